Context: an optimization exercise on an open-source flow, tuned for small area. The choices shown serve that exercise and are no tape-out recipe. Only simulation tests tie the RTL to the original design; equivalence was not proved. Runs are listed by start time; runs that overlapped did not see each other's results, and the first one shown may already differ from the original design. Some runs may be left out. An edit can pass the tests and still lose a function that they never use. No activity file was given, so power comes from the tool's default toggle rates.

==> design/flow/design.v <==
`timescale 1ns / 1ps
module dallanmaOngorucu(
input rst_g,
input clk_g,
input [31:0] i_buyruk_adresi,
input [31:0] i_buyruk,
input is_jr,
input is_branch,
input is_jalr,
input is_j,
input is_jal,
input is_comp,
output [31:0] o_atlanan_adres,
output o_buyruk_ongoru,
input guncelle_gecerli_g,
input [31:0] i_eski_buyruk,
input [31:0] i_eski_buyruk_adresi,
input i_buyruk_atladi,
input [31:0] i_atlanan_adres,
input i_ongoru_yanlis
    );
    reg [31:0] r_atlanan_adres;
    reg        r_buyruk_ongoru;
    assign o_atlanan_adres = r_atlanan_adres;
    assign o_buyruk_ongoru = r_buyruk_ongoru;
    reg [31:0] btb_t [0:31];    
    reg [1:0]  btb_c [0:31];    
    reg [7:0] bht;
    reg [2:0] bht_pointer;
    wire [4:0] r_idx = ((is_branch && guncelle_gecerli_g) ? {bht[4:1], i_buyruk_atladi} : bht[4:0])
                       ^ i_buyruk_adresi[6:2];
    wire [31:0] rd_t   = btb_t[r_idx];
    wire        rd_p   = btb_c[r_idx][1];
    wire upd_br  = (i_eski_buyruk[6:0] == 7'b1100011) && guncelle_gecerli_g;
    wire upd_j   = ((i_eski_buyruk[6:0] == 7'b1100111) || (is_comp && (i_eski_buyruk[15:12] == 4'b1001)))
                   && i_ongoru_yanlis;
    wire upd_c   = upd_br && i_ongoru_yanlis;
    wire [7:0] bht_sh = is_branch ? {bht[6:0], rd_p} : bht;
    wire [15:0] bht_ext = {8'd0, bht};
    wire [4:1] bht_rwd = {bht_ext[bht_pointer+4], bht_ext[bht_pointer+3], bht_ext[bht_pointer+2], bht_ext[bht_pointer+1]};
    wire [7:0] bht_next = upd_c ? {bht_sh[7:5], bht_rwd, i_buyruk_atladi} : bht_sh;
    wire [15:0] bht_next_ext = {8'd0, bht_next};
    wire [4:0] w_idx = {i_eski_buyruk_adresi[4], bht_next_ext[bht_pointer +: 4] ^ i_eski_buyruk_adresi[3:0]};
    wire [2:0] bht_pointer_next = upd_br ? ((bht_pointer != 3'd0) ? (is_branch ? bht_pointer : bht_pointer - 3'd1) : 3'd0)
                                         : (is_branch ? bht_pointer + 3'd1 : bht_pointer);
    wire [1:0] old_c = btb_c[w_idx];
    wire [1:0] new_c = i_buyruk_atladi ? ((old_c == 2'b11) ? 2'b11 : old_c + 2'b01)
                                       : ((old_c == 2'b00) ? 2'b00 : old_c - 2'b01);
    wire [31:0] w_t  = rst_g ? 32'd0 : (i_ongoru_yanlis ? i_atlanan_adres : i_eski_buyruk_adresi);
    wire [1:0]  w_c  = rst_g ? 2'b11 : new_c;
    wire        we_t = upd_br | upd_j;
    integer k;
    always @(posedge clk_g) begin
        for (k = 0; k < 32; k = k + 1) begin
            if (rst_g || (we_t && w_idx == k))
                btb_t[k] <= w_t;
            if (rst_g || (upd_c && w_idx == k))
                btb_c[k] <= w_c;
        end
    end
    wire [31:0] imm_jal = {{13{i_buyruk[31]}}, i_buyruk[19:12], i_buyruk[20], i_buyruk[30:21]};
    wire [31:0] imm_j   = {1'b0, {21{i_buyruk[11]}}, i_buyruk[4], i_buyruk[9:8], i_buyruk[10], i_buyruk[6], i_buyruk[7], i_buyruk[3:1], i_buyruk[5]};
    wire [31:0] jsum    = i_buyruk_adresi + (is_j ? imm_j : imm_jal);
    always @(posedge clk_g) begin
        if (rst_g) begin
            bht <= 8'd0;
            bht_pointer <= 3'd0;
            r_atlanan_adres <= 32'd0;
            r_buyruk_ongoru <= 1'b0;
        end else begin
            bht <= bht_next;
            bht_pointer <= bht_pointer_next;
            if (is_branch)
                r_buyruk_ongoru <= rd_p;
            if (is_j || is_jal)
                r_atlanan_adres <= jsum;
            else if (is_branch || is_jr || is_jalr)
                r_atlanan_adres <= rd_t;
        end
    end
endmodule
==> design/flow/run.sh <==
#!/bin/bash
# synth_recipe.tcl (not shown) runs the flow's synth.tcl, then flattens the netlist and writes it again
# the make line also repeats each setting of config.mk as NAME=value (left out here)
make -C /OpenROAD-flow-scripts/flow DESIGN_CONFIG=/design/flow/config.mk WORK_HOME=/design/flow/orfs CLKGATE_MAP_FILE= SYNTH_SCRIPT=/design/flow/synth_recipe.tcl finish
==> design/flow/config.mk <==
export PLATFORM = sky130hd
export DESIGN_NAME = dallanmaOngorucu
export DESIGN_NICKNAME = dallanmaOngorucu
export VERILOG_FILES = /design/flow/design.v
export SDC_FILE = /design/flow/constraint.sdc
export NUM_CORES = 4
export LEC_CHECK = 0
export CAP_MARGIN = 20
export CORE_MARGIN = 2
export CORE_UTILIZATION = 40
export SLEW_MARGIN = 20
==> design/flow/constraint.sdc <==
create_clock -name core_clock -period 10.0 [get_ports {clk_g}]
set_input_delay 2.0000 -clock core_clock [delete_from_list [all_inputs] [get_ports {clk_g}]]
set_output_delay 2.0000 -clock core_clock [all_outputs]
set_load 0.01 [all_outputs]
==> impl_metrics.toml, run 1 <==
[routing]
drt_first_iter_violations = 4870
vias = 29700
drtAntennaViolNets = 0
drt_first_pass_iters = 8
avgViaCountPerCell = 6.44
routedWlPerCell_um = 34.1
detail_route.wirelength_um = 158000
drc_errors = 0

[die]
dieArea_sq_um = 115000
die_w_um = 339
die_y_um = 339
start_util_pct = 40.2
core_sq_um = 112000
fp-row-count = 123
ios = 204

[setup_path]
path_cells = "clkdlybuf4s50_1, nand2_1, mux2i_4, xnor2_2, nand3_1, o22ai_1, nor2_1, nand3_2, nand4b_1, and3_1, nor2_1, a41o_2, buf_4"
crit_path_top_delay_cell = "clkdlybuf4s50_1"
required_ns = 10.39
path_buf_inv = 2
crit_top_cell = "nor2_1"
crit_type = "in -> reg"
startpoint_type = "input port"
slowest_delay_ns = 1.03
cp_max_fo = 23
cp_data_arrival_time_ns = 8.12
crit_path_end_kind = "register"
critical_path.top_delay_family = "simple AND/OR/NAND/NOR gates"

[logic_synthesis]
yosys_warnings = 3
synthCells = 2801
ys_seq_area_share_pct = 74.5
syn_avg_cell_area_sq_um = 16.1
ys_async_sr_fraction_pct = 0
yosysTopAreaCellShare_pct = 72.6
synth-seq-cells = 1132
synthFlopType = "edfxtp_1"
synth_area_leaders = "edfxtp_1 73%, a221oi_1 3.1%, a22o_1 3.1%, a22oi_1 2.9%, dfxtp_1 2.0%"
synth_area_leader_cell = "edfxtp_1"
synth_cell_types = 81
syn_area_sq_um = 45000
synth_edf_count = 1088

[worst_hold_path]
hold_class = "reg -> reg"

[placed_design]
io_buffers = 181
gp_congestion = 0.912
placed_cells = 4408
dp_hpwl_um = 85200
placed_area_sq_um = 49200

[timing]
tightestPinTransition_ns = 1.26
finalSetupViolCount = 0
max-slew-margin-rel_pct = 15.5
fin_skew_ns = 0.0686
slew_viol_final = 0
max_freq_mhz = 129
finalCritPeriodShare_pct = 77.3
tns_ns = 0
fin_crit_ns = 7.73
rsz0062_at_grt = "false"
hold_viol_final = 0

[clocking]
post_cts_buffers = 0
post_cts_resized = 0
root_buffer = "clkbuf_16"
numCtsBuffers = 111
clk_pin_slew_ns = 0.06
cts_sinks = 1132
postCtsHoldBufs = 0
clk_latency_ns = 0.72
clockBufferDepth = 3
cts_max_level = 3
tritoncts = "built"

[global_route]
grt_remaining_overflow = 0
grt_pass1_vias = 28500
grt_util_all_layers_pct = 26.7
grt_start_max_net_pins = 104
grt_pass1_wl_um = 219000
antenna_found_initial = 6

[finish]
nets = 3232
area_delta_synth_final_pct = 17.4
fin_cells = 4618
fillers = 9624
drive_above_1_share_pct = 12.5
fin_area_sq_um = 52800

[status]
status = "no timing/DRC/antenna violations"

[power]
p_per_area_nw_per_um2 = 211
ir_worst_vdd_uv = 170
p_leak_uw = 0.0180

[flow_run]
maxCapViolations = 0
[per-layer routing]
metal,vias to the layer above,GRT usage (%),share of wire (%)
met5,-,0,0.018
met4,4,7.77,3.2
li1,12100,-,-
met1,15100,36.9,38
met2,2185,42.3,46
met3,328,6.17,13
[layout by cell type, fill, tap and decap left out, types with 21 or more instances in the layout]
cell                n
nor3_1             23
clkinv_2           21
clkinv_1           28
clkbuf_16         112
dfxtp_1            44
a221oi_1          159
o32ai_1            24
clkbuf_1           26
a211oi_1           50
a22oi_1           175
buf_4              88
nor2_1             99
nor2_4             35
clkdlybuf4s50_1   179
ha_1               35
o21ai_0            40
edfxtp_1         1088
a21o_1             45
nand4_1            77
a22o_1            157
inv_1              29
mux2i_1            62
nand3_1            46
xor2_1             22
nand2_1            71
a21oi_1            90
[path summary, 6_finish.rpt]
| path | startpoint | endpoint | slack [ns] | cells after the start |
|---|---|---|---|---|
| worst max-delay path | is_branch | btb_t[18][8] | 2.27 | 13 |
| worst min-delay path | r_buyruk_ongoru | r_buyruk_ongoru | 0.52 | 2 |
| worst max register to register | bht_pointer[0] | btb_t[23][20] | 3.77 | 9 |
| worst min register to register | r_buyruk_ongoru | r_buyruk_ongoru | 0.52 | 2 |
[flip-flops by register name, summed over array words and instances, names as in the netlist]
name	count
bht	8
bht_pointer	3
btb_c	64
btb_t	1024
r_atlanan_adres	32
r_buyruk_ongoru	1
[final cells by class]
type / instances / area [sq um] / share of cell area [%]
clock inverters: 67 / 574 / 1.09
clock buffers: 138 / 2900 / 5.49
flip-flops and latches: 1132 / 33600 / 63.5
multi-input cells: 1472 / 11200 / 21.2
inverters: 31 / 116 / 0.220
repair buffers: 277 / 2620 / 4.95
diodes: 1 / 2.50 / 0.00474
well taps: 1500 / 1880 / 3.55
[logic make-up (layout without fill, tap and decap cells)]
kind of cell    after synthesis  count (layout)  synth area share, %
mux                          86              86                 2.13
buf+inv                     197             513                 1.74
compound gates              868             868                 14.9
other cells                   0               1                    0
flops                      1132            1132                 74.5
simple gates                443             443                 4.85
xor+xnor                     39              39                0.826
fa+ha+maj                    36              36                 1.02
[worst min-delay path: cells and delay by family, from the launching register on]
kind	cells	cell delay, ns
DFF	1	0.34
AOI/OAI and AO/OA	1	0.07
and+or+nand+nor	1	0.07
[synthesized netlist by cell type (all sizes together) (18+ instances only)]
cell type,n
nand2,71
clkbuf,129
a211oi,50
nand3,47
o32ai,29
and3,18
a22oi,175
nand4,77
ha,35
inv,30
dfxtp,44
nor3,30
xor2,23
mux2,18
a21oi,91
a21o,72
edfxtp,1088
buf,37
o21ai,41
mux2i,64
nor2,147
a221oi,160
a22o,157
[power breakdown]
group / internal, uW / switching, uW / leakage [uW]
clock: 2200 / 1830 / 0.00168
sequential: 5700 / 147 / 0.0110
combinational: 402 / 892 / 0.00533
[per-stage QoR]
stage | util (%) | setup WS [ns] | total power, uW | hold WS, ns
6_report | 47.2 | 2.27 | 11200 | 0.521
5_1_grt | 47.2 | 2.13 | 11500 | 0.546
4_1_cts | 47.1 | 2.41 | 11100 | 0.516
3_5_place_dp | 44.0 | 1.70 | 7200 | 0.501
3_3_place_gp | 43.9 | 1.83 | 7160 | 0.493
2_1_floorplan | - | 3.82 | 6530 | 0.524
==> inputs of run 2 (changes only) <==
--- a/design/flow/design.v
+++ b/design/flow/design.v
@@ -1,4 +1,29 @@
 `timescale 1ns / 1ps
+module ongoru_oku #(parameter W = 33, parameter N = 32) (
+    input  [N*W-1:0] d,
+    input  [N-1:0]   sel,
+    output reg [W-1:0] q
+);
+    integer k;
+    always @* begin
+        q = {W{1'b0}};
+        for (k = 0; k < N; k = k + 1)
+            q = q | ({W{sel[k]}} & d[k*W +: W]);
+    end
+endmodule
+module ongoru_yaz #(parameter W = 32, parameter N = 32) (
+    input  [N*W-1:0] q,
+    input  [W-1:0]   wd,
+    input  [N-1:0]   en,
+    input  [N-1:0]   hold,
+    output reg [N*W-1:0] d
+);
+    integer k;
+    always @* begin
+        for (k = 0; k < N; k = k + 1)
+            d[k*W +: W] = ({W{en[k]}} & wd) | ({W{hold[k]}} & q[k*W +: W]);
+    end
+endmodule
 module dallanmaOngorucu(
 input rst_g,
 input clk_g,
@@ -23,14 +48,22 @@
     reg        r_buyruk_ongoru;
     assign o_atlanan_adres = r_atlanan_adres;
     assign o_buyruk_ongoru = r_buyruk_ongoru;
-    reg [31:0] btb_t [0:31];    
-    reg [1:0]  btb_c [0:31];    
+    reg [1023:0] btb_t;
+    reg [63:0]   btb_c;
     reg [7:0] bht;
     reg [2:0] bht_pointer;
     wire [4:0] r_idx = ((is_branch && guncelle_gecerli_g) ? {bht[4:1], i_buyruk_atladi} : bht[4:0])
                        ^ i_buyruk_adresi[6:2];
-    wire [31:0] rd_t   = btb_t[r_idx];
-    wire        rd_p   = btb_c[r_idx][1];
+    wire [31:0] r_sel = 32'd1 << r_idx;
+    wire [32*33-1:0] rd_words;
+    genvar g;
+    generate for (g = 0; g < 32; g = g + 1) begin : rw
+        assign rd_words[g*33 +: 33] = {btb_c[g*2+1], btb_t[g*32 +: 32]};
+    end endgenerate
+    wire [32:0] rd;
+    ongoru_oku #(.W(33), .N(32)) u_oku (.d(rd_words), .sel(r_sel), .q(rd));
+    wire [31:0] rd_t = rd[31:0];
+    wire        rd_p = rd[32];
     wire upd_br  = (i_eski_buyruk[6:0] == 7'b1100011) && guncelle_gecerli_g;
     wire upd_j   = ((i_eski_buyruk[6:0] == 7'b1100111) || (is_comp && (i_eski_buyruk[15:12] == 4'b1001)))
                    && i_ongoru_yanlis;
@@ -41,22 +74,24 @@
     wire [7:0] bht_next = upd_c ? {bht_sh[7:5], bht_rwd, i_buyruk_atladi} : bht_sh;
     wire [15:0] bht_next_ext = {8'd0, bht_next};
     wire [4:0] w_idx = {i_eski_buyruk_adresi[4], bht_next_ext[bht_pointer +: 4] ^ i_eski_buyruk_adresi[3:0]};
+    wire [31:0] w_sel = 32'd1 << w_idx;
     wire [2:0] bht_pointer_next = upd_br ? ((bht_pointer != 3'd0) ? (is_branch ? bht_pointer : bht_pointer - 3'd1) : 3'd0)
                                          : (is_branch ? bht_pointer + 3'd1 : bht_pointer);
-    wire [1:0] old_c = btb_c[w_idx];
+    wire [1:0] old_c;
+    ongoru_oku #(.W(2), .N(32)) u_oku_c (.d(btb_c), .sel(w_sel), .q(old_c));
     wire [1:0] new_c = i_buyruk_atladi ? ((old_c == 2'b11) ? 2'b11 : old_c + 2'b01)
                                        : ((old_c == 2'b00) ? 2'b00 : old_c - 2'b01);
     wire [31:0] w_t  = rst_g ? 32'd0 : (i_ongoru_yanlis ? i_atlanan_adres : i_eski_buyruk_adresi);
     wire [1:0]  w_c  = rst_g ? 2'b11 : new_c;
-    wire        we_t = upd_br | upd_j;
-    integer k;
+    wire [31:0] en_t = {32{rst_g}} | ({32{upd_br | upd_j}} & w_sel);
+    wire [31:0] en_c = {32{rst_g}} | ({32{upd_c}} & w_sel);
+    wire [1023:0] btb_t_d;
+    wire [63:0]   btb_c_d;
+    ongoru_yaz #(.W(32), .N(32)) u_yaz_t (.q(btb_t), .wd(w_t), .en(en_t), .hold(~en_t), .d(btb_t_d));
+    ongoru_yaz #(.W(2),  .N(32)) u_yaz_c (.q(btb_c), .wd(w_c), .en(en_c), .hold(~en_c), .d(btb_c_d));
     always @(posedge clk_g) begin
-        for (k = 0; k < 32; k = k + 1) begin
-            if (rst_g || (we_t && w_idx == k))
-                btb_t[k] <= w_t;
-            if (rst_g || (upd_c && w_idx == k))
-                btb_c[k] <= w_c;
-        end
+        btb_t <= btb_t_d;
+        btb_c <= btb_c_d;
     end
     wire [31:0] imm_jal = {{13{i_buyruk[31]}}, i_buyruk[19:12], i_buyruk[20], i_buyruk[30:21]};
     wire [31:0] imm_j   = {1'b0, {21{i_buyruk[11]}}, i_buyruk[4], i_buyruk[9:8], i_buyruk[10], i_buyruk[6], i_buyruk[7], i_buyruk[3:1], i_buyruk[5]};
==> design/flow/flow/run.sh (new file) <==
#!/bin/bash
# Own layout flow: the standard synthesis unchanged, then the standard
# ORFS steps with a few extra settings:
#  - remove the buffers abc inserted (repair_design re-buffers what needs it)
#  - port buffers use the smallest buffer cell
#  - CTS with clkbuf_8 leaf clusters of at most 16 sinks and no dummy loads
#  - downsize gates off the critical paths after global routing
set -euo pipefail
bash standard.sh synth > log_synth.txt 2>&1
bash standard.sh \
  REMOVE_ABC_BUFFERS=1 \
  RECOVER_POWER=100 \
  "BUFFER_PORTS_ARGS=-buffer_cell sky130_fd_sc_hd__buf_1" \
  "CTS_ARGS=-sink_clustering_enable -repair_clock_nets -dont_use_dummy_load -buf_list {sky130_fd_sc_hd__clkbuf_8} -sink_clustering_size 16 -sink_clustering_max_diameter 60" \
  finish > log_finish.txt 2>&1
==> design/flow/standard.sh (new file) <==
#!/bin/bash
# synth_recipe.tcl (not shown) runs the flow's synth.tcl, then flattens the netlist and writes it again
# the make line also repeats each setting of config.mk as NAME=value (left out here)
make -C /OpenROAD-flow-scripts/flow DESIGN_CONFIG=/design/flow/config.mk WORK_HOME=/design/flow/orfs CLKGATE_MAP_FILE= SYNTH_SCRIPT=/design/flow/synth_recipe.tcl "${@:-finish}"
--- a/design/flow/config.mk
+++ b/design/flow/config.mk
@@ -7,5 +7,6 @@
 export LEC_CHECK = 0
 export CAP_MARGIN = 20
 export CORE_MARGIN = 2
-export CORE_UTILIZATION = 40
+export CORE_UTILIZATION = 60
 export SLEW_MARGIN = 20
+export SYNTH_HIERARCHICAL = 1
removed: design/flow/run.sh
==> impl_metrics.toml, run 2 <==
[setup_path]
slowest_delay_ns = 1.56
crit_path_end_kind = "register"
crit_type = "in -> reg"
cp_data_arrival_time_ns = 9.88
path_cells = "buf_1, nand2_1, mux2i_1, xor2_1, nand2_1, nor2_4, buf_4, a22oi_1, nand4_1, or4_1, mux2i_1, o21ai_0, o22ai_1, o31ai_1, xor2_1, nor3_1, clkbuf_1, a21o_1, clkbuf_1, a22o_1"
crit_path_top_delay_cell = "clkbuf_1"
critical_path.top_delay_family = "buffers and inverters"
cp_max_fo = 33
reg2reg_from = "bht[0]"
critPathLaunch = "guncelle_gecerli_g"
path_buf_inv = 4
startpoint_type = "input port"
required_ns = 10.69

[finish]
regMostFlops = "btb_t"
fillers = 6359
nets = 4375
fin_cells = 5210
mostFrequentLayoutCell = "dfxtp_1"
drive_above_1_share_pct = 8.57
area_delta_synth_final_pct = 1.56
layout_common_cells = "1,132 x dfxtp_1, 1,085 x a22o_1, 560 x a22oi_1"
largest_register_ff_count = 1024
reg_top3 = "btb_t (1024), btb_c (64), r_atlanan_adres (32)"

[global_route]
grt_util_all_layers_pct = 39.1
grt_pass1_wl_um = 244000
grt_remaining_overflow = 0
antenna_found_initial = 9
grt_pass1_vias = 38500
grt_start_max_net_pins = 80

[timing]
fin_crit_ns = 9.19
slew_viol_final = 943
tightestPinTransition_ns = 3.58
tns_ns = 0
max-slew-margin-rel_pct = -138
hold_viol_final = 0
max_freq_mhz = 109
finalCritPeriodShare_pct = 91.9
fin_skew_ns = 0.0836
rsz0062_at_grt = "false"
finalSetupViolCount = 0

[logic_synthesis]
ys_seq_area_share_pct = 48.0
synth.area.mux_share_pct = 2.04
synth_top_family_by_area = "compound AO/OA/AOI/OAI gates"
ys_async_sr_fraction_pct = 0
synth_edf_count = 0
synth_compound_area_share_pct = 33.6
synth_area_leaders = "dfxtp_1 48%, a22o_1 20%, a22oi_1 8.9%, buf_6 6.2%, nand4_1 2.0%"
synth_xor_area_share_pct = 0.650
synth_fa_ha_area_share_pct = 0.992
synth_cell_types = 73
synth_most_common_cell = "dfxtp_1"
yosysTopAreaCellShare_pct = 48.0
synth_commonest_cells = "1,132 x dfxtp_1, 1,085 x a22o_1, 560 x a22oi_1, 258 x buf_6, 148 x nand4_1"
synth_area_leader_cell = "dfxtp_1"
yosys_warnings = 11
synthCells = 4280
syn_avg_cell_area_sq_um = 11.0
syn_area_sq_um = 47200
synth-simple-area-share_pct = 5.70
synth-seq-cells = 1132
synthFlopType = "dfxtp_1"

[placed_design]
placed_cells = 5115
io_buffers = 181
gp_congestion = 0.911
dp_hpwl_um = 98900

[routing]
detail_route.wirelength_um = 165000
avgViaCountPerCell = 7.55
drc_errors = 0
vias = 39300
drt_first_pass_iters = 6
drt_first_iter_violations = 4720
routedWlPerCell_um = 31.7
drtAntennaViolNets = 0

[die]
fp-row-count = 102
dieArea_sq_um = 80900
start_util_pct = 60.8
core_sq_um = 77600
ios = 204
die_y_um = 284
die_w_um = 284

[clocking]
tritoncts = "built"
clockBufferDepth = 3
cts_max_level = 3
post_cts_resized = 0
root_buffer = "clkbuf_8"
post_cts_buffers = 0
cts_sinks = 1132
clk_latency_ns = 0.76
clk_pin_slew_ns = 0.09
numCtsBuffers = 89
postCtsHoldBufs = 0

[power]
p_per_area_nw_per_um2 = 192
p_leak_uw = 0.0186
ir_worst_vdd_uv = 127

[flow_run]
maxCapViolations = 29

[worst_hold_path]
hold_start = "btb_c[40]"
hold_class = "reg -> reg"

[status]
status = "failed layout checks"
violations = "capacitance limit, slew limit"
## run 2: cell types whose count changed after synthesis, sizes merged, moves of 33 or more
cell / delta
a221oi: -159
a22o: +931
a22oi: +387
a31o: +33
buf: +381
dfxtp: +1088
edfxtp: -1088
nand3: -35
nand4: +71
or4: +36
## run 2: per-layer routing
metal	up-vias	share of wire, %	wire [um]	GRT usage, %
li1	16600	-	-	-
met1	19400	40	65400	52.6
met2	2821	43	71800	60.0
met3	532	13	21100	10.1
met4	2	4.3	7080	15.9
met5	-	0.0079	13	0
## run 2: power by group
part / switching, uW / internal [uW]
Clock: 1440 / 796
Combinational: 1040 / 619
Sequential: 324 / 4990
## run 2: stage by stage
step	total power (uW)	worst slack, ns	util [%]	hold WS, ns	area [sq um]
detailed placement	7000	1.12	60.3	0.454	46800
finish	9210	0.808	61.8	0.478	47900
CTS	9160	1.81	61.9	0.477	48000
floorplan	6270	2.11	-	0.440	43100
global placement	6930	1.26	60.2	0.453	46700
global route	9510	0.727	61.8	0.488	47900
## run 2: cells by family (layout without fill, tap and decap cells)
| family | after synthesis | in the layout |
|---|---|---|
| AOI/OAI and AO/OA | 1959 | 1959 |
| xor gates and xnor gates | 35 | 35 |
| adders and majority gates | 37 | 37 |
| buffers and inverters | 545 | 431 |
| DFF | 1132 | 1132 |
| muxes | 91 | 91 |
| other | 0 | 4 |
| and+or+nand+nor | 481 | 481 |
## run 2: final timing paths
| path | end | slack [ns] | depth (start not counted) |
|---|---|---|---|
| min | btb_c[40] | 0.48 | 1 |
| max | btb_t[410] | 0.81 | 20 |
| min reg2reg | btb_c[40] | 0.48 | 1 |
| max reg2reg | btb_t[410] | 2.11 | 18 |
## run 2: layout make-up
| type | instances | area [sq um] | share of cell area (%) |
|---|---|---|---|
| flip-flops and latches | 1132 | 22700 | 47.3 |
| multi-input cells | 2603 | 21000 | 43.7 |
| inverters | 27 | 101 | 0.211 |
| repair buffers | 315 | 1660 | 3.47 |
| clock buffers | 89 | 1220 | 2.56 |
| diodes | 4 | 10.0 | 0.0209 |
| well taps | 1040 | 1300 | 2.72 |
==> inputs of run 3 (changes only) <==
--- a/design/flow/design.v
+++ b/design/flow/design.v
@@ -1,15 +1,43 @@
 `timescale 1ns / 1ps
-module ongoru_oku #(parameter W = 33, parameter N = 32) (
-    input  [N*W-1:0] d,
-    input  [N-1:0]   sel,
-    output reg [W-1:0] q
+module ongoru_aoi222 (
+    input a1, input a2, input b1, input b2, input c1, input c2,
+    output y
 );
-    integer k;
-    always @* begin
-        q = {W{1'b0}};
-        for (k = 0; k < N; k = k + 1)
-            q = q | ({W{sel[k]}} & d[k*W +: W]);
-    end
+    assign y = ~((a1 & a2) | (b1 & b2) | (c1 & c2));
+endmodule
+module ongoru_aoi22 (
+    input a1, input a2, input b1, input b2,
+    output y
+);
+    assign y = ~((a1 & a2) | (b1 & b2));
+endmodule
+module ongoru_oku_bit (
+    input  [31:0] d,
+    input  [31:0] sel,
+    output q
+);
+    wire [10:0] t;
+    genvar g;
+    generate for (g = 0; g < 10; g = g + 1) begin : a
+        ongoru_aoi222 u (.a1(d[3*g]), .a2(sel[3*g]), .b1(d[3*g+1]), .b2(sel[3*g+1]),
+                         .c1(d[3*g+2]), .c2(sel[3*g+2]), .y(t[g]));
+    end endgenerate
+    ongoru_aoi22 u_son (.a1(d[30]), .a2(sel[30]), .b1(d[31]), .b2(sel[31]), .y(t[10]));
+    assign q = ~&t;
+endmodule
+module ongoru_oku #(parameter W = 33) (
+    input  [32*W-1:0] d,
+    input  [31:0]     sel,
+    output [W-1:0]    q
+);
+    genvar b, k;
+    generate for (b = 0; b < W; b = b + 1) begin : bit_
+        wire [31:0] col;
+        for (k = 0; k < 32; k = k + 1) begin : c
+            assign col[k] = d[k*W + b];
+        end
+        ongoru_oku_bit u (.d(col), .sel(sel), .q(q[b]));
+    end endgenerate
 endmodule
 module ongoru_yaz #(parameter W = 32, parameter N = 32) (
     input  [N*W-1:0] q,
@@ -61,7 +89,7 @@
         assign rd_words[g*33 +: 33] = {btb_c[g*2+1], btb_t[g*32 +: 32]};
     end endgenerate
     wire [32:0] rd;
-    ongoru_oku #(.W(33), .N(32)) u_oku (.d(rd_words), .sel(r_sel), .q(rd));
+    ongoru_oku #(.W(33)) u_oku (.d(rd_words), .sel(r_sel), .q(rd));
     wire [31:0] rd_t = rd[31:0];
     wire        rd_p = rd[32];
     wire upd_br  = (i_eski_buyruk[6:0] == 7'b1100011) && guncelle_gecerli_g;
@@ -78,16 +106,18 @@
     wire [2:0] bht_pointer_next = upd_br ? ((bht_pointer != 3'd0) ? (is_branch ? bht_pointer : bht_pointer - 3'd1) : 3'd0)
                                          : (is_branch ? bht_pointer + 3'd1 : bht_pointer);
     wire [1:0] old_c;
-    ongoru_oku #(.W(2), .N(32)) u_oku_c (.d(btb_c), .sel(w_sel), .q(old_c));
+    ongoru_oku #(.W(2)) u_oku_c (.d(btb_c), .sel(w_sel), .q(old_c));
     wire [1:0] new_c = i_buyruk_atladi ? ((old_c == 2'b11) ? 2'b11 : old_c + 2'b01)
                                        : ((old_c == 2'b00) ? 2'b00 : old_c - 2'b01);
-    wire [31:0] w_t  = rst_g ? 32'd0 : (i_ongoru_yanlis ? i_atlanan_adres : i_eski_buyruk_adresi);
-    wire [1:0]  w_c  = rst_g ? 2'b11 : new_c;
-    wire [31:0] en_t = {32{rst_g}} | ({32{upd_br | upd_j}} & w_sel);
-    wire [31:0] en_c = {32{rst_g}} | ({32{upd_c}} & w_sel);
+    wire [31:0] w_t    = i_ongoru_yanlis ? i_atlanan_adres : i_eski_buyruk_adresi;
+    wire [1:0]  w_c    = rst_g ? 2'b11 : new_c;
+    wire [31:0] wr_t   = {32{upd_br | upd_j}} & w_sel;
+    wire [31:0] en_t   = {32{~rst_g}} & wr_t;
+    wire [31:0] hold_t = {32{~rst_g}} & ~wr_t;
+    wire [31:0] en_c   = {32{rst_g}} | ({32{upd_c}} & w_sel);
     wire [1023:0] btb_t_d;
     wire [63:0]   btb_c_d;
-    ongoru_yaz #(.W(32), .N(32)) u_yaz_t (.q(btb_t), .wd(w_t), .en(en_t), .hold(~en_t), .d(btb_t_d));
+    ongoru_yaz #(.W(32), .N(32)) u_yaz_t (.q(btb_t), .wd(w_t), .en(en_t), .hold(hold_t), .d(btb_t_d));
     ongoru_yaz #(.W(2),  .N(32)) u_yaz_c (.q(btb_c), .wd(w_c), .en(en_c), .hold(~en_c), .d(btb_c_d));
     always @(posedge clk_g) begin
         btb_t <= btb_t_d;
==> design/flow/flow/run.sh (replaced) <==
#!/bin/bash
# Own layout flow: the standard synthesis unchanged, then the standard
# ORFS steps with a few extra settings:
#  - remove the buffers abc inserted (repair_design re-buffers what needs it)
#  - port buffers use the smallest buffer cell
#  - CTS with clkbuf_8 leaf clusters of at most 16 sinks and no dummy loads
set -euo pipefail
bash standard.sh synth > log_synth.txt 2>&1
bash standard.sh \
  REMOVE_ABC_BUFFERS=1 \
  "BUFFER_PORTS_ARGS=-buffer_cell sky130_fd_sc_hd__buf_1" \
  "CTS_ARGS=-sink_clustering_enable -repair_clock_nets -dont_use_dummy_load -buf_list {sky130_fd_sc_hd__clkbuf_8} -sink_clustering_size 16 -sink_clustering_max_diameter 60" \
  finish > log_finish.txt 2>&1
==> impl_metrics.toml, run 3 <==
[status]
status = "no timing/DRC/antenna violations"

[finish]
multi_input_area_sq_um = 20300
reg_top3 = "btb_t (1024), btb_c (64), r_atlanan_adres (32)"
largest_register_ff_count = 1024
seqCellArea_sq_um = 22700
regMostFlops = "btb_t"
drive_above_1_share_pct = 10.7
nets = 4124
mostFrequentLayoutCell = "dfxtp_1"
fin_area_sq_um = 47300
fin_cells = 4899
layout_common_cells = "1,132 x dfxtp_1, 1,085 x a22o_1, 350 x a222oi_1"
area_delta_synth_final_pct = 3.92
fillers = 6000

[timing]
fin_skew_ns = 0.0956
finalCritPeriodShare_pct = 85.8
worst_slack_ns = 1.42
max-slew-margin-rel_pct = 17.9
hold_viol_final = 0
tns_ns = 0
tightestPinTransition_ns = 1.23
max_freq_mhz = 117
rsz0062_at_grt = "false"
slew_viol_final = 0
fin_crit_ns = 8.58
finalSetupViolCount = 0

[global_route]
grt_pass1_wl_um = 237000
grt_start_max_net_pins = 80
grt_pass1_vias = 37500
grt_util_all_layers_pct = 39.7
grt_remaining_overflow = 0
antenna_found_initial = 7

[power]
pwr-share-seq_pct = 59.4
pwr-share-clk_pct = 28.3
ir_worst_vdd_uv = 143
p_leak_uw = 0.0175
fin_total_pwr_uw = 7920
combPwrFrac_pct = 12.3
p_per_area_nw_per_um2 = 167
p_sw_uw = 2230
intPower_uw = 5690
p_sw_share_pct = 28.2

[clocking]
postCtsHoldBufs = 0
clk_latency_ns = 0.77
numCtsBuffers = 90
clk_pin_slew_ns = 0.06
clockBufferDepth = 3
post_cts_resized = 0
root_buffer = "clkbuf_8"
tritoncts = "built"
cts_sinks = 1132
post_cts_buffers = 0
cts_max_level = 3

[logic_synthesis]
synthFlopType = "dfxtp_1"
syn_area_sq_um = 45500
syn_avg_cell_area_sq_um = 11.7
synth_cell_types = 77
ys_async_sr_fraction_pct = 0
synth_most_common_cell = "dfxtp_1"
synth_edf_count = 0
synth-seq-cells = 1132
ys_seq_area_share_pct = 49.8
synth_commonest_cells = "1,132 x dfxtp_1, 1,085 x a22o_1, 350 x a222oi_1, 208 x buf_6, 128 x nor2_1"
synth_area_leader_cell = "dfxtp_1"
synth_area_leaders = "dfxtp_1 50%, a22o_1 21%, a222oi_1 7.7%, buf_6 5.1%, buf_2 1.2%"
yosys_warnings = 9
synthCells = 3903
yosysTopAreaCellShare_pct = 49.8

[flow_run]
maxCapViolations = 0

[die]
die_y_um = 279
die_w_um = 279
ios = 204
start_util_pct = 60.3
dieArea_sq_um = 78100
fp-row-count = 101
core_sq_um = 75600

[routing]
drt_first_pass_iters = 10
detail_route.wirelength_um = 162000
drc_errors = 0
routedWlPerCell_um = 33.1
avgViaCountPerCell = 7.72
drtAntennaViolNets = 0
drt_first_iter_violations = 6345
vias = 37800

[placed_design]
gp_congestion = 0.919
io_buffers = 181
placed_area_sq_um = 45800
dp_hpwl_um = 94700
pre_cts_ws_ns = 1.01
placed_cells = 4792

[setup_path]
cp_max_fo = 33
regToRegEndpoint = "btb_c[2]"
reg2reg_from = "bht[4]"
critPathLaunch = "i_buyruk_adresi[5]"
crit_type = "in -> reg"
cp_data_arrival_time_ns = 9.15
rr_worst_depth = 22
required_ns = 10.57
startpoint_type = "input port"
reg2reg_slack_ns = 2.64
crit_path_end_kind = "register"

[worst_hold_path]
hold_start = "btb_t[227]"
hold_class = "reg -> reg"
hold_depth = 1
whs_endpoint = "btb_t[227]"
-- run 3: cell count changes in the layout (fill, tap and decap cells not counted), moves of 18 or more --
cell / change
nor2_1: +21
clkbuf_1: -22
mux2_2: +34
a21oi_4: +21
nand4_1: -75
a22oi_2: +34
a31o_2: -19
or3_1: +36
or4_1: -36
a22oi_1: -559
mux2i_1: -30
a222oi_1: +350
nand3_1: +40
buf_4: -18
-- run 3: metal layers --
layer / global-route usage (%) / part of all wire, % / up-vias
met5: 0 / 0 / -
met4: 22.0 / 5.9 / 0
met3: 12.6 / 13 / 427
met2: 59.1 / 42 / 2646
met1: 51.3 / 39 / 18800
li1: - / - / 15900
-- run 3: logic make-up after synthesis --
kind of cell / synth area share, %
AO/OA/AOI/OAI: 33.3
flip-flops: 49.8
AND/OR/NAND/NOR: 5.61
buffers and inverters: 7.02
multiplexers: 2.55
adder cells (fa/ha/maj): 1.03
XOR/XNOR: 0.706
-- run 3: per-module statistics from Yosys, one instance, submodules excluded, excerpt --
module / flip-flops and latches / cell area (sq um)
ongoru_aoi222: 0 / 10.0
ongoru_oku_bit: 0 / 23.8
ongoru_aoi22: 0 / 12.5
dallanmaOngorucu: 1132 / 28500
-- run 3: final cells by class --
cell class | count | area share (%)
well taps | 978 | 2.59
diodes | 6 | 0.0317
clock buffers | 90 | 2.62
multi-input cells | 2379 | 42.9
repair buffers | 287 | 3.78
flip-flops and latches | 1132 | 47.9
inverters | 27 | 0.214
-- run 3: power groups by stage --
stage / clock network [uW] / registers [uW] / logic (uW)
6_report: 2240 / 4710 / 972
2_1_floorplan: 0 / 4770 / 518
3_3_place_gp: 0 / 4810 / 884
4_1_cts: 2250 / 4700 / 920
5_1_grt: 2410 / 4710 / 1010
3_5_place_dp: 0 / 4810 / 917
-- run 3: per-stage QoR --
step                      utilization (%)  hold slack [ns]
final                                62.6            0.477
after global routing                 62.6            0.485
after CTS                            62.2            0.477
after detailed placement             60.6            0.454
after global placement               60.4            0.452
after floorplan                         -            0.439
-- run 3: worst max-delay path by stage --
| stage | to | cells past startpoint |
|---|---|---|
| 2_1_floorplan | btb_c[61] | 23 |
| 3_3_place_gp | btb_c[22] | 23 |
| 3_5_place_dp | btb_c[46] | 23 |
| 4_1_cts | btb_c[8] | 23 |
| 5_1_grt | btb_c[2] | 23 |
| 6_report | btb_c[2] | 23 |
-- run 3: critical path, cell delays in order --
cell and delay [ns]:
buf_1 0.57, xnor2_1 0.22, nand2_1 0.24, or2_2 0.44, nor2_4 0.80, a222oi_1 0.25, nand4_1 0.16, or3_1 0.18
nand2_1 0.08, o21ai_0 0.10, mux2i_1 0.12, mux2_1 0.31, mux2i_1 0.20, mux2i_2 0.14, xnor2_2 0.54, or3_1 0.44
nor2_1 0.11, a222oi_1 0.34, nand4_1 0.22, or3_1 0.47, maj3_1 0.33, or2_2 0.57, a22o_1 0.31
==> inputs of run 4 (changes only) <==
--- a/design/flow/design.v
+++ b/design/flow/design.v
@@ -1,4 +1,32 @@
 `timescale 1ns / 1ps
+module ongoru_nor2 (input a, input b, output y);
+    assign y = ~(a | b);
+endmodule
+module ongoru_coz (
+    input  [4:0]  idx,
+    input         en,
+    output [31:0] y
+);
+    wire [3:0] pa_n = ~(4'd1 << idx[1:0]);
+    wire [7:0] pb_n = ~({8{en}} & (8'd1 << idx[4:2]));
+    genvar k;
+    generate for (k = 0; k < 32; k = k + 1) begin : r
+        ongoru_nor2 u (.a(pa_n[k%4]), .b(pb_n[k/4]), .y(y[k]));
+    end endgenerate
+endmodule
+module ongoru_coz_h (
+    input  [4:0]  idx,
+    input         en,
+    input         all,
+    output [31:0] y
+);
+    wire [3:0] pa_n = ~((4'd1 << idx[1:0]) | {4{all}});
+    wire [7:0] pb_n = ~(({8{en}} & (8'd1 << idx[4:2])) | {8{all}});
+    genvar k;
+    generate for (k = 0; k < 32; k = k + 1) begin : r
+        ongoru_nor2 u (.a(pa_n[k%4]), .b(pb_n[k/4]), .y(y[k]));
+    end endgenerate
+endmodule
 module ongoru_aoi222 (
     input a1, input a2, input b1, input b2, input c1, input c2,
     output y
@@ -24,6 +52,72 @@
     end endgenerate
     ongoru_aoi22 u_son (.a1(d[30]), .a2(sel[30]), .b1(d[31]), .b2(sel[31]), .y(t[10]));
     assign q = ~&t;
+endmodule
+module ongoru_hedef_bit (
+    input  [31:0] d,
+    input  [31:0] sel,
+    input  j, input sj,
+    input  h, input sh,
+    output q
+);
+    wire [11:0] t;
+    genvar g;
+    generate for (g = 0; g < 10; g = g + 1) begin : a
+        ongoru_aoi222 u (.a1(d[3*g]), .a2(sel[3*g]), .b1(d[3*g+1]), .b2(sel[3*g+1]),
+                         .c1(d[3*g+2]), .c2(sel[3*g+2]), .y(t[g]));
+    end endgenerate
+    ongoru_aoi222 u_son (.a1(d[30]), .a2(sel[30]), .b1(d[31]), .b2(sel[31]), .c1(j), .c2(sj), .y(t[10]));
+    assign t[11] = ~(h & sh);
+    assign q = ~&t;
+endmodule
+module ongoru_hedef (
+    input  [1023:0] d,
+    input  [31:0]   sel,
+    input  [31:0]   j, input sj,
+    input  [31:0]   h, input sh,
+    output [31:0]   q
+);
+    genvar b, k;
+    generate for (b = 0; b < 32; b = b + 1) begin : bit_
+        wire [31:0] col;
+        for (k = 0; k < 32; k = k + 1) begin : c
+            assign col[k] = d[k*32 + b];
+        end
+        ongoru_hedef_bit u (.d(col), .sel(sel), .j(j[b]), .sj(sj), .h(h[b]), .sh(sh), .q(q[b]));
+    end endgenerate
+endmodule
+module ongoru_fa (input a, input b, input ci, output s, output co);
+    assign s  = a ^ b ^ ci;
+    assign co = (a & b) | (ci & (a ^ b));
+endmodule
+module ongoru_topla (input [31:0] a, input [31:0] b, output [31:0] s);
+    wire [10:0] c;
+    assign c[0] = 1'b0;
+    genvar i;
+    generate for (i = 0; i < 10; i = i + 1) begin : lo
+        ongoru_fa u (.a(a[i]), .b(b[i]), .ci(c[i]), .s(s[i]), .co(c[i+1]));
+    end endgenerate
+    wire [9:0] c0, c1;
+    wire [8:0] s0, s1;
+    assign c0[0] = 1'b0;
+    assign c1[0] = 1'b1;
+    generate for (i = 0; i < 9; i = i + 1) begin : mid
+        ongoru_fa u0 (.a(a[10+i]), .b(b[10+i]), .ci(c0[i]), .s(s0[i]), .co(c0[i+1]));
+        ongoru_fa u1 (.a(a[10+i]), .b(b[10+i]), .ci(c1[i]), .s(s1[i]), .co(c1[i+1]));
+    end endgenerate
+    assign s[18:10] = c[10] ? s1 : s0;
+    wire c19 = c[10] ? c1[9] : c0[9];
+    wire x = b[19];
+    wire [12:0] p1, p0;
+    assign p1[0] = 1'b1;
+    assign p0[0] = 1'b1;
+    generate for (i = 0; i < 12; i = i + 1) begin : hi
+        assign p1[i+1] = p1[i] & a[19+i];
+        assign p0[i+1] = p0[i] & ~a[19+i];
+        assign s[19+i] = a[19+i] ^ ((c19 & ~x & p1[i]) | (~c19 & x & p0[i]));
+    end endgenerate
+    wire c31 = x ? (c19 | ~p0[12]) : (c19 & p1[12]);
+    assign s[31] = a[31] ^ b[31] ^ c31;
 endmodule
 module ongoru_oku #(parameter W = 33) (
     input  [32*W-1:0] d,
@@ -82,16 +176,14 @@
     reg [2:0] bht_pointer;
     wire [4:0] r_idx = ((is_branch && guncelle_gecerli_g) ? {bht[4:1], i_buyruk_atladi} : bht[4:0])
                        ^ i_buyruk_adresi[6:2];
-    wire [31:0] r_sel = 32'd1 << r_idx;
-    wire [32*33-1:0] rd_words;
-    genvar g;
-    generate for (g = 0; g < 32; g = g + 1) begin : rw
-        assign rd_words[g*33 +: 33] = {btb_c[g*2+1], btb_t[g*32 +: 32]};
-    end endgenerate
-    wire [32:0] rd;
-    ongoru_oku #(.W(33)) u_oku (.d(rd_words), .sel(r_sel), .q(rd));
-    wire [31:0] rd_t = rd[31:0];
-    wire        rd_p = rd[32];
+    wire [31:0] p_sel;
+    ongoru_coz u_coz_p (.idx(r_idx), .en(is_branch), .y(p_sel));
+    wire rd_p;
+    ongoru_oku #(.W(1)) u_oku_p (.d({btb_c[63], btb_c[61], btb_c[59], btb_c[57], btb_c[55], btb_c[53], btb_c[51], btb_c[49],
+                                      btb_c[47], btb_c[45], btb_c[43], btb_c[41], btb_c[39], btb_c[37], btb_c[35], btb_c[33],
+                                      btb_c[31], btb_c[29], btb_c[27], btb_c[25], btb_c[23], btb_c[21], btb_c[19], btb_c[17],
+                                      btb_c[15], btb_c[13], btb_c[11], btb_c[9],  btb_c[7],  btb_c[5],  btb_c[3],  btb_c[1]}),
+                                 .sel(p_sel), .q(rd_p));
     wire upd_br  = (i_eski_buyruk[6:0] == 7'b1100011) && guncelle_gecerli_g;
     wire upd_j   = ((i_eski_buyruk[6:0] == 7'b1100111) || (is_comp && (i_eski_buyruk[15:12] == 4'b1001)))
                    && i_ongoru_yanlis;
@@ -102,19 +194,19 @@
     wire [7:0] bht_next = upd_c ? {bht_sh[7:5], bht_rwd, i_buyruk_atladi} : bht_sh;
     wire [15:0] bht_next_ext = {8'd0, bht_next};
     wire [4:0] w_idx = {i_eski_buyruk_adresi[4], bht_next_ext[bht_pointer +: 4] ^ i_eski_buyruk_adresi[3:0]};
-    wire [31:0] w_sel = 32'd1 << w_idx;
     wire [2:0] bht_pointer_next = upd_br ? ((bht_pointer != 3'd0) ? (is_branch ? bht_pointer : bht_pointer - 3'd1) : 3'd0)
                                          : (is_branch ? bht_pointer + 3'd1 : bht_pointer);
+    wire [31:0] en_c;
+    ongoru_coz_h u_coz_c (.idx(w_idx), .en(upd_c), .all(rst_g), .y(en_c));
     wire [1:0] old_c;
-    ongoru_oku #(.W(2)) u_oku_c (.d(btb_c), .sel(w_sel), .q(old_c));
+    ongoru_oku #(.W(2)) u_oku_c (.d(btb_c), .sel(en_c), .q(old_c));
     wire [1:0] new_c = i_buyruk_atladi ? ((old_c == 2'b11) ? 2'b11 : old_c + 2'b01)
                                        : ((old_c == 2'b00) ? 2'b00 : old_c - 2'b01);
     wire [31:0] w_t    = i_ongoru_yanlis ? i_atlanan_adres : i_eski_buyruk_adresi;
     wire [1:0]  w_c    = rst_g ? 2'b11 : new_c;
-    wire [31:0] wr_t   = {32{upd_br | upd_j}} & w_sel;
-    wire [31:0] en_t   = {32{~rst_g}} & wr_t;
-    wire [31:0] hold_t = {32{~rst_g}} & ~wr_t;
-    wire [31:0] en_c   = {32{rst_g}} | ({32{upd_c}} & w_sel);
+    wire [31:0] en_t;
+    ongoru_coz u_coz_t (.idx(w_idx), .en((upd_br | upd_j) & ~rst_g), .y(en_t));
+    wire [31:0] hold_t = ~(en_t | {32{rst_g}});
     wire [1023:0] btb_t_d;
     wire [63:0]   btb_c_d;
     ongoru_yaz #(.W(32), .N(32)) u_yaz_t (.q(btb_t), .wd(w_t), .en(en_t), .hold(hold_t), .d(btb_t_d));
@@ -125,22 +217,27 @@
     end
     wire [31:0] imm_jal = {{13{i_buyruk[31]}}, i_buyruk[19:12], i_buyruk[20], i_buyruk[30:21]};
     wire [31:0] imm_j   = {1'b0, {21{i_buyruk[11]}}, i_buyruk[4], i_buyruk[9:8], i_buyruk[10], i_buyruk[6], i_buyruk[7], i_buyruk[3:1], i_buyruk[5]};
-    wire [31:0] jsum    = i_buyruk_adresi + (is_j ? imm_j : imm_jal);
+    wire [31:0] jsum;
+    ongoru_topla u_topla (.a(i_buyruk_adresi), .b(is_j ? imm_j : imm_jal), .s(jsum));
+    wire s_jump = (is_j || is_jal) && !rst_g;
+    wire s_tab  = (is_branch || is_jr || is_jalr) && !(is_j || is_jal) && !rst_g;
+    wire s_hold = !(is_branch || is_jr || is_jalr || is_j || is_jal) && !rst_g;
+    wire [31:0] t_sel;
+    ongoru_coz u_coz_h (.idx(r_idx), .en(s_tab), .y(t_sel));
+    wire [31:0] r_atlanan_adres_d;
+    ongoru_hedef u_hedef (.d(btb_t), .sel(t_sel), .j(jsum), .sj(s_jump), .h(r_atlanan_adres), .sh(s_hold),
+                          .q(r_atlanan_adres_d));
     always @(posedge clk_g) begin
+        r_atlanan_adres <= r_atlanan_adres_d;
         if (rst_g) begin
             bht <= 8'd0;
             bht_pointer <= 3'd0;
-            r_atlanan_adres <= 32'd0;
             r_buyruk_ongoru <= 1'b0;
         end else begin
             bht <= bht_next;
             bht_pointer <= bht_pointer_next;
             if (is_branch)
                 r_buyruk_ongoru <= rd_p;
-            if (is_j || is_jal)
-                r_atlanan_adres <= jsum;
-            else if (is_branch || is_jr || is_jalr)
-                r_atlanan_adres <= rd_t;
         end
     end
 endmodule
==> impl_metrics.toml, run 4 <==
[status]
status = "no timing/DRC/antenna violations"

[routing]
vias = 36200
drt_first_iter_violations = 6230
drc_errors = 0
drt_first_pass_iters = 12
detail_route.wirelength_um = 155000
routedWlPerCell_um = 33.3
avgViaCountPerCell = 7.79
drtAntennaViolNets = 0

[timing]
slew_viol_final = 0
hold_viol_final = 0
fin_skew_ns = 0.111
rsz0062_at_grt = "false"
max-slew-margin-rel_pct = 22.2
finalSetupViolCount = 0
fin_crit_ns = 9.10
tns_ns = 0
worst_slack_ns = 0.902
max_freq_mhz = 110
finalCritPeriodShare_pct = 91.0
tightestPinTransition_ns = 1.16

[worst_hold_path]
whs_endpoint = "btb_c[16]"
hold_depth = 1
hold_start = "btb_c[16]"
hold_class = "reg -> reg"

[finish]
fin_cells = 4645
reg_top3 = "btb_t (1024), btb_c (64), r_atlanan_adres (32)"
fillers = 5715
largest_register_ff_count = 1024
regMostFlops = "btb_t"
mostFrequentLayoutCell = "dfxtp_1"
postLayoutCoreUtil_pct = 62.2
area_delta_synth_final_pct = 3.07
nets = 3887
layout_common_cells = "1,132 x dfxtp_1, 1,086 x a22o_1, 382 x a222oi_1"
drive_above_1_share_pct = 10.0

[die]
die_w_um = 274
start_util_pct = 60.3
dieArea_sq_um = 75300
core_sq_um = 72700
fp-row-count = 99
ios = 204
die_y_um = 274

[global_route]
grt_util_all_layers_pct = 39.7
grt_start_max_net_pins = 36
grt_pass1_vias = 35100
grt_remaining_overflow = 0
antenna_found_initial = 9
grt_pass1_wl_um = 227000

[setup_path]
crit_path_end_kind = "register"
crit_type = "in -> reg"
critPathLaunch = "is_j"
reg2reg_from = "bht[1]"
regToRegEndpoint = "btb_c[56]"
cp_data_arrival_time_ns = 9.71
required_ns = 10.61
startpoint_type = "input port"
reg2reg_slack_ns = 2.91
rr_worst_depth = 21
cp_max_fo = 10

[placed_design]
pre_cts_ws_ns = 0.308
dp_hpwl_um = 92500
io_buffers = 181
placed_cells = 4554
gp_congestion = 0.888

[flow_run]
maxCapViolations = 0

[power]
ir_worst_vdd_uv = 145
p_per_area_nw_per_um2 = 168
p_leak_uw = 0.0167

[logic_synthesis]
synthCells = 3628
ys_async_sr_fraction_pct = 0
synth_cell_types = 76
syn_area_sq_um = 43900
ys_seq_area_share_pct = 51.7
synth_commonest_cells = "1,132 x dfxtp_1, 1,086 x a22o_1, 382 x a222oi_1, 208 x buf_6, 181 x nor2_1"
synthFlopType = "dfxtp_1"
synth_area_leader_cell = "dfxtp_1"
synth_edf_count = 0
yosys_warnings = 9
synth_area_leaders = "dfxtp_1 52%, a22o_1 22%, a222oi_1 8.7%, buf_6 5.3%, nor2_1 1.5%"
yosysTopAreaCellShare_pct = 51.7
synth-seq-cells = 1132
syn_avg_cell_area_sq_um = 12.1
synth_most_common_cell = "dfxtp_1"

[clocking]
tritoncts = "built"
post_cts_buffers = 0
postCtsHoldBufs = 0
numCtsBuffers = 84
clk_latency_ns = 0.74
cts_sinks = 1132
clockBufferDepth = 3
root_buffer = "clkbuf_8"
cts_max_level = 3
post_cts_resized = 0
clk_pin_slew_ns = 0.10
run 4: cell types whose count changed after synthesis, sizes merged, moves of 29 or more:
cell and delta:
a2111o +32, a21o -42, a21oi -80, a222oi +32, a22oi -34, ha -29, nor2 +45, or3 -41
run 4: critical path, stage by stage:
cell and delay [ns]:
buf_1 0.10, mux2_2 0.36, fa_1 0.42, fa_1 0.40
fa_1 0.39, fa_1 0.38, fa_1 0.40, fa_1 0.40
fa_1 0.42, fa_1 0.40, fa_1 0.43, fa_1 0.59
mux2i_1 0.39, ha_1 0.28, or4b_4 0.51, or3_2 0.42
o21ai_0 0.11, xor2_1 0.11, a222oi_1 0.51, nand3_1 0.31
a2111o_1 0.36
run 4: per-module statistics from Yosys, one instance, submodules excluded, excerpt:
module | flip-flops and latches | cells inside | area [sq um]
ongoru_topla | 0 | 65 | 554
ongoru_aoi22 | 0 | 1 | 12.5
dallanmaOngorucu | 1132 | 1445 | 24700
ongoru_aoi222 | 0 | 1 | 10.0
ongoru_coz | 0 | 12 | 98.8
ongoru_coz_h | 0 | 19 | 106
ongoru_fa | 0 | 1 | 20.0
ongoru_oku_bit | 0 | 4 | 23.8
ongoru_hedef_bit | 0 | 4 | 28.8
ongoru_nor2 | 0 | 1 | 3.75
run 4: routing by layer:
metal	wire length, um	GRT usage, %	vias to the layer above
met2	67700	60.5	2585
met3	18400	9.89	458
li1	-	-	15000
met4	8850	20.2	4
met1	59700	52.3	18200
met5	26	0	-
run 4: through the flow:
step / total power, uW / cell area (sq um) / hold slack, ns
floorplan: 5120 / 41000 / 0.439
global placement: 5450 / 44000 / 0.452
detailed placement: 5470 / 44000 / 0.453
CTS: 7550 / 45200 / 0.479
global route: 7770 / 45200 / 0.492
finish: 7590 / 45200 / 0.479
run 4: how the worst max path moves through the flow:
stage / end / slack [ns] / cells past startpoint
2_1_floorplan: r_atlanan_adres[28] / 1.40 / 20
3_3_place_gp: r_atlanan_adres[29] / 0.40 / 21
3_5_place_dp: r_atlanan_adres[29] / 0.31 / 21
4_1_cts: r_atlanan_adres[29] / 1.06 / 21
5_1_grt: r_atlanan_adres[24] / 0.72 / 21
6_report: r_atlanan_adres[24] / 0.90 / 21
run 4: layout make-up:
cell class                 count  area (sq um)  area share [%]
sequential                  1132         22700            50.1
multi-input combinational   2123         18500            40.9
timing repair buffer         289          1510            3.33
tap                          959          1200            2.65
clock buffer                  84          1160            2.56
inverter                      52           200           0.443
antenna                        6          15.0          0.0332
run 4: cell families (layout without fill, tap and decap cells):
group | Yosys count | after routing | synth area share [%]
compound gates | 1585 | 1585 | 32.6
flops | 1132 | 1132 | 51.7
simple gates | 399 | 399 | 4.75
buf+inv | 374 | 425 | 7.06
mux | 78 | 78 | 1.94
fa+ha+maj | 34 | 34 | 1.45
xor+xnor | 24 | 24 | 0.479
other cells | 2 | 9 | 0.0171
run 4: where the power goes:
group	switching, uW	total [uW]	leakage [uW]	internal [uW]
clock	1430	2190	0.000604	755
sequential	70.9	4660	0.00915	4580
combinational	533	745	0.00696	212
total	2040	7590	0.0167	5550
==> inputs of run 5 (changes only) <==
--- a/design/flow/config.mk
+++ b/design/flow/config.mk
@@ -7,6 +7,6 @@
 export LEC_CHECK = 0
 export CAP_MARGIN = 20
 export CORE_MARGIN = 2
-export CORE_UTILIZATION = 60
+export CORE_UTILIZATION = 70
 export SLEW_MARGIN = 20
 export SYNTH_HIERARCHICAL = 1
==> impl_metrics.toml, run 5 <==
[global_route]
grt_util_all_layers_pct = 45.2
grt_remaining_overflow = 0
grt_start_max_net_pins = 34
grt_pass1_vias = 35800
grt_pass1_wl_um = 222000
antenna_found_initial = 10

[finish]
layout_common_cells = "1,132 x dfxtp_1, 1,086 x a22o_1, 382 x a222oi_1"
nets = 3886
reg_top3 = "btb_t (1024), btb_c (64), r_atlanan_adres (32)"
drive_above_1_share_pct = 9.98
area_delta_synth_final_pct = 2.63
mostFrequentLayoutCell = "dfxtp_1"
regMostFlops = "btb_t"
largest_register_ff_count = 1024

[routing]
drtAntennaViolNets = 0
drt_first_iter_violations = 6894
drc_errors = 0
detail_route.wirelength_um = 150000
routedWlPerCell_um = 33.3
avgViaCountPerCell = 8.08
drt_first_pass_iters = 13
vias = 36600

[logic_synthesis]
synth_compound_area_share_pct = 32.6
synth_edf_count = 0
synth_area_leaders = "dfxtp_1 52%, a22o_1 22%, a222oi_1 8.7%, buf_6 5.3%, nor2_1 1.5%"
syn_avg_cell_area_sq_um = 12.1
synth_cell_types = 76
synthFlopType = "dfxtp_1"
synth.area.mux_share_pct = 1.94
synth_fa_ha_area_share_pct = 1.45
synthCells = 3628
ys_async_sr_fraction_pct = 0
synth_area_leader_cell = "dfxtp_1"
synth_xor_area_share_pct = 0.479
synth_commonest_cells = "1,132 x dfxtp_1, 1,086 x a22o_1, 382 x a222oi_1, 208 x buf_6, 181 x nor2_1"
synth-simple-area-share_pct = 4.75
ys_seq_area_share_pct = 51.7
synth-seq-cells = 1132
syn_area_sq_um = 43900
yosys_warnings = 9
yosysTopAreaCellShare_pct = 51.7
synth_most_common_cell = "dfxtp_1"
synth_top_family_by_area = "compound AO/OA/AOI/OAI gates"

[setup_path]
startpoint_type = "input port"
path_cells = "buf_1, mux2_2, fa_1, fa_1, fa_1, fa_1, fa_1, fa_1, fa_1, fa_1, fa_1, fa_1, mux2i_1, ha_1, or4b_4, or2_4, a2bb2oi_1, xnor2_1, a222oi_1, nand3_1, a2111o_1"
crit_path_end_kind = "register"
required_ns = 10.62
cp_max_fo = 10
crit_top_cell = "fa_1"
crit_type = "in -> reg"
crit_path_top_delay_cell = "fa_1"
cp_data_arrival_time_ns = 9.71
slowest_delay_ns = 0.58

[die]
die_y_um = 254
ios = 204
fp-row-count = 91
start_util_pct = 71.0
core_sq_um = 61800
dieArea_sq_um = 64700
die_w_um = 254

[clocking]
clk_latency_ns = 0.75
post_cts_resized = 0
clockBufferDepth = 3
cts_sinks = 1132
clk_pin_slew_ns = 0.10
root_buffer = "clkbuf_8"
numCtsBuffers = 81
postCtsHoldBufs = 0
cts_max_level = 3
tritoncts = "built"
post_cts_buffers = 0

[worst_hold_path]
hold_class = "reg -> reg"

[placed_design]
pre_cts_ws_ns = 0.338
io_buffers = 181
dp_hpwl_um = 90100
gp_congestion = 0.956

[timing]
hold_viol_final = 0
slew_viol_final = 0
tns_ns = 0
tightestPinTransition_ns = 1.11
worst_slack_ns = 0.908
fin_crit_ns = 9.09
finalSetupViolCount = 0
max-slew-margin-rel_pct = 26.0
finalCritPeriodShare_pct = 90.9
rsz0062_at_grt = "false"
max_freq_mhz = 110
fin_skew_ns = 0.0931

[power]
ir_worst_vdd_uv = 145
p_per_area_nw_per_um2 = 167
p_leak_uw = 0.0167

[flow_run]
maxCapViolations = 0

[status]
status = "no timing/DRC/antenna violations"
## run 5: cell counts after synthesis
No cell type changed its count.
## run 5: metal layers
metal  routed length [um]  global-route usage [%]  part of all wire (%)  vias up
met5                   31                       0                 0.021        -
met4                10900                    30.0                   7.3        4
met3                21200                    12.5                    14      658
met2                64600                    67.6                    43     3137
met1                53700                    57.4                    36    17800
li1                     -                       -                     -    15000
## run 5: worst max-delay path: cells and delay by family
kind | cells | cell delay (ns)
XOR/XNOR | 1 | 0.15
AO/OA/AOI/OAI | 3 | 0.91
adder cells (fa/ha/maj) | 11 | 4.56
AND/OR/NAND/NOR | 3 | 1.06
buffers and inverters | 1 | 0.10
multiplexers | 2 | 0.93
## run 5: final cells by class
class                   instances  area (sq um)
multi-input cells            2123         18500
clock buffers                  81          1110
flip-flops and latches       1132         22700
fillers                      4410         16800
inverters                      52           200
well taps                     837          1050
diodes                          9          22.5
repair buffers                291          1510
## run 5: modules after synthesis, one instance, submodules excluded, excerpt
module	flops+latches	area [sq um]	cells
ongoru_coz_h	0	106	19
ongoru_fa	0	20.0	1
ongoru_topla	0	554	65
dallanmaOngorucu	1132	24700	1445
ongoru_aoi222	0	10.0	1
ongoru_oku_bit	0	23.8	4
ongoru_nor2	0	3.75	1
ongoru_aoi22	0	12.5	1
## run 5: stage by stage
stage | area [sq um] | hold slack (ns) | cells | utilization, % | power, uW
after floorplan | 41000 | 0.439 | 3307 | - | 5120
after global placement | 43900 | 0.451 | 4435 | 71.0 | 5430
after detailed placement | 43900 | 0.454 | 4435 | 71.0 | 5460
after CTS | 45000 | 0.472 | 4516 | 72.8 | 7470
after global routing | 45000 | 0.491 | 4525 | 72.8 | 7690
final | 45000 | 0.475 | 4525 | 72.8 | 7520
## run 5: cells by family after synthesis
kind of cell	Yosys count
mux	78
simple gates	399
other cells	2
compound gates	1585
fa+ha+maj	34
buf+inv	374
flops	1132
xor+xnor	24
## run 5: final timing paths
check	start	end	slack, ns	cells after the start
max	is_j	r_atlanan_adres[29]	0.91	21
min	btb_t[199]	btb_t[199]	0.48	1
max reg2reg	bht[0]	btb_c[50]	2.74	24
min reg2reg	btb_t[199]	btb_t[199]	0.48	1
## run 5: report_power, final
part	switching, uW	total, uW	internal [uW]
Clock	1400	2120	729
Combinational	532	742	211
Sequential	64.8	4650	4580
==> inputs of run 6 (changes only) <==
==> design/flow/config.mk (replaced) <==
export PLATFORM = sky130hd
export DESIGN_NAME = dallanmaOngorucu
export DESIGN_NICKNAME = dallanmaOngorucu
export VERILOG_FILES = /design/flow/design.v
export SDC_FILE = /design/flow/constraint.sdc
export NUM_CORES = 4
export LEC_CHECK = 0
export CAP_MARGIN = 5
export CORE_MARGIN = 2
export CORE_UTILIZATION = 60
export SLEW_MARGIN = 5
export SYNTH_HIERARCHICAL = 1
==> impl_metrics.toml, run 6 <==
[status]
status = "no timing/DRC/antenna violations"

[finish]
largest_register_ff_count = 1024
regMostFlops = "btb_t"
reg_top3 = "btb_t (1024), btb_c (64), r_atlanan_adres (32)"
nets = 3886
drive_above_1_share_pct = 9.95
layout_common_cells = "1,132 x dfxtp_1, 1,086 x a22o_1, 382 x a222oi_1"
area_delta_synth_final_pct = 3.03
postLayoutCoreUtil_pct = 62.2
fin_area_sq_um = 45200
mostFrequentLayoutCell = "dfxtp_1"

[timing]
holdWs_ns = 0.478
tightestPinTransition_ns = 1.26
rsz0062_at_grt = "false"
finalSetupViolCount = 0
hold_viol_final = 0
slew_viol_final = 0
fin_crit_ns = 9.08
tns_ns = 0
max-slew-margin-rel_pct = 15.6
max_freq_mhz = 110
fin_skew_ns = 0.101
finalCritPeriodShare_pct = 90.8

[global_route]
met1_usage_pct = 52.3
grt_pass1_wl_um = 227000
top_usage_layer = "met2"
grt_remaining_overflow = 0
grt_pass1_vias = 35100
use_met3_pct = 9.89
grt_util_all_layers_pct = 39.7
antenna_found_initial = 9
globalRouteMet2Util_pct = 60.5
grt_start_max_net_pins = 36

[setup_path]
slowest_delay_ns = 0.59
cp_data_arrival_time_ns = 9.69
path_cells = "buf_1, mux2_2, fa_1, fa_1, fa_1, fa_1, fa_1, fa_1, fa_1, fa_1, fa_1, fa_1, mux2i_1, ha_1, or4b_4, or3_2, o21ai_0, xor2_1, a222oi_1, nand3_1, a2111o_1"
crit_path_top_delay_cell = "fa_1"
path_buf_inv = 1
critical_path.top_delay_family = "adder cells"
cp_max_fo = 10
required_ns = 10.61
crit_type = "in -> reg"
crit_path_end_kind = "register"
startpoint_type = "input port"
crit_top_cell = "fa_1"

[logic_synthesis]
synth_edf_count = 0
synthCells = 3628
synth_area_leader_cell = "dfxtp_1"
synth_area_leaders = "dfxtp_1 52%, a22o_1 22%, a222oi_1 8.7%, buf_6 5.3%, nor2_1 1.5%"
syn_avg_cell_area_sq_um = 12.1
ys_seq_area_share_pct = 51.7
synth-seq-cells = 1132
yosysTopAreaCellShare_pct = 51.7
syn_area_sq_um = 43900
yosys_warnings = 9
synth_commonest_cells = "1,132 x dfxtp_1, 1,086 x a22o_1, 382 x a222oi_1, 208 x buf_6, 181 x nor2_1"
synth_cell_types = 76
synthFlopType = "dfxtp_1"
ys_async_sr_fraction_pct = 0
synth_most_common_cell = "dfxtp_1"

[clocking]
clk_latency_ns = 0.74
root_buffer = "clkbuf_8"
numCtsBuffers = 84
cts_max_level = 3
clockBufferDepth = 3
postCtsHoldBufs = 0
tritoncts = "built"
post_cts_buffers = 0
clk_pin_slew_ns = 0.10
post_cts_resized = 0
cts_sinks = 1132

[routing]
detail_route.wirelength_um = 154000
drc_errors = 0
drt_first_pass_iters = 12
routedWlPerCell_um = 33.2
vias = 36100
drt_first_iter_violations = 6237
drtAntennaViolNets = 0
avgViaCountPerCell = 7.77

[power]
pwr-share-clk_pct = 28.8
fin_total_pwr_uw = 7590
p_leak_uw = 0.0167
p_per_area_nw_per_um2 = 168
ir_worst_vdd_uv = 144
p_sw_share_pct = 26.8
p_sw_uw = 2040
intPower_uw = 5550
pwr-share-seq_pct = 61.4
combPwrFrac_pct = 9.8

[flow_run]
maxCapViolations = 0

[die]
dieArea_sq_um = 75300
start_util_pct = 60.3
core_sq_um = 72700
fp-row-count = 99
die_w_um = 274
ios = 204
die_y_um = 274

[placed_design]
gp_congestion = 0.888
placed_area_sq_um = 44000
io_buffers = 181
dp_hpwl_um = 92500

[worst_hold_path]
hold_class = "reg -> reg"
[run 6: cell counts after synthesis]
Identical to the previous run, type by type.
[run 6: path summary, 6_finish.rpt]
path,end,from,depth (start not counted),slack (ns)
worst min register to register,r_buyruk_ongoru,r_buyruk_ongoru,2,0.48
worst min-delay path,r_buyruk_ongoru,r_buyruk_ongoru,2,0.48
worst max-delay path,r_atlanan_adres[24],is_j,21,0.92
worst max register to register,btb_c[34],bht[1],20,2.59
[run 6: per-layer routing]
layer,vias up,part of all wire (%)
li1,15000,-
met1,18100,39
met2,2581,44
met3,443,12
met4,4,5.7
met5,-,0.017
[run 6: cells by family after synthesis]
group / after synthesis / synth area share, %
buffers and inverters: 374 / 7.06
and+or+nand+nor: 399 / 4.75
muxes: 78 / 1.94
DFF: 1132 / 51.7
other: 2 / 0.0171
AOI/OAI and AO/OA: 1585 / 32.6
xor gates and xnor gates: 24 / 0.479
adders and majority gates: 34 / 1.45
[run 6: final cells by class]
class	count	area [sq um]
fill	5717	27500
sequential	1132	22700
multi-input combinational	2123	18500
timing repair buffer	288	1490
tap	959	1200
clock buffer	84	1160
inverter	52	200
antenna	6	15.0
[run 6: through the flow]
step,setup slack (ns),instances
2_1_floorplan,1.40,3307
3_3_place_gp,0.404,4554
3_5_place_dp,0.308,4554
4_1_cts,1.06,4638
5_1_grt,0.722,4643
6_report,0.918,4644
[run 6: worst min-delay path, stage by stage, from the launching register on]
cell and delay [ns]:
dfxtp_1 0.31, nand2b_1 0.06, a21oi_1 0.06
[run 6: modules after synthesis (local to each module, per instance), excerpt]
module            area (sq um)  cells inside
ongoru_nor2               3.75             1
ongoru_hedef_bit          28.8             4
ongoru_oku_bit            23.8             4
ongoru_aoi22              12.5             1
ongoru_coz                98.8            12
ongoru_aoi222             10.0             1
dallanmaOngorucu         24700          1445
ongoru_fa                 20.0             1
ongoru_coz_h               106            19
ongoru_topla               554            65
[run 6: power by group through the flow]
stage	Combinational, uW	Clock (uW)	Sequential (uW)
floorplan	380	0	4740
global placement	695	0	4750
global route	774	2340	4660
detailed placement	719	0	4760
CTS	721	2180	4650
finish	746	2190	4660
==> inputs of run 7 (changes only) <==
==> design/flow/flow/run.sh (replaced) <==
#!/bin/bash
# Own layout flow: the standard synthesis unchanged, then the standard
# ORFS steps with a few extra settings:
#  - remove the buffers abc inserted (repair_design re-buffers what needs it)
#  - port buffers use the smallest buffer cell
#  - CTS with clkbuf_16 leaf clusters of at most 30 sinks and no dummy loads
set -euo pipefail
bash standard.sh synth > log_synth.txt 2>&1
bash standard.sh \
  REMOVE_ABC_BUFFERS=1 \
  "BUFFER_PORTS_ARGS=-buffer_cell sky130_fd_sc_hd__buf_1" \
  "CTS_ARGS=-sink_clustering_enable -repair_clock_nets -dont_use_dummy_load -buf_list {sky130_fd_sc_hd__clkbuf_16} -sink_clustering_size 30 -sink_clustering_max_diameter 60" \
  finish > log_finish.txt 2>&1
==> design/flow/config.mk (replaced) <==
export PLATFORM = sky130hd
export DESIGN_NAME = dallanmaOngorucu
export DESIGN_NICKNAME = dallanmaOngorucu
export VERILOG_FILES = /design/flow/design.v
export SDC_FILE = /design/flow/constraint.sdc
export NUM_CORES = 4
export LEC_CHECK = 0
export CAP_MARGIN = 20
export CORE_MARGIN = 2
export CORE_UTILIZATION = 70
export SLEW_MARGIN = 20
export SYNTH_HIERARCHICAL = 1
==> impl_metrics.toml, run 7 <==
[power]
p_per_area_nw_per_um2 = 172
ir_worst_vdd_uv = 169
p_leak_uw = 0.0168
fin_total_pwr_uw = 7770

[logic_synthesis]
yosysTopAreaCellShare_pct = 51.7
synth-seq-cells = 1132
synthCells = 3628
ys_async_sr_fraction_pct = 0
synth_area_leaders = "dfxtp_1 52%, a22o_1 22%, a222oi_1 8.7%, buf_6 5.3%, nor2_1 1.5%"
synth_area_leader_cell = "dfxtp_1"
synthFlopType = "dfxtp_1"
synth_most_common_cell = "dfxtp_1"
synth_cell_types = 76
ys_seq_area_share_pct = 51.7
syn_area_sq_um = 43900
synth_edf_count = 0
syn_avg_cell_area_sq_um = 12.1
synth_commonest_cells = "1,132 x dfxtp_1, 1,086 x a22o_1, 382 x a222oi_1, 208 x buf_6, 181 x nor2_1"
yosys_warnings = 9

[finish]
layout_common_cells = "1,132 x dfxtp_1, 1,086 x a22o_1, 382 x a222oi_1"
mostFrequentLayoutCell = "dfxtp_1"
nets = 3860
drive_above_1_share_pct = 9.33
fillers = 4358
fin_cells = 4496
area_delta_synth_final_pct = 3.21
regMostFlops = "btb_t"
reg_top3 = "btb_t (1024), btb_c (64), r_atlanan_adres (32)"
largest_register_ff_count = 1024
fin_area_sq_um = 45300

[routing]
avgViaCountPerCell = 8.13
drtAntennaViolNets = 0
drc_errors = 0
drt_first_pass_iters = 12
vias = 36600
routedWlPerCell_um = 33.4
drt_first_iter_violations = 6886
detail_route.wirelength_um = 150000

[global_route]
grt_pass1_wl_um = 222000
grt_start_max_net_pins = 34
grt_pass1_vias = 35700
antenna_found_initial = 7
grt_util_all_layers_pct = 45.0
grt_remaining_overflow = 0

[timing]
max-slew-margin-rel_pct = 24.1
slew_viol_final = 0
fin_skew_ns = 0.109
fin_crit_ns = 9.21
hold_viol_final = 0
finalCritPeriodShare_pct = 92.1
tightestPinTransition_ns = 1.14
worst_slack_ns = 0.787
finalSetupViolCount = 0
rsz0062_at_grt = "false"
max_freq_mhz = 109
tns_ns = 0

[die]
die_w_um = 254
ios = 204
die_y_um = 254
dieArea_sq_um = 64700
core_sq_um = 61800
fp-row-count = 91
start_util_pct = 71.0

[setup_path]
cp_data_arrival_time_ns = 9.77
crit_type = "in -> reg"
slowest_delay_ns = 0.62
path_cells = "buf_1, mux2_2, fa_1, fa_1, fa_1, fa_1, fa_1, fa_1, fa_1, fa_1, fa_1, fa_1, mux2i_1, ha_1, or4b_4, or2_4, a2bb2oi_1, xnor2_1, a222oi_1, nand3_1, a2111o_1"
critical_path.top_delay_family = "adder cells"
reg2reg_from = "bht[0]"
reg2reg_slack_ns = 2.55
rr_worst_depth = 24
crit_top_cell = "fa_1"
critPathLaunch = "is_j"
cp_max_fo = 10
startpoint_type = "input port"
path_buf_inv = 1
required_ns = 10.56
regToRegEndpoint = "btb_c[10]"
crit_path_top_delay_cell = "mux2i_1"
crit_path_end_kind = "register"

[flow_run]
maxCapViolations = 0

[worst_hold_path]
hold_depth = 1
hold_class = "reg -> reg"
whs_endpoint = "btb_c[14]"
hold_start = "btb_c[14]"

[clocking]
cts_sinks = 1132
cts_max_level = 2
numCtsBuffers = 55
clockBufferDepth = 3
tritoncts = "built"
postCtsHoldBufs = 0
clk_pin_slew_ns = 0.10
post_cts_buffers = 0
root_buffer = "clkbuf_16"
clk_latency_ns = 0.69
post_cts_resized = 0

[placed_design]
io_buffers = 181
pre_cts_ws_ns = 0.338
dp_hpwl_um = 90100
placed_cells = 4435
placed_area_sq_um = 43900
gp_congestion = 0.956

[status]
status = "no timing/DRC/antenna violations"
## run 7: cell count changes in the layout (fill, tap and decap cells not counted), sizes merged
cell    before  now
buf        287  290
clkbuf      85   56
## run 7: logic make-up after synthesis
| family | share of synthesized area (%) |
|---|---|
| xor gates and xnor gates | 0.479 |
| muxes | 1.94 |
| and+or+nand+nor | 4.75 |
| buffers and inverters | 7.06 |
| DFF | 51.7 |
| AOI/OAI and AO/OA | 32.6 |
| adders and majority gates | 1.45 |
| other | 0.0171 |
## run 7: worst max-delay path by stage
stage                                to  slack [ns]  cells past startpoint
floorplan           r_atlanan_adres[28]        1.40                     20
global placement    r_atlanan_adres[28]        0.54                     21
detailed placement  r_atlanan_adres[29]        0.34                     21
CTS                 r_atlanan_adres[29]        1.01                     21
global route        r_atlanan_adres[29]        0.64                     21
finish              r_atlanan_adres[29]        0.79                     21
## run 7: metal layers
layer / global-route usage [%] / part of all wire, % / vias to the layer above
met2: 67.2 / 43 / 3163
li1: - / - / 15000
met5: 0 / 0.024 / -
met3: 12.7 / 14 / 662
met1: 56.9 / 36 / 17800
met4: 30.2 / 7.3 / 6
## run 7: stage by stage
stage	hold slack, ns	utilization [%]
2_1_floorplan	0.439	-
3_5_place_dp	0.454	71.0
6_report	0.476	73.2
5_1_grt	0.486	73.2
3_3_place_gp	0.451	71.0
4_1_cts	0.476	73.2
## run 7: per-module statistics from Yosys (local to each module, per instance), a selection
module,flip-flops and latches,copies in the design,cells,cell area (sq um)
dallanmaOngorucu,1132,1,1445,24700
ongoru_aoi22,0,3,1,12.5
ongoru_aoi222,0,382,1,10.0
ongoru_coz,0,3,12,98.8
ongoru_coz_h,0,1,19,106
ongoru_fa,0,28,1,20.0
ongoru_hedef_bit,0,32,4,28.8
ongoru_nor2,0,128,1,3.75
ongoru_oku_bit,0,3,4,23.8
ongoru_topla,0,1,65,554
## run 7: where the power goes
| group | total [uW] | switching, uW | internal, uW |
|---|---|---|---|
| Combinational | 743 | 532 | 211 |
| Sequential | 4650 | 64.8 | 4580 |
| Clock | 2380 | 1400 | 979 |
| Total | 7770 | 2000 | 5770 |
## run 7: final cells by class
type                       count  area, sq um  area share, %
antenna                        6         15.0         0.0332
clock buffer                  55         1380           3.04
multi-input combinational   2123        18500           40.8
tap                          837         1050           2.31
sequential                  1132        22700           50.0
timing repair buffer         291         1510           3.33
inverter                      52          200          0.442
==> inputs of run 8 (changes only) <==
==> design/flow/flow/run.sh (replaced) <==
#!/bin/bash
# Own layout flow: the standard synthesis unchanged, then the standard
# ORFS steps with a few extra settings:
#  - remove the buffers abc inserted (repair_design re-buffers what needs it)
#  - port buffers use the smallest buffer cell
#  - CTS with clkbuf_8 leaf clusters of at most 16 sinks and no dummy loads
set -euo pipefail
bash standard.sh synth > log_synth.txt 2>&1
bash standard.sh \
  REMOVE_ABC_BUFFERS=1 \
  "BUFFER_PORTS_ARGS=-buffer_cell sky130_fd_sc_hd__buf_1" \
  "CTS_ARGS=-sink_clustering_enable -repair_clock_nets -dont_use_dummy_load -buf_list {sky130_fd_sc_hd__clkbuf_8} -sink_clustering_size 16 -sink_clustering_max_diameter 60" \
  finish > log_finish.txt 2>&1
==> design/flow/config.mk (replaced) <==
export PLATFORM = sky130hd
export DESIGN_NAME = dallanmaOngorucu
export DESIGN_NICKNAME = dallanmaOngorucu
export VERILOG_FILES = /design/flow/design.v
export SDC_FILE = /design/flow/constraint.sdc
export NUM_CORES = 4
export LEC_CHECK = 0
export CAP_MARGIN = 5
export CORE_MARGIN = 2
export CORE_UTILIZATION = 75
export SLEW_MARGIN = 5
export SYNTH_HIERARCHICAL = 1
==> impl_metrics.toml, run 8 <==
[die]
dieArea_sq_um = 60400
start_util_pct = 75.9
core_sq_um = 57800
ios = 204
die_y_um = 246
die_w_um = 246
fp-row-count = 88

[power]
p_sw_share_pct = 26.5
pwr-share-clk_pct = 28.3
pwr-share-seq_pct = 61.9
fin_total_pwr_uw = 7520
p_per_area_nw_per_um2 = 168
p_sw_uw = 1990
intPower_uw = 5520
p_leak_uw = 0.0167
combPwrFrac_pct = 9.8
ir_worst_vdd_uv = 155

[timing]
fin_crit_ns = 8.94
rsz0062_at_grt = "false"
finalSetupViolCount = 0
max-slew-margin-rel_pct = 18.8
tightestPinTransition_ns = 1.22
finalCritPeriodShare_pct = 89.4
tns_ns = 0
worst_slack_ns = 1.06
fin_skew_ns = 0.0750
hold_viol_final = 0
max_freq_mhz = 112
slew_viol_final = 0

[logic_synthesis]
synthFlopType = "dfxtp_1"
syn_avg_cell_area_sq_um = 12.1
ys_seq_area_share_pct = 51.7
synth_cell_types = 76
synth_area_leader_cell = "dfxtp_1"
synth_most_common_cell = "dfxtp_1"
synth_commonest_cells = "1,132 x dfxtp_1, 1,086 x a22o_1, 382 x a222oi_1, 208 x buf_6, 181 x nor2_1"
ys_async_sr_fraction_pct = 0
synthCells = 3628
yosysTopAreaCellShare_pct = 51.7
synth_area_leaders = "dfxtp_1 52%, a22o_1 22%, a222oi_1 8.7%, buf_6 5.3%, nor2_1 1.5%"
syn_area_sq_um = 43900
synth_edf_count = 0
yosys_warnings = 9
synth-seq-cells = 1132

[finish]
area_delta_synth_final_pct = 2.26
largest_register_ff_count = 1024
reg_top3 = "btb_t (1024), btb_c (64), r_atlanan_adres (32)"
mostFrequentLayoutCell = "dfxtp_1"
fin_area_sq_um = 44900
nets = 3885
layout_common_cells = "1,132 x dfxtp_1, 1,086 x a22o_1, 382 x a222oi_1"
regMostFlops = "btb_t"
fillers = 3825
drive_above_1_share_pct = 9.90

[global_route]
grt_util_all_layers_pct = 47.6
top_usage_layer = "met2"
met1_usage_pct = 59.3
antenna_found_initial = 3
grt_start_max_net_pins = 40
grt_pass1_vias = 36500
grt_remaining_overflow = 0
globalRouteMet2Util_pct = 70.3
grt_pass1_wl_um = 220000
use_met3_pct = 15.5

[placed_design]
placed_area_sq_um = 43700
io_buffers = 181
pre_cts_ws_ns = 0.440
gp_congestion = 0.933
dp_hpwl_um = 87400

[setup_path]
reg2reg_slack_ns = 2.81
startpoint_type = "input port"
rr_worst_depth = 24
cp_max_fo = 10
crit_type = "in -> reg"
cp_data_arrival_time_ns = 9.53
crit_path_end_kind = "register"
required_ns = 10.59
reg2reg_from = "bht[0]"
regToRegEndpoint = "btb_c[34]"

[clocking]
post_cts_resized = 0
clk_latency_ns = 0.74
root_buffer = "clkbuf_8"
clk_pin_slew_ns = 0.09
cts_sinks = 1132
postCtsHoldBufs = 0
tritoncts = "built"
post_cts_buffers = 0
clockBufferDepth = 3
cts_max_level = 3
numCtsBuffers = 81

[routing]
drtAntennaViolNets = 0
drt_first_pass_iters = 14
drc_errors = 0
detail_route.wirelength_um = 148000
avgViaCountPerCell = 8.25
vias = 36700
drt_first_iter_violations = 6731
routedWlPerCell_um = 33.2

[worst_hold_path]
hold_class = "reg -> reg"
hold_depth = 2
hold_start = "r_buyruk_ongoru"
whs_endpoint = "r_buyruk_ongoru"

[status]
status = "no timing/DRC/antenna violations"

[flow_run]
maxCapViolations = 0
## run 8: changes by cell type in the layout (fill, tap and decap cells not counted)
cell	previous run	this run
nor2_2	78	85
nor2_4	19	12
clkbuf_16	55	0
xor2_2	2	0
xor2_1	12	14
buf_4	110	109
diode_2	6	4
clkbuf_8	0	81
## run 8: logic make-up after synthesis
kind of cell | after synthesis | synth area share [%]
fa+ha+maj | 34 | 1.45
xor+xnor | 24 | 0.479
flops | 1132 | 51.7
other cells | 2 | 0.0171
compound gates | 1585 | 32.6
buf+inv | 374 | 7.06
mux | 78 | 1.94
simple gates | 399 | 4.75
## run 8: per-stage QoR
stage	utilization (%)	cells	hold slack (ns)
floorplan	-	3307	0.439
global placement	75.7	4362	0.451
detailed placement	75.7	4362	0.454
CTS	77.6	4443	0.471
global route	77.6	4444	0.490
finish	77.6	4447	0.469
## run 8: final cells by class
type                    instances  area [sq um]  share of cell area, %
flip-flops and latches       1132         22700                   50.5
clock buffers                  81          1110                   2.48
diodes                          4          10.0                 0.0223
repair buffers                290          1500                   3.34
inverters                      52           200                  0.446
well taps                     765           957                   2.13
multi-input cells            2123         18400                   41.1
## run 8: worst max path at each step
stage / slack [ns] / depth (start not counted) / end / from
detailed placement: 0.44 / 21 / r_atlanan_adres[29] / is_j
floorplan: 1.40 / 20 / r_atlanan_adres[28] / is_j
CTS: 1.18 / 21 / r_atlanan_adres[29] / is_j
finish: 1.06 / 21 / r_atlanan_adres[26] / is_j
global placement: 0.66 / 21 / r_atlanan_adres[28] / is_j
global route: 0.87 / 21 / r_atlanan_adres[29] / is_j
## run 8: modules after synthesis (local to each module, per instance), excerpt
module | cells inside | area, sq um | flops+latches | copies in the design
dallanmaOngorucu | 1445 | 24700 | 1132 | 1
ongoru_hedef_bit | 4 | 28.8 | 0 | 32
ongoru_oku_bit | 4 | 23.8 | 0 | 3
ongoru_fa | 1 | 20.0 | 0 | 28
ongoru_aoi222 | 1 | 10.0 | 0 | 382
ongoru_nor2 | 1 | 3.75 | 0 | 128
ongoru_aoi22 | 1 | 12.5 | 0 | 3
ongoru_coz | 12 | 98.8 | 0 | 3
ongoru_coz_h | 19 | 106 | 0 | 1
ongoru_topla | 65 | 554 | 0 | 1
## run 8: worst max-delay path: stages
cell,delay (ns)
buf_1,0.11
mux2_2,0.36
fa_1,0.41
fa_1,0.39
fa_1,0.40
fa_1,0.39
fa_1,0.41
fa_1,0.40
fa_1,0.42
fa_1,0.40
fa_1,0.43
fa_1,0.59
mux2i_1,0.30
ha_1,0.24
or4b_4,0.51
or2_4,0.30
mux2i_1,0.16
xor2_1,0.10
a222oi_1,0.43
nand3_1,0.39
a2111o_1,0.39
## run 8: power groups by stage
| stage | Sequential, uW | Combinational [uW] | Clock, uW |
|---|---|---|---|
| 6_report | 4660 | 736 | 2120 |
| 2_1_floorplan | 4740 | 380 | 0 |
| 4_1_cts | 4650 | 700 | 2090 |
| 3_3_place_gp | 4750 | 671 | 0 |
| 5_1_grt | 4660 | 761 | 2260 |
| 3_5_place_dp | 4750 | 698 | 0 |
## run 8: layer usage
layer | wire (um) | part of all wire [%]
met5 | 30 | 0.020
met4 | 11000 | 7.5
met3 | 22600 | 15
met2 | 62700 | 42
met1 | 51400 | 35

-- what the ideal ports hide --
No port has a modelled driver above. Below, the same layouts with a new extraction and two added sets of constraints.
Step 1, drivers: a clkbuf_16 drives clk_g and a buf_2 each remaining input, both assumed.
Step 2, shift: input delay + t, output delay - t, t = (earliest + latest rising clock arrival at the registers) / 2. This alone moves slack from input paths to output paths.
Three values: ideal, step 1, step 2; two values: the first two.
| run | shift t [ns] | slack for setup (ns) | worst setup path at the end | worst register clock-pin slew, ns |
|---|---|---|---|---|
| run 1 | 0.762 | 2.268 / 2.322 / 1.559 | input to register | 0.07 / 0.07 |
| run 2 | 0.789 | 0.808 / 0.860 / 0.071 | input to register | 0.11 / 0.11 |
| run 3 | 0.794 | 1.420 / 1.450 / 0.656 | input to register | 0.11 / 0.11 |
| run 4 | 0.758 | 0.902 / 0.941 / 0.182 | input to register | 0.11 / 0.11 |
| run 5 | 0.775 | 0.908 / 0.950 / 0.175 | input to register | 0.11 / 0.11 |
| run 6 | 0.758 | 0.918 / 0.957 / 0.199 | input to register | 0.11 / 0.11 |
| run 7 | 0.704 | 0.787 / 0.829 / 0.125 | input to register | 0.12 / 0.12 |
| run 8 | 0.770 | 1.056 / 1.083 / 0.312 | input to register | 0.10 / 0.10 |
For run 3, which loses most, drivers alone change the setup slack by +0.030 ns; drivers and shift together by -0.764 ns.
